Context: an optimization exercise on an open-source flow, tuned for a short achievable clock period and few clock cycles. The choices shown serve that exercise and are no tape-out recipe.
Only simulation tests tie the RTL to the original design; equivalence was not proved.
The runs stand in the order in which they began. Some may have run side by side, so a run need not build on the results above it, and the first need not be the original design.
The series may have gaps, and a smaller design here may also do less where the tests do not look.
Power and IR drop assume default switching activity.

==> design.v <==
`timescale 1ns / 1ps
module Program_counter (
    input clk,
    input rst,
    input [31:0] nextPC,
    output reg [31:0] PC
);
  always @(posedge clk) begin
    if (rst) PC <= 32'b0;
    else PC <= nextPC;
  end
endmodule
`timescale 1ns / 1ps
module Next_pc (
    input [31:0] PC,
    input [31:0] instruction,
    input jump_or_not,
    input Branch,
    input not_eq,
    input zero,
    output reg [31:0] nextPC
);
  reg [31:0] sign_ext;
  reg [31:0] old_alter;   
  reg [31:0] jump;   
  reg zero_alter;
  always @(PC) begin
    old_alter = PC + 4;
  end
  always @(zero, not_eq) begin
    zero_alter = zero;
    if (not_eq == 1) begin
      zero_alter = !zero_alter;
    end
  end
  always @(instruction, old_alter) begin
    jump = {old_alter[31:28], instruction[25:0], 2'b0};
    if (instruction[15] == 1'b0) begin
      sign_ext = {16'b0, instruction[15:0]};
    end else begin
      sign_ext = {{16{1'b1}}, instruction[15:0]};
    end
    sign_ext = {sign_ext[29:0], 2'b0};   
  end
  always @(old_alter, sign_ext, jump, Branch, zero_alter, jump_or_not) begin
    if (Branch == 1 & zero_alter == 1) begin
      nextPC = old_alter + sign_ext;
    end else begin
      nextPC = old_alter;
    end
    if (jump_or_not == 1) begin
      nextPC = jump;
    end
  end
endmodule
`timescale 1ns / 1ps
module instruction_memory (address,imem_addr,imem_data,control,func,instruction);
  input [31:0] address;
  output [31:0] imem_addr;
  input [31:0] imem_data;
  output reg [31:0] instruction;
  output reg [5:0] func,control;
  assign imem_addr = address;
  always @(imem_data) begin
    instruction = imem_data;
    control = instruction[31:26];
    func = instruction[5:0];
  end
endmodule
`timescale 1ns / 1ps
module Register (
    input clk,
    input [31:0] instruction, 
    input WriteEnable,
    input destination,
    input [31:0] WriteData,
    output [31:0] ReadData1,
    output [31:0] ReadData2
);
  wire [4:0] dest_for_imm,dest_for_reg;
  assign dest_for_imm = instruction[20:16];
  assign dest_for_reg = instruction[15:11];
  reg [31:0] RegData[31:0];
  assign ReadData1 = RegData[instruction[25:21]];
  assign ReadData2 = RegData[instruction[20:16]];
  always @(posedge clk) begin
    if (WriteEnable == 1'b1 ) begin
        if(destination==1'b0)RegData[dest_for_imm] <= WriteData;  
		    else RegData[dest_for_reg] <= WriteData;  
    end
  end
endmodule
`timescale 1ns / 1ps
module ALU (data1, read2, instruction, source, ctrl_alu, zero, ALUresult);
input[31:0] data1, read2, instruction;
input source;
input [ 3:0] ctrl_alu;
output reg zero;
output reg [31:0] ALUresult;
  reg [31:0] data2;
  always @(source, read2, instruction) begin
    if (source == 0) begin
      data2 = read2;
    end else begin
      if (instruction[15] == 1'b0) begin
        data2 = {16'b0, instruction[15:0]};
      end else begin
        data2 = {{16{1'b1}}, instruction[15:0]};
      end
    end
  end
 always @(data1, data2, ctrl_alu) begin
  if (ctrl_alu == 4'b0000) begin
    ALUresult = data1 & data2;   
  end else if (ctrl_alu == 4'b0001) begin
    ALUresult = data1 | data2;   
  end else if (ctrl_alu == 4'b0010) begin
    ALUresult = data1 + data2;   
  end else if (ctrl_alu == 4'b0110) begin
    ALUresult = data1 - data2;   
  end else if (ctrl_alu == 4'b0111) begin
    ALUresult = (data1 < data2) ? 1 : 0;   
  end else if (ctrl_alu == 4'b1100) begin
    ALUresult = data1 | ~data2;   
  end else if (ctrl_alu == 4'b0101) begin
    ALUresult = data1 - data2;   
  end else if (ctrl_alu == 4'b0011) begin
    ALUresult = data1 ^ data2;   
  end else begin
    ALUresult = 32'b0;
  end
    if (ALUresult == 0) begin
      zero = 1;
    end else begin
      zero = 0;
    end
  end
endmodule
`timescale 1ns / 1ps
module ALU_control (
    input [1:0] Operation,
    input [5:0] instruction,
    output reg [3:0] ctrl_alu
);
  always @(Operation, instruction) begin
    if (Operation == 2'b00) begin
      ctrl_alu = 4'b0010;
    end else if (Operation == 2'b01) begin
      ctrl_alu = 4'b0110;
    end else if (Operation == 2'b10) begin
      if (instruction[5:0] == 6'b100000) begin
        ctrl_alu = 4'b0010;
      end else if (instruction[5:0] == 6'b100001) begin
        ctrl_alu = 4'b0010;
      end else if (instruction[5:0] == 6'b100010) begin
        ctrl_alu = 4'b0110;
      end else if (instruction[5:0] == 6'b100011) begin
        ctrl_alu = 4'b0101;
      end else if (instruction[5:0] == 6'b100100) begin
        ctrl_alu = 4'b0000;
      end else if (instruction[5:0] == 6'b100101) begin
        ctrl_alu = 4'b0001;
      end else if (instruction[5:0] == 6'b100110) begin
        ctrl_alu = 4'b0011;
      end else if (instruction[5:0] == 6'b100111) begin
        ctrl_alu = 4'b1100;
      end else if (instruction[5:0] == 6'b101010) begin
        ctrl_alu = 4'b0111;
      end else if (instruction[5:0] == 6'b101011) begin
        ctrl_alu = 4'b0111;
      end else begin
        ctrl_alu = 4'b0000;
      end
    end else begin
      ctrl_alu = 4'b0000;
    end
  end
endmodule
`timescale 1ns / 1ps
module Control (instruction, destination, jump_or_not, Branch, not_eq, read_memory, memory_to_register, Operation, write_memory, source, write_register);
    input [31:0] instruction;
    output reg destination, jump_or_not, Branch, not_eq, read_memory, memory_to_register, write_memory, source, write_register;
    output reg [1:0] Operation;
  always @(instruction) begin
    if (instruction[31:26] == 6'b000000) begin 
        destination = 1;
        source = 0;
        memory_to_register = 0;
        write_register = 1;
        read_memory = 0;
        write_memory = 0;
        Branch = 0;
        not_eq = 0;
        Operation = 2'b10;
        jump_or_not = 0;
    end
    else if (instruction[31:26] == 6'b001000) begin
        destination = 0;
        source = 1;
        memory_to_register = 0;
        write_register = 1;
        read_memory = 0;
        write_memory = 0;
        Branch = 0;
        not_eq = 0;
        Operation = 2'b00;
        jump_or_not = 0;
    end
    else if (instruction[31:26] == 6'b001100) begin
        destination = 0;
        source = 1;
        memory_to_register = 0;
        write_register = 1;
        read_memory = 0;
        write_memory = 0;
        Branch = 0;
        not_eq = 0;
        Operation = 2'b11;
        jump_or_not = 0;
    end
    else if (instruction[31:26] == 6'b000100) begin
        destination = 0;
        source = 0;
        memory_to_register = 0;
        write_register = 0;
        read_memory = 0;
        write_memory = 0;
        Branch = 1;
        not_eq = 0;
        Operation = 2'b01;
        jump_or_not = 0;
    end
    else if (instruction[31:26] == 6'b000101) begin
        destination = 0;
        source = 0;
        memory_to_register = 0;
        write_register = 0;
        read_memory = 0;
        write_memory = 0;
        Branch = 1;
        not_eq = 1;
        Operation = 2'b01;
        jump_or_not = 0;
    end
    else if (instruction[31:26] == 6'b100011) begin
        destination = 0;
        source = 1;
        memory_to_register = 1;
        write_register = 1;
        read_memory = 1;
        write_memory = 0;
        Branch = 0;
        not_eq = 0;
        Operation = 2'b00;
        jump_or_not = 0;
    end
    else if (instruction[31:26] == 6'b101011) begin
        destination = 0;
        source = 1;
        memory_to_register = 0;
        write_register = 0;
        read_memory = 0;
        write_memory = 1;
        Branch = 0;
        not_eq = 0;
        Operation = 2'b00;
        jump_or_not = 0;
    end
    else if (instruction[31:26] == 6'b000010) begin
        destination = 0;
        source = 0;
        memory_to_register = 0;
        write_register = 0;
        read_memory = 0;
        write_memory = 0;
        Branch = 0;
        not_eq = 0;
        Operation = 2'b01;
        jump_or_not = 1;
    end
    else begin
        destination = 0;
        source = 0;
        memory_to_register = 0;
        write_register = 0;
        read_memory = 0;
        write_memory = 0;
        Branch = 0;
        not_eq = 0;
        Operation = 2'b00;
        jump_or_not = 0;
    end
  end 
endmodule
`timescale 1ns / 1ps
module data_memory (clk,address,writeData,result,write_memory,read_memory,memory_to_register,readData);
    input clk;
    input [31:0] address,writeData,result;
    input write_memory,read_memory,memory_to_register;
    output reg [31:0] readData;
    reg [31:0] memory_data[31:0]; 
  always @(posedge clk) begin
    if (write_memory) begin
      memory_data[address[4:0]] <= writeData;
    end
  end
  always @(address,read_memory,memory_to_register,result) begin
    if (read_memory) begin
      if (memory_to_register) readData = memory_data[address[4:0]];
	  else readData = result;  
    end 
	else readData = result;
  end
endmodule
`timescale 1ns / 1ps
module top (
    input         clk,
    input         rst,
    output [31:0] imem_addr,
    input  [31:0] imem_data,
    output        reg_we,
    output [ 4:0] reg_waddr,
    output [31:0] reg_wdata,
    output        mem_we,
    output [ 4:0] mem_addr,
    output [31:0] mem_wdata
);
    wire Result_zero, dstRegister, Jumpcontrol, Branchcontrol, Branchnotequal, readmemory, memorytoregister, writememory, Src_ALU, writeRegister;
    wire [1:0] final_op;
    wire [3:0] controlALU;
    wire [ 5:0] control_mem, function_memory;
    wire [31:0] in, out, instruction_memory,register_data,read_data1, read_data2, final_result;
    wire reg_write_en = writeRegister & ~rst;
    wire mem_write_en = writememory & ~rst;
  Program_counter t1 (
      .clk   (clk),
      .rst   (rst),
      .nextPC(in),
      .PC    (out)
  );
  instruction_memory t2 (
      .address    (out),
      .imem_addr  (imem_addr),
      .imem_data  (imem_data),
      .control    (control_mem),
      .func       (function_memory),
      .instruction(instruction_memory)
  );
  Register reg1 (
      .clk        (clk),
      .instruction(instruction_memory),
      .WriteEnable(reg_write_en),
      .destination(dstRegister),
      .WriteData  (register_data),
      .ReadData1  (read_data1),
      .ReadData2  (read_data2)
  );
  ALU t4 (
      .data1      (read_data1),
      .read2      (read_data2),
      .instruction(instruction_memory),
      .source     (Src_ALU),
      .ctrl_alu (controlALU),
      .zero       (Result_zero),
      .ALUresult  (final_result)
  );
  ALU_control t5 (
      .Operation      (final_op),
      .instruction(function_memory),
      .ctrl_alu (controlALU)
  );
  Control t6 (
      .instruction(instruction_memory),
      .destination     (dstRegister),
      .jump_or_not       (Jumpcontrol),
      .Branch     (Branchcontrol),
      .not_eq        (Branchnotequal),
      .read_memory    (readmemory),
      .memory_to_register   (memorytoregister),
      .Operation      (final_op),
      .write_memory   (writememory),
      .source     (Src_ALU),
      .write_register   (writeRegister)
  );
  data_memory mem (
      .clk      (clk),
      .address  (final_result),
      .writeData(read_data2),
      .result   (final_result),
      .write_memory (mem_write_en),
      .read_memory  (readmemory),
      .memory_to_register (memorytoregister),
      .readData (register_data)
  );
  Next_pc t8 (
      .PC         (out),
      .instruction(instruction_memory),
      .jump_or_not       (Jumpcontrol),
      .Branch     (Branchcontrol),
      .not_eq        (Branchnotequal),
      .zero       (Result_zero),
      .nextPC     (in)
  );
  assign reg_we    = reg_write_en;
  assign reg_waddr = dstRegister ? instruction_memory[15:11] : instruction_memory[20:16];
  assign reg_wdata = register_data;
  assign mem_we    = mem_write_en;
  assign mem_addr  = final_result[4:0];
  assign mem_wdata = read_data2;
endmodule
==> run.sh <==
#!/bin/bash
# synth_recipe.tcl (not shown) runs the flow's synth.tcl, then flattens the netlist and writes it again
# the make line also repeats each setting of config.mk as NAME=value (left out here)
make -C /OpenROAD-flow-scripts/flow DESIGN_CONFIG=/design/flow/config.mk WORK_HOME=/design/flow/orfs CLKGATE_MAP_FILE= SYNTH_SCRIPT=/design/flow/synth_recipe.tcl finish
==> config.mk <==
export PLATFORM = sky130hd
export DESIGN_NAME = top
export DESIGN_NICKNAME = top
export VERILOG_FILES = /design/flow/design.v
export SDC_FILE = /design/flow/constraint.sdc
export NUM_CORES = 4
export LEC_CHECK = 0
export CAP_MARGIN = 20
export CORE_MARGIN = 2
export CORE_UTILIZATION = 40
export PLACE_DENSITY = 0.6
export SLEW_MARGIN = 20
==> constraint.sdc <==
create_clock -name core_clock -period 11.0 [get_ports {clk}]
set_input_delay 2.2000 -clock core_clock [delete_from_list [all_inputs] [get_ports {clk}]]
set_output_delay 2.2000 -clock core_clock [all_outputs]
set_load 0.01 [all_outputs]
==> summary.txt, run 1 <==
===============================================================================================
RD Place Congestion                                                                       0.970
Critical path's slowest cell                                                       sky130_fd_sc_hd__mux4_2
DRC                                                                                           0
Final clock skew                                                                        68.3 ps
Quantity of I/O buffers inserted on ports                                                   139
Total placed cells including tap cells                                                    10336
Wire length after detailed routing                                                    316000 µm
Post-synth EDFFs                                                                           2048
Initial core utilization                                                                  40.1%
Worst R2R End                                                                         t1.PC[24]
Worst-case hold slack                                                                    669 ps
Outcome                                                                            complete, no violations
Worst endpoint data arrival time                                                        8600 ps
Die height                                                                               497 µm
Final number of max-transition violations                                                     0
Net Switching                                                                         0.00732 W
Via count of the first global-routing pass                                                62781
CTS buffer count                                                                            213
Number of filler cells placed in the layout                                               20801
Critical setup path kind                                                           input port to output pin
Worst-skew pair later-pin latency                                                        890 ps
Depth of the worst register-to-register path                                                 27
Slew headroom                                                                             23.6%
Power Internal                                                                         0.0158 W
Delay-heaviest family, CP                                                          buffers and inverters
Endpoint of the worst hold path                                                       t1.PC[31]
Mean area per synthesized cell                                                         14.4 µm²
Critical path startpoint category                                                    input port
Area of the mapped netlist                                                           0.0974 mm²
Area of the die                                                                       0.248 mm²
Sum of internal, switching and leakage power                                           0.0231 W
Num rows                                                                                    181
Final cell count without fillers                                                          10753
Number of cells on the worst hold path                                                        3
Wirelength per Cell                                                                     29.3 µm
Capturing element type of the critical path                                          output pin
Number of endpoints with negative hold slack in the final report                              0
Required time reported for the critical path endpoint                                   8800 ps
Clock group share of total power                                                          31.5%
Fmax achieved                                                                          92.6 MHz
Main synth FF type                                                                 sky130_fd_sc_hd__edfxtp_1
Routed vias                                                                               63839
Post-synthesis sequential area ratio                                                      63.7%
Slew of the pin with the lowest slew margin                                             1140 ps
Beginning of the critical path                                                     imem_data[16]
Yosys warning count                                                                           8
Min-delay worst type                                                               register to register
Final period utilization                                                                  98.2%
Clock period minus final worst setup slack                                             10800 ps
Net Sw Frac                                                                               31.7%
Net count, final                                                                           7558
Global-route usage over all layers                                                        25.1%
Hold Crit Start                                                                       t1.PC[31]
Delay of the slowest critical-path stage                                                 520 ps
Clock input transition at the sequential cells of the worst setup and hold paths          60 ps
CTS Sinks                                                                                  2078
Number of setup violations in the final report                                                0
Share of flip-flops with an asynchronous set or reset                                        0%
Final Core Density                                                                        47.8%
Most prevalent standard cell on the critical path                                  sky130_fd_sc_hd__buf_12
Reg-to-reg slack, setup                                                                 3670 ps
Leakage component of the power                                                          40.1 nW
Fraction of power consumed by combinational cells                                         27.7%
Remaining antenna violation count after routing                                               0
X dimension of the die                                                                   497 µm
Average vias per placed instance                                                           5.94
1st-pass router iterations                                                                    6
Total negative setup slack                                                                 0 ps
Power density of the placed cells                                                    199 mW/mm²
Total of max-cap violations                                                                   0
Synthesis-to-layout area growth                                                           19.1%
Yosys cell types                                                                             89
Wire length of the first global-routing pass                                          451000 µm
DRT iter0 DRCs                                                                             7962
RSZ-0062 raised after global routing                                                        yes
HPWL after detailed placement                                                         198000 µm
Clock tree from TritonCTS                                                                  done
Share of final-layout standard cells stronger than drive strength 1                       25.0%
Highest net fanout along the worst path                                                      22
Count of H-tree levels built during CTS                                                       4
Number of buffers on the longest clock path                                                   3
Number of synthesized register bits                                                        2078
Sequential cell fraction of total power                                                   40.8%
I/O Pins                                                                                    142
Cells after synthesis                                                                      6751
Number of buffers and inverters on the critical path                                         13
Area inside the core boundary                                                         0.243 mm²
Worst R2R Start                                                                    reg1.RegData[2][1]
Antenna violations before repair                                                              7
GRT Residual Overflow                                                                         0
Largest net degree at the start of global routing                                            67
Maximum resistive drop on vdd                                                          0.159 mV
Cell chosen for the clock root                                                     sky130_fd_sc_hd__clkbuf_16
===============================================================================================
==> state kept, by name (all words and copies together) (netlist names) <==
register,flops
mem.memory_data,1024
reg1.RegData,1024
t1.PC,30
==> per-layer routing <==
| metal | vias up | share of wire [%] | global-route usage, % |
|---|---|---|---|
| met2 | 3127 | 48 | 41.4 |
| met4 | 6 | 3.6 | 8.59 |
| li1 | 27292 | - | - |
| met1 | 32822 | 39 | 33.6 |
| met5 | - | 0.013 | 0 |
| met3 | 592 | 8.7 | 4.33 |
==> Yosys cell counts, drive strengths merged, types with 17 or more instances <==
library cell | n | share of area (%)
nor2 | 242 | 0.93
nand3 | 53 | 0.27
nand2b | 22 | 0.14
buf | 99 | 0.43
xnor2 | 63 | 0.57
a21oi | 643 | 3.3
a211oi | 45 | 0.35
nor3 | 38 | 0.20
clkbuf | 349 | 1.3
ha | 158 | 2.0
nor4 | 35 | 0.23
and3 | 21 | 0.13
mux4 | 640 | 15
o21ai | 104 | 0.54
a31oi | 21 | 0.13
edfxtp | 2048 | 63
xor2 | 23 | 0.21
o21a | 28 | 0.22
mux2i | 82 | 0.84
o22ai | 149 | 0.96
mux2 | 29 | 0.34
dfxtp | 30 | 0.62
a21o | 30 | 0.23
o31ai | 17 | 0.13
inv | 131 | 0.50
nand2 | 1412 | 5.4
==> worst min-delay path: cells and delay by family, from the launching register on <==
family / cells / cell delay (ps)
AOI/OAI and AO/OA: 1 / 110
xor gates and xnor gates: 1 / 100
DFF: 1 / 360
and+or+nand+nor: 1 / 60
==> timing repair <==
action | CTS | global route
hold buffers | 0 | 0
resized for setup | 27 | 54
cloned | 0 | 2
pin swaps | 2 | 6
setup endpoints to repair | 32 | 31
buffers inserted | 3 | 9
==> cells in the final DEF, fill, tap and decap left out, types with 34 or more instances in the layout <==
master                            count
sky130_fd_sc_hd__a211oi_1            42
sky130_fd_sc_hd__a21oi_1            620
sky130_fd_sc_hd__buf_12             106
sky130_fd_sc_hd__buf_4              600
sky130_fd_sc_hd__clkbuf_1            34
sky130_fd_sc_hd__clkbuf_16          217
sky130_fd_sc_hd__clkdlybuf4s50_1    100
sky130_fd_sc_hd__clkinv_1            42
sky130_fd_sc_hd__clkinv_2            48
sky130_fd_sc_hd__edfxtp_1          2048
sky130_fd_sc_hd__ha_1               158
sky130_fd_sc_hd__inv_1              128
sky130_fd_sc_hd__mux2i_1             73
sky130_fd_sc_hd__mux4_2             640
sky130_fd_sc_hd__nand2_1           1408
sky130_fd_sc_hd__nand3_1             49
sky130_fd_sc_hd__nor2_1             177
sky130_fd_sc_hd__nor2_4              64
sky130_fd_sc_hd__nor3_1              37
sky130_fd_sc_hd__o21ai_0             72
sky130_fd_sc_hd__o22ai_1            149
sky130_fd_sc_hd__xnor2_1             63
==> cells by family after synthesis <==
family / synth area share [%]
simple gates: 8.16
other cells: 0.00385
flops: 63.7
buf+inv: 2.28
fa+ha+maj: 2.09
mux: 16.0
compound gates: 6.97
xor+xnor: 0.773
==> layout make-up <==
cell class,count,area [µm²],area share [%]
clock buffer,249,5510,4.75
multi-input combinational,4095,34200,29.5
clock inverter,153,1560,1.34
timing repair buffer,844,8140,7.02
sequential,2078,62100,53.5
inverter,131,499,0.430
tap,3202,4010,3.45
antenna,1,2.50,0.00216
==> worst max path at each step <==
stage / end / slack [ps] / cells past startpoint
after global routing: reg_wdata[1] / -20 / 30
after detailed placement: reg_wdata[1] / -1020 / 27
final: reg_wdata[1] / 200 / 30
after floorplan: reg_wdata[15] / 20 / 25
after CTS: reg_wdata[3] / 5 / 29
after global placement: reg_wdata[1] / -1000 / 27
==> power by group through the flow <==
stage / Sequential, W / Combinational [W] / Clock [W]
floorplan: 0.00960 / 0.00320 / 0
global placement: 0.00958 / 0.00619 / 0
detailed placement: 0.00958 / 0.00625 / 0
CTS: 0.00941 / 0.00632 / 0.00737
global route: 0.00941 / 0.00688 / 0.00767
finish: 0.00941 / 0.00641 / 0.00727
==> metrics by stage <==
| stage | area, µm² | setup WS [ps] |
|---|---|---|
| after floorplan | 97700 | 15.3 |
| after global placement | 108000 | -1000 |
| after detailed placement | 108000 | -1020 |
| after CTS | 116000 | 5.05 |
| after global routing | 116000 | -17.7 |
| final | 116000 | 203 |
Testbench counts, summed over its fixed seeds: cycles 103,332.
==> run 2, diff against run 1 <==
==> design.v (replaced) <==
`timescale 1ns / 1ps
module top (
    input         clk,
    input         rst,
    output [31:0] imem_addr,
    input  [31:0] imem_data,
    output        reg_we,
    output [ 4:0] reg_waddr,
    output [31:0] reg_wdata,
    output        mem_we,
    output [ 4:0] mem_addr,
    output [31:0] mem_wdata
);
  reg [31:0] pc;
  reg [31:0] rf[0:31];
  reg [31:0] dm[0:31];
  wire [31:0] ir = imem_data;
  wire [5:0] op = ir[31:26];
  wire [4:0] rs = ir[25:21];
  wire [4:0] rt = ir[20:16];
  wire [4:0] rd = ir[15:11];
  wire [5:0] fn = ir[5:0];
  wire [31:0] simm = {{16{ir[15]}}, ir[15:0]};
  wire is_r    = (op == 6'b000000);
  wire is_addi = (op == 6'b001000);
  wire is_andi = (op == 6'b001100);
  wire is_lw   = (op == 6'b100011);
  wire is_sw   = (op == 6'b101011);
  wire is_beq  = (op == 6'b000100);
  wire is_bne  = (op == 6'b000101);
  wire is_j    = (op == 6'b000010);
  reg        s2_rwe;      
  reg        s2_mwe;      
  reg        s2_ld;       
  reg [4:0]  s2_dst;
  reg [31:0] s2_a, s2_b, s2_sd;
  reg [4:0]  s2_maddr;    
  reg        s2_add, s2_sub, s2_and, s2_or, s2_xor, s2_nor, s2_slt;
  wire [31:0] s2_res;
  wire byp_a = s2_rwe && (s2_dst == rs);
  wire byp_b = s2_rwe && (s2_dst == rt);
  wire [31:0] rA = byp_a ? s2_res : rf[rs];
  wire [31:0] rB = byp_b ? s2_res : rf[rt];
  wire [31:0] pc4 = pc + 32'd4;
  wire [31:0] br_tgt = pc4 + {simm[29:0], 2'b00};
  wire [31:0] j_tgt = {pc4[31:28], ir[25:0], 2'b00};
  wire eq = (rA == rB);
  wire taken = (is_beq && eq) || (is_bne && !eq);
  wire [31:0] seq_pc = rst ? 32'd0 : (is_j ? j_tgt : pc4);
  wire [31:0] next_pc = (taken && !rst) ? br_tgt : seq_pc;
  always @(posedge clk) pc <= next_pc;
  reg d_add, d_sub, d_and, d_or, d_xor, d_nor, d_slt;
  always @* begin
    {d_add, d_sub, d_and, d_or, d_xor, d_nor, d_slt} = 7'b0;
    if (is_r) begin
      case (fn)
        6'b100000, 6'b100001: d_add = 1'b1;
        6'b100010, 6'b100011: d_sub = 1'b1;
        6'b100101: d_or = 1'b1;
        6'b100110: d_xor = 1'b1;
        6'b100111: d_nor = 1'b1;
        6'b101010, 6'b101011: d_slt = 1'b1;
        default: d_and = 1'b1;
      endcase
    end else if (is_andi) d_and = 1'b1;
    else d_add = 1'b1;
  end
  always @(posedge clk) begin
    s2_rwe <= !rst && (is_r || is_addi || is_andi || is_lw);
    s2_mwe <= !rst && is_sw;
    s2_ld <= is_lw;
    s2_dst <= is_r ? rd : rt;
    s2_a <= rA;
    s2_b <= is_r ? rB : simm;
    s2_sd <= rB;
    s2_maddr <= rA[4:0] + ir[4:0];
    {s2_add, s2_sub, s2_and, s2_or, s2_xor, s2_nor, s2_slt} <=
        {d_add, d_sub, d_and, d_or, d_xor, d_nor, d_slt};
  end
  wire [32:0] diff = {1'b0, s2_a} - {1'b0, s2_b};
  wire [31:0] alu = ({32{s2_add}} & (s2_a + s2_b)) |
                    ({32{s2_sub}} & diff[31:0]) |
                    ({32{s2_and}} & (s2_a & s2_b)) |
                    ({32{s2_or}}  & (s2_a | s2_b)) |
                    ({32{s2_xor}} & (s2_a ^ s2_b)) |
                    ({32{s2_nor}} & (s2_a | ~s2_b)) |
                    ({31'b0, s2_slt & diff[32]});
  assign s2_res = s2_ld ? dm[s2_maddr] : alu;
  always @(posedge clk) begin
    if (s2_rwe) rf[s2_dst] <= s2_res;
    if (s2_mwe) dm[s2_maddr] <= s2_sd;
  end
  reg        o_rwe, o_mwe;
  reg [4:0]  o_rwaddr, o_maddr;
  reg [31:0] o_rwdata, o_mwdata;
  always @(posedge clk) begin
    o_rwe <= s2_rwe && !rst;
    o_mwe <= s2_mwe && !rst;
    o_rwaddr <= s2_dst;
    o_rwdata <= s2_res;
    o_maddr <= s2_maddr;
    o_mwdata <= s2_sd;
  end
  assign imem_addr = pc;
  assign reg_we    = o_rwe & ~rst;
  assign reg_waddr = o_rwaddr;
  assign reg_wdata = o_rwdata;
  assign mem_we    = o_mwe & ~rst;
  assign mem_addr  = o_maddr;
  assign mem_wdata = o_mwdata;
endmodule
--- a/config.mk
+++ b/config.mk
@@ -7,2 +7,3 @@
 export LEC_CHECK = 0
+export ABC_CLOCK_PERIOD_IN_PS = 4000
 export CAP_MARGIN = 20
@@ -11,2 +12,3 @@
 export PLACE_DENSITY = 0.6
+export SETUP_SLACK_MARGIN = 5
 export SLEW_MARGIN = 20
==> summary.txt, run 2 <==
===============================================================================================
1st-pass router iterations                                                                    8   +2
Yosys cell types                                                                            109   +22%
Synthesis-to-layout area growth                                                           16.7%
Most frequent standard cell in the layout excluding fill and tap cells             sky130_fd_sc_hd__edfxtp_1
Number of synthesized register bits                                                        2270   +9.2%
Outcome                                                                            complete, no violations
Die height                                                                               513 µm   +3.1%
DRC                                                                                           0   unchanged
Clock input transition at the sequential cells of the worst setup and hold paths          60 ps   about the same
Count of H-tree levels built during CTS                                                       4   unchanged
Number of buffers and inverters on the critical path                                          5   -8
Final clock skew                                                                         125 ps   +56.3 ps
Wirelength per Cell                                                                     36.0 µm   +23%
Quantity of I/O buffers inserted on ports                                                   139   unchanged
Area of the mapped netlist                                                            0.104 mm²   +6.4%
Global-route usage over all layers                                                        27.5%   +2.5 points
Post-synthesis sequential area ratio                                                      63.6%   -0.15 points
Final period utilization                                                                  56.7%   -41 points
Clock group share of total power                                                          36.7%   +5.2 points
Delay-heaviest family, CP                                                          simple AND/OR/NAND/NOR gates
Cell type with the highest aggregate area in the netlist                           sky130_fd_sc_hd__edfxtp_1
Final number of max-transition violations                                                     0   unchanged
Cells after synthesis                                                                      6333   -6.2%
Cell-by-cell trace of the critical path                                            buf_16 -> buf_4 -> buf_4 -> mux4_2 -> a22oi_1 -> o21ai_1 -> nor3_2 -> a21oi_2 -> xor2_1 -> a31oi_1 -> nand4_1 -> or4_1 -> or4_4 -> o31a_1 -> o21ai_4 -> buf_12 -> buf_12 -> mux2_4
Delay of the slowest critical-path stage                                                 590 ps   +70 ps
Wire length of the first global-routing pass                                          510000 µm   +13%
Critical path's slowest cell                                                       sky130_fd_sc_hd__mux4_2
Clock period minus final worst setup slack                                              6240 ps   -4560 ps
Net count, final                                                                           6868   -9.1%
Main synth FF type                                                                 sky130_fd_sc_hd__edfxtp_1
Capturing element type of the critical path                                            register
RD Place Congestion                                                                       0.951   -2.0%
Slew of the pin with the lowest slew margin                                             1220 ps   +84.1 ps
Final Core Density                                                                        47.0%   -0.77 points
Most frequent cells in the layout                                                  2048 x sky130_fd_sc_hd__edfxtp_1, 631 x sky130_fd_sc_hd__mux4_2, 456 x sky130_fd_sc_hd__mux2i_1, 264 x sky130_fd_sc_hd__nand2_1
Number of setup violations in the final report                                                0   unchanged
Clock tree from TritonCTS                                                                  done
Worst R2R Start                                                                     s2_maddr[2]
DRT iter0 DRCs                                                                             9679   +22%
Num rows                                                                                    186   +2.8%
Number of endpoints with negative hold slack in the final report                              0   unchanged
Sequential cell fraction of total power                                                   45.4%   +4.6 points
Fmax achieved                                                                           160 MHz   +73%
Maximum resistive drop on vdd                                                          0.185 mV   +17%
Count leader, synth                                                                sky130_fd_sc_hd__edfxtp_1
Initial core utilization                                                                  40.3%   +0.16 points
Area of all sequential standard cells                                                0.0660 mm²   +6.3%
Total area of multi-input combinational cells                                        0.0365 mm²   +6.7%
Mean area per synthesized cell                                                         16.4 µm²   +13%
Top area cells in the synthesized netlist                                          sky130_fd_sc_hd__edfxtp_1 59%, sky130_fd_sc_hd__mux4_2 14%, sky130_fd_sc_hd__mux2i_1 4.5%
Fraction of post-synthesis cell area in the top cell type by area                         59.3%   -3.8 points
Yosys warning count                                                                           1   -7
Share of final-layout standard cells stronger than drive strength 1                       24.7%   -0.27 points
Commonest cells in the netlist                                                     2048 x sky130_fd_sc_hd__edfxtp_1, 631 x sky130_fd_sc_hd__mux4_2, 469 x sky130_fd_sc_hd__mux2i_1
Net Sw Frac                                                                               28.3%   -3.4 points
Critical setup path kind                                                           input port to register
Slew headroom                                                                             17.6%   -6.0 points
Depth of the worst register-to-register path                                                 18   -33%
Beginning of the critical path                                                     imem_data[16]
CTS buffer count                                                                            231   +8.5%
Leakage component of the power                                                          40.9 nW   +2.0%
Share of flip-flops with an asynchronous set or reset                                        0%   unchanged
Number of cells on the worst hold path                                                        0   -3
Worst endpoint data arrival time                                                        6940 ps   -1660 ps
Wire length after detailed routing                                                    369000 µm   +17%
Number of filler cells placed in the layout                                               21658   +4.1%
Hold Crit Start                                                                     s2_maddr[3]
Reg-to-reg slack, setup                                                                 4810 ps   +1140 ps
HPWL after detailed placement                                                         220000 µm   +11%
Power Internal                                                                         0.0161 W   +2.4%
Area inside the core boundary                                                         0.257 mm²   +6.0%
Area of the die                                                                       0.263 mm²   +6.4%
Worst R2R End                                                                            pc[14]
Average vias per placed instance                                                           6.44   +8.5%
Cell chosen for the clock root                                                     sky130_fd_sc_hd__clkbuf_16
I/O Pins                                                                                    142   unchanged
Number of buffers on the longest clock path                                                   3   unchanged
Min-delay worst type                                                               register to register
Required time reported for the critical path endpoint                                  11710 ps   +2910 ps
Antenna violations before repair                                                             16   +9
Worst-skew pair later-pin latency                                                        920 ps   +30 ps
Fraction of power consumed by combinational cells                                         17.8%   -9.9 points
GRT Residual Overflow                                                                         0   unchanged
Routed vias                                                                               66154   +3.6%
Critical path startpoint category                                                    input port
Post-synth EDFFs                                                                           2048   unchanged
Total negative setup slack                                                                 0 ps   unchanged
Endpoint of the worst hold path                                                      o_maddr[3]
Via count of the first global-routing pass                                                63935   +1.8%
Post-cts hold buffer count                                                                    0   unchanged
CTS Sinks                                                                                  2270   +9.2%
X dimension of the die                                                                   513 µm   +3.1%
Net Switching                                                                         0.00639 W   -13%
Largest net degree at the start of global routing                                            68   +1.5%
Total of max-cap violations                                                                   0   unchanged
RSZ-0062 raised after global routing                                                        yes
Power density of the placed cells                                                    186 mW/mm²   -6.4%
Highest net fanout along the worst path                                                       6   -73%
Remaining antenna violation count after routing                                               0   unchanged
===============================================================================================
==> run 2: metal layers <==
layer	track usage [%]	part of all wire, %	up-vias
met3	5.71	11	774
met1	37.5	38	34633
met4	12.2	5.2	2
li1	-	-	26370
met2	42.7	46	4375
met5	0	0.0035	-
==> run 2: how the worst max path moves through the flow <==
stage / slack [ps] / cells after the start / to
floorplan: 4720 / 18 / pc[11]
global placement: 2220 / 15 / pc[5]
detailed placement: 2160 / 15 / pc[6]
CTS: 4920 / 17 / pc[19]
global route: 4800 / 18 / pc[19]
finish: 4760 / 18 / pc[14]
==> run 2: worst reg2reg max path, cell delays in order, from the launching register on <==
cell and delay [ps]:
sky130_fd_sc_hd__dfxtp_2 320, sky130_fd_sc_hd__buf_6 410, sky130_fd_sc_hd__buf_4 430, sky130_fd_sc_hd__or2_2 390
sky130_fd_sc_hd__o32ai_1 200, sky130_fd_sc_hd__nor4_2 530, sky130_fd_sc_hd__and4_1 400, sky130_fd_sc_hd__a31o_2 400
sky130_fd_sc_hd__a21oi_1 190, sky130_fd_sc_hd__xor2_1 180, sky130_fd_sc_hd__a31oi_1 300, sky130_fd_sc_hd__nand4_1 140
sky130_fd_sc_hd__or4_1 550, sky130_fd_sc_hd__or4_4 500, sky130_fd_sc_hd__o31a_1 300, sky130_fd_sc_hd__o21ai_4 150
sky130_fd_sc_hd__buf_12 140, sky130_fd_sc_hd__buf_12 140, sky130_fd_sc_hd__mux2_4 310
==> run 2: cell type report <==
cell class / count / share of cell area (%)
Inverter: 150 / 0.492
Tap cell: 3384 / 3.50
Multi-Input combinational cell: 3527 / 30.2
Clock inverter: 134 / 1.50
Antenna cell: 18 / 0.0372
Clock buffer: 304 / 5.16
Timing Repair inverter: 1 / 0.00414
Sequential cell: 2270 / 54.5
Timing Repair Buffer: 478 / 4.62
==> run 2: stage by stage <==
step	setup WS, ps	area [µm²]	std cells	power, W	hold WS [ps]
final	4760	121000	10266	0.0225	515
after global placement	2220	110000	9678	0.0141	555
after CTS	4920	121000	10232	0.0225	517
after global routing	4800	121000	10255	0.0231	518
after floorplan	4720	104000	6334	0.0125	329
after detailed placement	2160	110000	9678	0.0141	573
==> run 2: kinds of logic after synthesis <==
logic type / share of synthesized area [%]
AOI/OAI and AO/OA: 6.47
xor gates and xnor gates: 0.997
adders and majority gates: 2.14
buffers and inverters: 2.61
DFF: 63.6
muxes: 19.0
other: 0.00362
and+or+nand+nor: 5.21
==> run 2: repair_timing <==
item,in CTS,in global routing
buffers inserted,73,15
pin swaps,24,9
cloned,43,1
endpoints found under the setup margin,31,29
endpoints found under the hold margin,0,0
gates resized for setup,233,33
==> run 2: power by group through the flow <==
stage               Combinational, W  Clock (W)  Sequential (W)
floorplan                    0.00217          0          0.0103
global placement             0.00363          0          0.0104
detailed placement           0.00367          0          0.0104
CTS                          0.00394    0.00834          0.0102
global route                 0.00418    0.00868          0.0102
finish                       0.00402    0.00828          0.0102
Testbench counts for the RTL of run 2, summed over its fixed seeds: cycles 103,492.
==> run 3, diff against run 2 <==
--- a/design.v
+++ b/design.v
@@ -36,3 +36,3 @@
   reg [31:0] s2_a, s2_b, s2_sd;
-  reg [4:0]  s2_maddr;    
+  reg [4:0]  s2_imm;      
   reg        s2_add, s2_sub, s2_and, s2_or, s2_xor, s2_nor, s2_slt;
@@ -46,6 +46,19 @@
   wire [31:0] j_tgt = {pc4[31:28], ir[25:0], 2'b00};
-  wire eq = (rA == rB);
-  wire taken = (is_beq && eq) || (is_bne && !eq);
-  wire [31:0] seq_pc = rst ? 32'd0 : (is_j ? j_tgt : pc4);
-  wire [31:0] next_pc = (taken && !rst) ? br_tgt : seq_pc;
+  wire is_br = is_beq || is_bne;
+  wire pred_t = is_br && ((rs == rt) ? is_beq : ir[15]);
+  reg        s2_br, s2_bne, s2_pred;
+  reg [31:0] s2_alt;        
+  wire s2_eq = (s2_a == s2_sd);
+  wire mispredict = s2_br && ((s2_bne ^ s2_eq) != s2_pred);
+  wire [31:0] next_pc = rst ? 32'd0 :
+                        mispredict ? s2_alt :
+                        is_j ? j_tgt :
+                        pred_t ? br_tgt : pc4;
+  wire v1 = !rst && !mispredict;    
+  always @(posedge clk) begin
+    s2_br <= v1 && is_br;
+    s2_bne <= is_bne;
+    s2_pred <= pred_t;
+    s2_alt <= pred_t ? pc4 : br_tgt;
+  end
   always @(posedge clk) pc <= next_pc;
@@ -68,4 +81,4 @@
   always @(posedge clk) begin
-    s2_rwe <= !rst && (is_r || is_addi || is_andi || is_lw);
-    s2_mwe <= !rst && is_sw;
+    s2_rwe <= v1 && (is_r || is_addi || is_andi || is_lw);
+    s2_mwe <= v1 && is_sw;
     s2_ld <= is_lw;
@@ -75,3 +88,3 @@
     s2_sd <= rB;
-    s2_maddr <= rA[4:0] + ir[4:0];
+    s2_imm <= ir[4:0];
     {s2_add, s2_sub, s2_and, s2_or, s2_xor, s2_nor, s2_slt} <=
@@ -87,2 +100,3 @@
                     ({31'b0, s2_slt & diff[32]});
+  wire [4:0] s2_maddr = s2_a[4:0] + s2_imm;
   assign s2_res = s2_ld ? dm[s2_maddr] : alu;
==> summary.txt, run 3 <==
===============================================================================================
Outcome                                                                            complete, no violations
Main synth FF type                                                                 sky130_fd_sc_hd__edfxtp_1
Most used routing layer in global routing                                                  met2
DRC                                                                                           0   unchanged
Wire length of the first global-routing pass                                          483000 µm   -5.3%
Endpoint of the worst hold path                                                       s2_alt[0]
Routed vias                                                                               63052   -4.7%
Reg-to-reg slack, setup                                                                 5060 ps   +250 ps
Average vias per placed instance                                                           6.37   -1.2%
Number of synthesized register bits                                                        2280   +0.44%
Via count of the first global-routing pass                                                61126   -4.4%
Maximum resistive drop on vdd                                                          0.172 mV   -7.4%
Min-delay worst type                                                               register to register
Number of setup violations in the final report                                                0   unchanged
RSZ-0062 raised after global routing                                                        yes
Slew of the pin with the lowest slew margin                                             1190 ps   -28.4 ps
Post-synthesis sequential area ratio                                                      64.4%   +0.82 points
Post-cts hold buffer count                                                                    0   unchanged
Cell type with the highest aggregate area in the netlist                           sky130_fd_sc_hd__edfxtp_1
Depth of the worst register-to-register path                                                 17   -1
Main combinational cell family by area after synthesis                             multiplexers
Required time reported for the critical path endpoint                                  11770 ps   +60 ps
Highest net fanout along the worst path                                                      34   +28
Yosys cell types                                                                             88   -19%
Multiplexer area fraction after synthesis                                                 19.9%   +0.92 points
Clock tree from TritonCTS                                                                  done
GRT Residual Overflow                                                                         0   unchanged
Fraction of the mapped netlist area in adder cells                                        2.25%   +0.11 points
Number of cells on the worst hold path                                                        0   unchanged
GR Layer Usage met1                                                                       35.3%   -2.1 points
CTS Sinks                                                                                  2280   +0.44%
Wirelength per Cell                                                                     35.1 µm   -2.4%
Final number of max-transition violations                                                     0   unchanged
Area inside the core boundary                                                         0.256 mm²   -0.54%
Capturing element type of the critical path                                            register
Sequential cell fraction of total power                                                   45.7%   +0.3 points
Fmax achieved                                                                           168 MHz   +5.0%
Yosys warning count                                                                           1   unchanged
Remaining antenna violation count after routing                                               0   unchanged
1st-pass router iterations                                                                    8   unchanged
Die height                                                                               511 µm   -0.48%
Share of final-layout standard cells stronger than drive strength 1                       26.5%   +1.8 points
Largest net degree at the start of global routing                                           115   +69%
Antenna violations before repair                                                              9   -7
Area of the die                                                                       0.261 mm²   -0.96%
HPWL after detailed placement                                                         205000 µm   -6.7%
Most frequent standard cell in the layout excluding fill and tap cells             sky130_fd_sc_hd__edfxtp_1
DRT iter0 DRCs                                                                             9006   -7.0%
Final period utilization                                                                  54.0%   -2.7 points
Met3 Resource Use GR                                                                      5.21%   -0.50 points
Synthesis-to-layout area growth                                                           16.0%
Number of endpoints with negative hold slack in the final report                              0   unchanged
Wire length after detailed routing                                                    348000 µm   -5.9%
Number of filler cells placed in the layout                                               21587   -0.33%
Worst-skew pair later-pin latency                                                        920 ps   about the same
Quantity of I/O buffers inserted on ports                                                   141   +1.4%
Final Core Density                                                                        46.5%   -0.47 points
Final clock skew                                                                        66.9 ps   -57.6 ps
X dimension of the die                                                                   511 µm   -0.48%
Initial core utilization                                                                  40.1%   -0.17 points
Power density of the placed cells                                                    187 mW/mm²   +0.12%
Clock input transition at the sequential cells of the worst setup and hold paths          60 ps   about the same
Slew headroom                                                                             19.9%   +2.3 points
Count of H-tree levels built during CTS                                                       4   unchanged
Cells after synthesis                                                                      5969   -5.7%
Total placed cells including tap cells                                                     9323   -3.7%
Clock period minus final worst setup slack                                              5940 ps   -295 ps
Critical setup path kind                                                           register to register
Fraction of post-synthesis cell area in the top cell type by area                         59.9%   +0.58 points
Worst endpoint data arrival time                                                        6710 ps   -230 ps
Worst R2R End                                                                          s2_b[27]
Num rows                                                                                    186   unchanged
Commonest cells in the netlist                                                     2048 x sky130_fd_sc_hd__edfxtp_1, 774 x sky130_fd_sc_hd__mux4_2, 315 x sky130_fd_sc_hd__nand2_1
Cell chosen for the clock root                                                     sky130_fd_sc_hd__clkbuf_16
Total of max-cap violations                                                                   0   unchanged
Clock group share of total power                                                          35.1%   -1.6 points
Net count, final                                                                           6523   -5.0%
Area of the mapped netlist                                                            0.103 mm²   -0.97%
Hold Crit Start                                                                           pc[0]
Leakage component of the power                                                          39.6 nW   -3.1%
Area fraction in and, or, nand and nor cells after synthesis                              4.22%   -1.0 points
Critical path startpoint category                                                      register
Xor-xnor portion of the synthesized cell area                                             1.04%   +0.044 points
I/O Pins                                                                                    142   unchanged
CTS buffer count                                                                            225   -2.6%
Top area cells in the synthesized netlist                                          sky130_fd_sc_hd__edfxtp_1 60%, sky130_fd_sc_hd__mux4_2 17%, sky130_fd_sc_hd__dfxtp_1 4.5%
Power Internal                                                                         0.0158 W   -1.9%
Final cell count without fillers                                                           9900   -3.6%
Global-route usage over all layers                                                        26.1%   -1.5 points
Post-synth EDFFs                                                                           2048   unchanged
Synth Area in Compound Gates                                                              5.92%   -0.55 points
Net Switching                                                                         0.00638 W   -0.18%
Area of all sequential standard cells                                                0.0662 mm²   +0.28%
Count leader, synth                                                                sky130_fd_sc_hd__edfxtp_1
Share of flip-flops with an asynchronous set or reset                                        0%   unchanged
Fraction of power consumed by combinational cells                                         19.2%   +1.4 points
Total negative setup slack                                                                 0 ps   unchanged
Mean area per synthesized cell                                                         17.2 µm²   +5.1%
Number of buffers on the longest clock path                                                   3   unchanged
Net Sw Frac                                                                               28.7%   +0.35 points
Met2 Resource Use GR                                                                      41.5%   -1.2 points
RD Place Congestion                                                                       0.911   -4.2%
Most frequent cells in the layout                                                  2048 x sky130_fd_sc_hd__edfxtp_1, 774 x sky130_fd_sc_hd__mux4_2, 313 x sky130_fd_sc_hd__nand2_1, 258 x sky130_fd_sc_hd__mux2i_1, 239 x sky130_fd_sc_hd__buf_4
Total area of multi-input combinational cells                                        0.0355 mm²   -2.8%
===============================================================================================
## run 3: cell count changes after synthesis, moves of 19 or more
cell / previous run / this run
sky130_fd_sc_hd__buf_4: 62 / 21
sky130_fd_sc_hd__o21ai_1: 22 / 2
sky130_fd_sc_hd__mux4_2: 631 / 774
sky130_fd_sc_hd__clkbuf_1: 169 / 203
sky130_fd_sc_hd__nor2_1: 308 / 210
sky130_fd_sc_hd__nand3_1: 124 / 88
sky130_fd_sc_hd__a22oi_1: 158 / 63
sky130_fd_sc_hd__nand2_1: 269 / 315
sky130_fd_sc_hd__nand2b_1: 41 / 20
sky130_fd_sc_hd__mux2_2: 49 / 30
sky130_fd_sc_hd__mux2i_1: 469 / 265
## run 3: repair_timing
item                       in CTS  in global routing
buffers inserted               68                 47
cloned                         21                  5
setup endpoints to repair    2154               1124
gates resized for setup       106                 57
pin swaps                      21                 14
## run 3: cells by family after synthesis
group	after synthesis
adders and majority gates	182
and+or+nand+nor	908
xor gates and xnor gates	122
muxes	1069
AOI/OAI and AO/OA	878
buffers and inverters	530
DFF	2280
## run 3: per-stage QoR
step	hold slack, ps	total power, W	setup WS (ps)	area, µm²
2_1_floorplan	329	0.0124	4160	103000
3_3_place_gp	360	0.0140	3010	109000
3_5_place_dp	363	0.0141	3080	109000
4_1_cts	378	0.0221	4810	118000
5_1_grt	387	0.0228	4880	119000
6_report	377	0.0222	5060	119000
## run 3: worst max path at each step
stage | slack, ps | end | start
after floorplan | 4160 | dm[12][0] | register
after global placement | 3010 | rf[12][2] | register
after CTS | 4810 | rf[9][23] | register
after detailed placement | 3080 | rf[3][24] | register
final | 5060 | s2_b[27] | register
after global routing | 4880 | s2_b[27] | register
## run 3: per-layer routing
metal,share of wire (%),routed length (µm)
met5,0.0037,13
met4,4.3,15100
met3,10,35800
met2,47,164000
met1,38,133000
## run 3: area by class of cell
class                   instances  share of cell area, %
diodes                          6                 0.0126
clock buffers                 316                   5.31
clock inverters               114                   1.03
inverters                     158                  0.536
multi-input cells            3166                   29.8
flip-flops and latches       2280                   55.5
well taps                    3384                   3.55
repair buffers                466                   4.18
repair inverters               10                 0.0630
## run 3: power by group through the flow
stage / clock network, W / logic, W / registers, W
after floorplan: 0 / 0.00208 / 0.0103
after global placement: 0 / 0.00367 / 0.0104
after detailed placement: 0 / 0.00371 / 0.0104
after CTS: 0.00789 / 0.00407 / 0.0102
after global routing: 0.00824 / 0.00443 / 0.0102
final: 0.00780 / 0.00426 / 0.0102
## run 3: worst max-delay path: stages, from the launching register on
cell and delay (ps):
sky130_fd_sc_hd__dfxtp_4 500, sky130_fd_sc_hd__buf_12 170, sky130_fd_sc_hd__buf_12 250, sky130_fd_sc_hd__mux4_2 620, sky130_fd_sc_hd__a22o_1 280, sky130_fd_sc_hd__a31oi_1 250
sky130_fd_sc_hd__o211a_2 400, sky130_fd_sc_hd__ha_1 420, sky130_fd_sc_hd__a21oi_1 370, sky130_fd_sc_hd__o21ai_0 160, sky130_fd_sc_hd__a21oi_1 230, sky130_fd_sc_hd__o21ai_0 180
sky130_fd_sc_hd__and3_1 210, sky130_fd_sc_hd__a2111oi_1 480, sky130_fd_sc_hd__mux2i_1 170, sky130_fd_sc_hd__o32a_2 630, sky130_fd_sc_hd__o21a_1 280, sky130_fd_sc_hd__a21o_1 170
Testbench counts for the RTL of run 3, summed over its fixed seeds: cycles 108,398.
==> run 4, diff against run 3 <==
==> design.v (replaced) <==
`timescale 1ns / 1ps
module dec (
    input  [31:0] ir,
    output        rwe,       
    output        mwe,       
    output        ld,
    output        br,        
    output        bne,
    output        jmp,
    output        use_rs,
    output        use_rt,
    output [4:0]  dst,
    output [6:0]  aluop      
);
  wire [5:0] op = ir[31:26];
  wire [5:0] fn = ir[5:0];
  wire is_r    = (op == 6'b000000);
  wire is_addi = (op == 6'b001000);
  wire is_andi = (op == 6'b001100);
  wire is_lw   = (op == 6'b100011);
  wire is_sw   = (op == 6'b101011);
  wire is_beq  = (op == 6'b000100);
  wire is_bne  = (op == 6'b000101);
  assign jmp = (op == 6'b000010);
  assign rwe = is_r | is_addi | is_andi | is_lw;
  assign mwe = is_sw;
  assign ld  = is_lw;
  assign br  = is_beq | is_bne;
  assign bne = is_bne;
  assign use_rs = rwe | is_sw | br;
  assign use_rt = is_r | is_sw | br;
  assign dst = is_r ? ir[15:11] : ir[20:16];
  reg [6:0] a;
  always @* begin
    a = 7'b0;
    if (is_r) begin
      case (fn)
        6'b100000, 6'b100001: a[0] = 1'b1;
        6'b100010, 6'b100011: a[1] = 1'b1;
        6'b100101: a[3] = 1'b1;
        6'b100110: a[4] = 1'b1;
        6'b100111: a[5] = 1'b1;
        6'b101010, 6'b101011: a[6] = 1'b1;
        default: a[2] = 1'b1;
      endcase
    end else if (is_andi) a[2] = 1'b1;
    else a[0] = 1'b1;
  end
  assign aluop = a;
endmodule
module alu (
    input  [31:0] a,
    input  [31:0] b,
    input  [6:0]  op,
    output [31:0] y
);
  wire [32:0] diff = {1'b0, a} - {1'b0, b};
  assign y = ({32{op[0]}} & (a + b)) |
             ({32{op[1]}} & diff[31:0]) |
             ({32{op[2]}} & (a & b)) |
             ({32{op[3]}} & (a | b)) |
             ({32{op[4]}} & (a ^ b)) |
             ({32{op[5]}} & (a | ~b)) |
             ({31'b0, op[6] & diff[32]});
endmodule
module top (
    input         clk,
    input         rst,
    output [31:0] imem_addr,
    input  [31:0] imem_data,
    output        reg_we,
    output [ 4:0] reg_waddr,
    output [31:0] reg_wdata,
    output        mem_we,
    output [ 4:0] mem_addr,
    output [31:0] mem_wdata
);
  localparam QN = 3;   
  reg [31:0] pc;
  reg [31:0] rf[0:31];
  reg [31:0] dm[0:31];
  reg [31:0] ic_data[0:31];
  reg [24:0] ic_tag[0:31];
  reg [31:2] ic_tgt[0:31];
  reg [2:0]  ic_fl[0:31];    
  reg [31:0] ic_v;
  reg        vA, vB;             
  reg        rweA, rweB, mweA, mweB, ldA, ldB, brA, brB, bneA, bneB, prA, prB;
  reg [4:0]  dstA, dstB, immA, immB;
  reg [31:0] aA, bA, sdA, aB, bB, sdB, altA, altB;
  reg [6:0]  opA, opB;
  wire [31:0] resA, resB;
  wire [31:0] pc4 = pc + 32'd4;
  wire [31:0] pc8 = pc + 32'd8;
  wire [31:0] i0 = imem_data;
  wire [4:0] ic_idx = pc[6:2];
  wire [31:0] i1 = ic_data[ic_idx];
  wire hit1 = ic_v[ic_idx] && (ic_tag[ic_idx] == pc4[31:7]);
  wire [31:0] tgt1 = {ic_tgt[ic_idx], 2'b00};
  wire pt1 = ic_fl[ic_idx][2];
  wire c_rwe1 = ic_fl[ic_idx][1];
  wire c_mem1 = ic_fl[ic_idx][0];
  wire rwe0, mwe0, ld0, br0, bne0, j0, urs0, urt0;
  wire rwe1, mwe1, ld1, br1, bne1, j1, urs1, urt1;
  wire [4:0] dst0, dst1;
  wire [6:0] op0, op1;
  dec d0 (.ir(i0), .rwe(rwe0), .mwe(mwe0), .ld(ld0), .br(br0), .bne(bne0), .jmp(j0),
          .use_rs(urs0), .use_rt(urt0), .dst(dst0), .aluop(op0));
  dec d1 (.ir(i1), .rwe(rwe1), .mwe(mwe1), .ld(ld1), .br(br1), .bne(bne1), .jmp(j1),
          .use_rs(urs1), .use_rt(urt1), .dst(dst1), .aluop(op1));
  wire [4:0] rs0 = i0[25:21], rt0 = i0[20:16];
  wire [4:0] rs1 = i1[25:21], rt1 = i1[20:16];
  wire [31:0] simm0 = {{16{i0[15]}}, i0[15:0]};
  wire [31:0] simm1 = {{16{i1[15]}}, i1[15:0]};
  wire [31:0] r0a = (rweB && dstB == rs0) ? resB : (rweA && dstA == rs0) ? resA : rf[rs0];
  wire [31:0] r0b = (rweB && dstB == rt0) ? resB : (rweA && dstA == rt0) ? resA : rf[rt0];
  wire [31:0] r1a = (rweB && dstB == rs1) ? resB : (rweA && dstA == rs1) ? resA : rf[rs1];
  wire [31:0] r1b = (rweB && dstB == rt1) ? resB : (rweA && dstA == rt1) ? resA : rf[rt1];
  wire bt_0 = br0 && ((rs0 == rt0) ? !bne0 : i0[15]);    
  wire pt0 = j0 || bt_0;
  wire [31:0] bt0 = pc4 + {simm0[29:0], 2'b00};
  wire [31:0] jt0 = {pc4[31:28], i0[25:0], 2'b00};
  wire [31:0] tgt0 = j0 ? jt0 : bt0;
  reg [2:0] qn;                        
  wire [1:0] k2 = rweA + rweB;         
  wire [2:0] qsum = qn + k2;
  wire [2:0] qn_ub = (qsum == 0) ? 3'd0 : qsum - 3'd1;
  wire room2 = (qn_ub <= QN - 1);      
  wire dep = rwe0 && ((urs1 && rs1 == dst0) || (urt1 && rt1 == dst0));
  wire pair = hit1 && !pt0 && !dep && !((mwe0 | ld0) && c_mem1) &&
              (room2 || !(rwe0 && c_rwe1));
  wire eqA = (aA == sdA);
  wire eqB = (aB == sdB);
  wire mispA = vA && brA && ((bneA ^ eqA) != prA);
  wire mispB = vB && brB && ((bneB ^ eqB) != prB);
  wire misp = mispA || mispB;
  wire [31:0] alt = mispA ? altA : altB;
  wire okB = vB && !mispA;             
  wire [31:0] next_pc = rst ? 32'd0 :
                        misp ? alt :
                        pt0 ? tgt0 :
                        !pair ? pc4 :
                        pt1 ? tgt1 : pc8;
  wire go = !rst && !misp;
  always @(posedge clk) begin
    pc <= next_pc;
    vA <= go;
    rweA <= go && rwe0;
    mweA <= go && mwe0;
    brA <= go && br0;
    ldA <= ld0;
    bneA <= bne0;
    prA <= bt_0;
    altA <= bt_0 ? pc4 : bt0;
    dstA <= dst0;
    immA <= i0[4:0];
    aA <= r0a;
    bA <= (rwe0 && !ld0 && i0[31:26] != 6'b000000) ? simm0 : r0b;
    sdA <= r0b;
    opA <= op0;
    vB <= go && pair;
    rweB <= go && pair && rwe1;
    mweB <= go && pair && mwe1;
    brB <= go && pair && br1;
    ldB <= ld1;
    bneB <= bne1;
    prB <= pt1;
    altB <= pt1 ? pc8 : tgt1;
    dstB <= dst1;
    immB <= i1[4:0];
    aB <= r1a;
    bB <= (rwe1 && !ld1 && i1[31:26] != 6'b000000) ? simm1 : r1b;
    sdB <= r1b;
    opB <= op1;
  end
  wire [4:0] fidx = pc[6:2] - 5'd1;
  always @(posedge clk) begin
    if (rst) ic_v <= 32'b0;
    else ic_v[fidx] <= 1'b1;
    if (!rst) begin
      ic_data[fidx] <= i0;
      ic_tag[fidx] <= pc[31:7];
      ic_tgt[fidx] <= tgt0[31:2];
      ic_fl[fidx] <= {pt0, rwe0, mwe0 | ld0};
    end
  end
  wire [31:0] aluA, aluB;
  alu ua (.a(aA), .b(bA), .op(opA), .y(aluA));
  alu ub (.a(aB), .b(bB), .op(opB), .y(aluB));
  wire [4:0] maA = aA[4:0] + immA;
  wire [4:0] maB = aB[4:0] + immB;
  assign resA = ldA ? dm[maA] : aluA;
  assign resB = ldB ? dm[maB] : aluB;
  wire wA = rweA;
  wire wB = rweB && okB;
  wire sA = mweA;
  wire sB = mweB && okB;
  wire [4:0] st_addr = sA ? maA : maB;
  wire [31:0] st_data = sA ? sdA : sdB;
  always @(posedge clk) begin
    if (wA) rf[dstA] <= resA;
    if (wB) rf[dstB] <= resB;
    if (sA || sB) dm[st_addr] <= st_data;
  end
  reg        o_rwe;
  reg [36:0] o_r;
  reg [36:0] q[0:QN-1];
  wire [36:0] eA = {dstA, resA};
  wire [36:0] eB = {dstB, resB};
  wire [1:0] k = wA + wB;
  wire [2:0] tot = qn + k;             
  wire [36:0] eAB = wA ? eA : eB;
  wire [36:0] el0 = (qn > 0) ? q[0] : eAB;
  wire [36:0] el1 = (qn > 1) ? q[1] : (qn == 1) ? eAB : eB;
  wire [36:0] el2 = (qn > 2) ? q[2] : (qn == 2) ? eAB : eB;
  wire [36:0] el3 = (qn == 3) ? eAB : eB;
  always @(posedge clk) begin
    if (rst) begin
      o_rwe <= 1'b0;
      qn <= 3'd0;
    end else begin
      o_rwe <= (tot != 0);
      if (tot != 0) qn <= tot - 3'd1;
      else qn <= 3'd0;
    end
    o_r <= el0;
    q[0] <= el1;
    q[1] <= el2;
    q[2] <= el3;
  end
  reg        o_mwe;
  reg [4:0]  o_maddr;
  reg [31:0] o_mwdata;
  always @(posedge clk) begin
    o_mwe <= (sA || sB) && !rst;
    o_maddr <= st_addr;
    o_mwdata <= st_data;
  end
  assign imem_addr = pc;
  assign reg_we    = o_rwe & ~rst;
  assign reg_waddr = o_r[36:32];
  assign reg_wdata = o_r[31:0];
  assign mem_we    = o_mwe & ~rst;
  assign mem_addr  = o_maddr;
  assign mem_wdata = o_mwdata;
endmodule
==> flow/run.sh (new file) <==
#!/bin/bash
# The standard layout, with timing repair aiming below the clock period:
# repair_timing works until the setup slack reaches the margin given here.
set -euo pipefail
bash standard.sh SETUP_SLACK_MARGIN=6.3 finish > make_finish.log 2>&1
==> standard.sh (new file) <==
#!/bin/bash
# synth_recipe.tcl (not shown) runs the flow's synth.tcl, then flattens the netlist and writes it again
# the make line also repeats each setting of config.mk as NAME=value (left out here)
make -C /OpenROAD-flow-scripts/flow DESIGN_CONFIG=/design/flow/config.mk WORK_HOME=/design/flow/orfs CLKGATE_MAP_FILE= SYNTH_SCRIPT=/design/flow/synth_recipe.tcl "${@:-finish}"
--- a/config.mk
+++ b/config.mk
@@ -7,7 +7,7 @@
 export LEC_CHECK = 0
-export ABC_CLOCK_PERIOD_IN_PS = 4000
+export ABC_CLOCK_PERIOD_IN_PS = 3000
 export CAP_MARGIN = 20
 export CORE_MARGIN = 2
-export CORE_UTILIZATION = 40
-export PLACE_DENSITY = 0.6
+export CORE_UTILIZATION = 55
+export PLACE_DENSITY = 0.65
 export SETUP_SLACK_MARGIN = 5
removed: run.sh
==> summary.txt, run 4 <==
===============================================================================================
Net count, final                                                                          19652   +200%
Post-synth EDFFs                                                                           4928   +140%
Worst-case hold slack                                                                    398 ps   +21.0 ps
1st-pass router iterations                                                                   11   +3
Sequential cell fraction of total power                                                   34.4%   -11 points
X dimension of the die                                                                   708 µm   +39%
Leakage component of the power                                                           107 nW   +170%
Main synth FF type                                                                 sky130_fd_sc_hd__edfxtp_1
Wirelength per Cell                                                                     41.4 µm   +18%
Power Internal                                                                         0.0457 W   +190%
CTS Sinks                                                                                  5486   +140%
Clock period minus final worst setup slack                                              5060 ps   -882 ps
Critical setup path kind                                                           input port to register
Fmax achieved                                                                           198 MHz   +17%
Number of endpoints with negative hold slack in the final report                              0   unchanged
Worst-skew pair later-pin latency                                                       1120 ps   +200 ps
Multiplexer area fraction after synthesis                                                 22.0%   +2.1 points
Average vias per placed instance                                                           7.45   +17%
Final number of max-transition violations                                                     0   unchanged
Share of flip-flops with an asynchronous set or reset                                        0%   unchanged
Yosys warning count                                                                           3   +2
Slew headroom                                                                             9.02%   -11 points
Net Switching                                                                          0.0288 W   +350%
Number of setup violations in the final report                                                0   unchanged
Commonest cells in the netlist                                                     4928 x sky130_fd_sc_hd__edfxtp_1, 3198 x sky130_fd_sc_hd__nand2_1, 1976 x sky130_fd_sc_hd__mux4_2
Post-cts hold buffer count                                                                    0   unchanged
Delay of the slowest critical-path stage                                                 730 ps   +100 ps
Power density of the placed cells                                                    238 mW/mm²   +28%
Top area cells in the synthesized netlist                                          sky130_fd_sc_hd__edfxtp_1 54%, sky130_fd_sc_hd__mux4_2 16%, sky130_fd_sc_hd__mux2i_1 4.4%
Required time reported for the critical path endpoint                                  11950 ps   +180 ps
Wire length after detailed routing                                                   1090000 µm   +210%
Count of H-tree levels built during CTS                                                       6   +2
Global-route usage over all layers                                                        42.1%   +16 points
Total of max-cap violations                                                                   0   unchanged
Clock group share of total power                                                          26.6%   -8.5 points
Cells after synthesis                                                                     19204   +220%
Clock input transition at the sequential cells of the worst setup and hold paths          60 ps   about the same
HPWL after detailed placement                                                         594000 µm   +190%
Die height                                                                               708 µm   +39%
Num rows                                                                                    258   +39%
Clock tree from TritonCTS                                                                  done
Number of synthesized register bits                                                        5486   +140%
Synthesis-to-layout area growth                                                           14.7%
Quantity of I/O buffers inserted on ports                                                   141   unchanged
CTS buffer count                                                                            586   +160%
Fraction of power consumed by combinational cells                                         39.0%   +20 points
Largest net degree at the start of global routing                                           106   -7.8%
Area inside the core boundary                                                         0.494 mm²   +93%
Initial core utilization                                                                  55.2%   +15 points
Area of all sequential standard cells                                                 0.159 mm²   +140%
Cell chosen for the clock root                                                     sky130_fd_sc_hd__clkbuf_16
Cell type with the highest aggregate area in the netlist                           sky130_fd_sc_hd__edfxtp_1
Xor-xnor portion of the synthesized cell area                                            0.844%   -0.20 points
Maximum resistive drop on vdd                                                          0.352 mV   +100%
Routed vias                                                                              196259   +210%
DRC                                                                                           0   unchanged
Outcome                                                                            complete, no violations
Share of final-layout standard cells stronger than drive strength 1                       24.7%   -1.8 points
Yosys cell types                                                                            103   +17%
Highest net fanout along the worst path                                                      61   +79%
Cell-by-cell trace of the critical path                                            buf_12 -> buf_6 -> buf_6 -> mux4_2 -> mux4_2 -> mux2i_4 -> nand2_1 -> nand3_1 -> o21ai_0 -> mux2_2
Mean area per synthesized cell                                                         14.2 µm²   -17%
Most frequent standard cell in the layout excluding fill and tap cells             sky130_fd_sc_hd__edfxtp_1
RSZ-0062 raised after global routing                                                        yes
Area of the die                                                                       0.502 mm²   +92%
Final period utilization                                                                  46.0%   -8.0 points
Min-delay worst type                                                               register to register
Final clock skew                                                                        80.4 ps   +13.5 ps
Post-synthesis sequential area ratio                                                      58.3%   -6.1 points
Count leader, synth                                                                sky130_fd_sc_hd__edfxtp_1
Via count of the first global-routing pass                                               182763   +200%
Critical path's slowest cell                                                       sky130_fd_sc_hd__mux2i_4
RD Place Congestion                                                                       0.984   +8.0%
Remaining antenna violation count after routing                                               0   unchanged
Wire length of the first global-routing pass                                         1470000 µm   +200%
Number of filler cells placed in the layout                                               35767   +66%
Worst endpoint data arrival time                                                        6010 ps   -700 ps
Total negative setup slack                                                                 0 ps   unchanged
Net Sw Frac                                                                               38.6%   +9.9 points
Most frequent cells in the layout                                                  4928 x sky130_fd_sc_hd__edfxtp_1, 3165 x sky130_fd_sc_hd__nand2_1, 1976 x sky130_fd_sc_hd__mux4_2, 1168 x sky130_fd_sc_hd__mux2i_1, 863 x sky130_fd_sc_hd__nand3_1
Fraction of the mapped netlist area in adder cells                                        1.47%   -0.78 points
Area of the mapped netlist                                                            0.273 mm²   +170%
Number of buffers on the longest clock path                                                   4   +1
DRT iter0 DRCs                                                                            35448   +290%
Main combinational cell family by area after synthesis                             multiplexers
Fraction of post-synthesis cell area in the top cell type by area                         54.2%   -5.6 points
Synth Area in Compound Gates                                                              6.12%   +0.20 points
Total area of multi-input combinational cells                                         0.111 mm²   +210%
Slew of the pin with the lowest slew margin                                             1360 ps   +171 ps
Antenna violations before repair                                                             74   +65
Capturing element type of the critical path                                            register
I/O Pins                                                                                    142   unchanged
Critical path startpoint category                                                    input port
GRT Residual Overflow                                                                         0   unchanged
Area fraction in and, or, nand and nor cells after synthesis                              8.37%   +4.1 points
===============================================================================================
run 4: changes by cell type after synthesis, sizes merged, moves of 802 or more:
cell	change
nand2	+2882
mux4	+1202
clkbuf	+902
edfxtp	+2880
nand3	+802
mux2i	+940
run 4: layout make-up:
| type | count | area share, % |
|---|---|---|
| Multi-Input combinational cell | 11797 | 35.4 |
| Sequential cell | 5486 | 50.9 |
| Clock inverter | 298 | 0.940 |
| Tap cell | 6500 | 2.60 |
| Timing Repair Buffer | 1147 | 4.68 |
| Antenna cell | 65 | 0.0520 |
| Inverter | 285 | 0.351 |
| Clock buffer | 772 | 5.11 |
run 4: logic make-up after synthesis:
group / Yosys count
mux: 3480
buf+inv: 1951
simple gates: 5270
flops: 5486
xor+xnor: 263
fa+ha+maj: 315
compound gates: 2439
run 4: path summary, 6_finish.rpt:
path / startpoint / to / slack [ps] / cells past startpoint
worst max-delay path: imem_data[17] / bA[8] / 5940 / 10
worst min-delay path: q[1][26] / q[0][26] / 400 / 2
worst min register to register: q[1][26] / q[0][26] / 400 / 2
worst max register to register: aA[24] / rf[18][1] / 6080 / 11
run 4: timing repair:
| action | in CTS | in global routing |
|---|---|---|
| endpoints found under the setup margin | 5945 | 2455 |
| gates cloned | 77 | 41 |
| pin swaps | 109 | 66 |
| gates resized for setup | 736 | 324 |
| buffers inserted | 217 | 84 |
run 4: per-layer routing:
metal	GRT usage (%)	vias up	share of wire (%)
met1	54.3	99055	34
met5	0.211	-	0.051
met3	14.3	4156	15
li1	-	75497	-
met4	28.8	58	8.8
met2	60.4	17493	43
run 4: power by group through the flow:
stage | combinational, W | clock (W) | sequential (W)
after floorplan | 0.0158 | 0 | 0.0256
after global placement | 0.0251 | 0 | 0.0260
after detailed placement | 0.0254 | 0 | 0.0260
after CTS | 0.0272 | 0.0198 | 0.0256
after global routing | 0.0297 | 0.0206 | 0.0256
final | 0.0290 | 0.0198 | 0.0256
run 4: stage by stage:
step / util (%) / std cells / worst slack [ps] / power (W) / cell area, µm²
finish: 63.3 / 26350 / 5940 / 0.0744 / 313000
global route: 63.3 / 26294 / 6040 / 0.0759 / 313000
CTS: 62.7 / 26158 / 6030 / 0.0725 / 310000
detailed placement: 57.4 / 24794 / 4030 / 0.0514 / 283000
global placement: 57.3 / 24787 / 4030 / 0.0511 / 283000
floorplan: - / 19204 / 5400 / 0.0414 / 274000
run 4: worst max-delay path, delay by kind of cell:
kind,cells,cell delay [ps]
mux,4,1980
buf+inv,3,1170
simple gates,2,250
compound gates,1,140
Testbench counts for the RTL of run 4, summed over its fixed seeds: cycles 86,259.
==> run 5, diff against run 4 <==
--- a/design.v
+++ b/design.v
@@ -77,3 +77,3 @@
 );
-  localparam QN = 3;   
+  localparam QN = 24;   
   reg [31:0] pc;
@@ -82,5 +82,5 @@
   reg [31:0] ic_data[0:31];
-  reg [24:0] ic_tag[0:31];
+  reg [31:2] ic_n[0:31];     
   reg [31:2] ic_tgt[0:31];
-  reg [2:0]  ic_fl[0:31];    
+  reg [1:0]  ic_fl[0:31];    
   reg [31:0] ic_v;
@@ -91,5 +91,6 @@
   reg [6:0]  opA, opB;
+  reg [4:0]  biA, biB;        
+  reg        lateB, fLa, fLb;  
   wire [31:0] resA, resB;
   wire [31:0] pc4 = pc + 32'd4;
-  wire [31:0] pc8 = pc + 32'd8;
   wire [31:0] i0 = imem_data;
@@ -97,5 +98,6 @@
   wire [31:0] i1 = ic_data[ic_idx];
-  wire hit1 = ic_v[ic_idx] && (ic_tag[ic_idx] == pc4[31:7]);
+  wire tag1 = ic_v[ic_idx];
+  wire [31:0] n1 = {ic_n[ic_idx], 2'b00};     
+  wire [31:0] n1p4 = n1 + 32'd4;
   wire [31:0] tgt1 = {ic_tgt[ic_idx], 2'b00};
-  wire pt1 = ic_fl[ic_idx][2];
   wire c_rwe1 = ic_fl[ic_idx][1];
@@ -118,14 +120,29 @@
   wire [31:0] r1b = (rweB && dstB == rt1) ? resB : (rweA && dstA == rt1) ? resA : rf[rt1];
-  wire bt_0 = br0 && ((rs0 == rt0) ? !bne0 : i0[15]);    
+  reg [1:0]  bc[0:31];
+  reg [31:0] bv;
+  wire [4:0] bi0 = pc[6:2];
+  wire [4:0] bi1 = n1[6:2];
+  wire bt_0 = br0 && ((rs0 == rt0) ? !bne0 : (bv[bi0] ? bc[bi0][1] : i0[15]));
+  wire bt_1 = br1 && ((rs1 == rt1) ? !bne1 : (bv[bi1] ? bc[bi1][1] : i1[15]));
+  wire pt1 = j1 || bt_1;
   wire pt0 = j0 || bt_0;
-  wire [31:0] bt0 = pc4 + {simm0[29:0], 2'b00};
+  wire [30:0] bsum = {pc[31:2], 1'b1} + {simm0[29:0], 1'b1};
+  wire [31:0] bt0 = {bsum[30:1], 2'b00};
   wire [31:0] jt0 = {pc4[31:28], i0[25:0], 2'b00};
   wire [31:0] tgt0 = j0 ? jt0 : bt0;
-  reg [2:0] qn;                        
+  reg [4:0] qn;                        
   wire [1:0] k2 = rweA + rweB;         
-  wire [2:0] qsum = qn + k2;
-  wire [2:0] qn_ub = (qsum == 0) ? 3'd0 : qsum - 3'd1;
+  wire [5:0] qsum = qn + k2;
+  wire [5:0] qn_ub = (qsum == 0) ? 6'd0 : qsum - 6'd1;
   wire room2 = (qn_ub <= QN - 1);      
-  wire dep = rwe0 && ((urs1 && rs1 == dst0) || (urt1 && rt1 == dst0));
-  wire pair = hit1 && !pt0 && !dep && !((mwe0 | ld0) && c_mem1) &&
+  wire fla = rwe0 && urs1 && (rs1 == dst0);
+  wire flb = rwe0 && urt1 && (rt1 == dst0);
+  wire dep = (fla || flb) && !br1;
+  wire [29:0] bx = pc[31:2], by = simm0[29:0], bs = n1[31:2];
+  wire [29:0] cin = bx ^ by ^ bs;                        
+  wire [29:0] cout = (bx & by) | ((bx | by) & cin);      
+  wire n1_bt = cin[0] && (cin[29:1] == cout[28:0]);
+  wire n1_jt = (n1 == jt0);
+  wire hit1 = tag1 && (pt0 ? (j0 ? n1_jt : n1_bt) : (n1 == pc4));
+  wire pair = hit1 && !dep && !(mwe0 && c_mem1) &&
               (room2 || !(rwe0 && c_rwe1));
@@ -133,13 +150,54 @@
   wire eqB = (aB == sdB);
-  wire mispA = vA && brA && ((bneA ^ eqA) != prA);
-  wire mispB = vB && brB && ((bneB ^ eqB) != prB);
+  reg        lt_v, lt_bne, lt_pr;
+  reg [31:0] lt_a, lt_b;
+  reg [4:0]  lt_bi;
+  reg [31:0] lt_alt;
+  wire lt_tk = lt_bne ^ (lt_a == lt_b);
+  wire kill2 = lt_v && (lt_tk != lt_pr);
+  wire okA = vA && !kill2;             
+  wire mispA = okA && brA && ((bneA ^ eqA) != prA);
+  wire mispB = vB && !kill2 && brB && !lateB && ((bneB ^ eqB) != prB);
   wire misp = mispA || mispB;
   wire [31:0] alt = mispA ? altA : altB;
-  wire okB = vB && !mispA;             
+  wire okB = vB && !mispA && !kill2;   
+  always @(posedge clk) begin
+    lt_v <= !rst && okB && brB && lateB;
+    lt_a <= fLa ? resA : aB;
+    lt_b <= fLb ? resA : sdB;
+    lt_bne <= bneB;
+    lt_pr <= prB;
+    lt_bi <= biB;
+    lt_alt <= altB;
+  end
+  wire tkA = bneA ^ eqA;
+  wire tkB = bneB ^ eqB;
+  always @(posedge clk) begin
+    if (rst) bv <= 32'b0;
+    else begin
+      if (lt_v) begin
+        bv[lt_bi] <= 1'b1;
+        if (!bv[lt_bi]) bc[lt_bi] <= lt_tk ? 2'b10 : 2'b01;
+        else if (lt_tk && bc[lt_bi] != 2'b11) bc[lt_bi] <= bc[lt_bi] + 2'b01;
+        else if (!lt_tk && bc[lt_bi] != 2'b00) bc[lt_bi] <= bc[lt_bi] - 2'b01;
+      end
+      if (okA && brA) begin
+        bv[biA] <= 1'b1;
+        if (!bv[biA]) bc[biA] <= tkA ? 2'b10 : 2'b01;
+        else if (tkA && bc[biA] != 2'b11) bc[biA] <= bc[biA] + 2'b01;
+        else if (!tkA && bc[biA] != 2'b00) bc[biA] <= bc[biA] - 2'b01;
+      end
+      if (okB && brB && !lateB) begin
+        bv[biB] <= 1'b1;
+        if (!bv[biB]) bc[biB] <= tkB ? 2'b10 : 2'b01;
+        else if (tkB && bc[biB] != 2'b11) bc[biB] <= bc[biB] + 2'b01;
+        else if (!tkB && bc[biB] != 2'b00) bc[biB] <= bc[biB] - 2'b01;
+      end
+    end
+  end
   wire [31:0] next_pc = rst ? 32'd0 :
+                        kill2 ? lt_alt :
                         misp ? alt :
-                        pt0 ? tgt0 :
-                        !pair ? pc4 :
-                        pt1 ? tgt1 : pc8;
-  wire go = !rst && !misp;
+                        pair ? (pt1 ? tgt1 : n1p4) :
+                        pt0 ? tgt0 : pc4;
+  wire go = !rst && !misp && !kill2;
   always @(posedge clk) begin
@@ -166,4 +224,9 @@
     bneB <= bne1;
-    prB <= pt1;
-    altB <= pt1 ? pc8 : tgt1;
+    prB <= bt_1;
+    biA <= bi0;
+    lateB <= fla || flb;
+    fLa <= fla;
+    fLb <= flb;
+    biB <= bi1;
+    altB <= pt1 ? n1p4 : tgt1;
     dstB <= dst1;
@@ -175,11 +238,17 @@
   end
-  wire [4:0] fidx = pc[6:2] - 5'd1;
+  reg        lastv;
+  reg [31:0] last_pc;
+  always @(posedge clk) begin
+    lastv <= go;
+    last_pc <= pair ? n1 : pc;
+  end
+  wire [4:0] fidx = last_pc[6:2];
   always @(posedge clk) begin
     if (rst) ic_v <= 32'b0;
-    else ic_v[fidx] <= 1'b1;
-    if (!rst) begin
+    else if (lastv) ic_v[fidx] <= 1'b1;
+    if (!rst && lastv) begin
       ic_data[fidx] <= i0;
-      ic_tag[fidx] <= pc[31:7];
+      ic_n[fidx] <= pc[31:2];
       ic_tgt[fidx] <= tgt0[31:2];
-      ic_fl[fidx] <= {pt0, rwe0, mwe0 | ld0};
+      ic_fl[fidx] <= {rwe0, mwe0 | ld0};
     end
@@ -193,5 +262,5 @@
   assign resB = ldB ? dm[maB] : aluB;
-  wire wA = rweA;
+  wire wA = rweA && !kill2;
   wire wB = rweB && okB;
-  wire sA = mweA;
+  wire sA = mweA && !kill2;
   wire sB = mweB && okB;
@@ -210,8 +279,11 @@
   wire [1:0] k = wA + wB;
-  wire [2:0] tot = qn + k;             
+  wire [5:0] tot = qn + k;             
   wire [36:0] eAB = wA ? eA : eB;
-  wire [36:0] el0 = (qn > 0) ? q[0] : eAB;
-  wire [36:0] el1 = (qn > 1) ? q[1] : (qn == 1) ? eAB : eB;
-  wire [36:0] el2 = (qn > 2) ? q[2] : (qn == 2) ? eAB : eB;
-  wire [36:0] el3 = (qn == 3) ? eAB : eB;
+  reg [36:0] el[0:QN];
+  integer n;
+  always @* begin
+    for (n = 0; n < QN; n = n + 1)
+      el[n] = (qn > n) ? q[n] : (qn == n) ? eAB : eB;
+    el[QN] = (qn == QN) ? eAB : eB;
+  end
   always @(posedge clk) begin
@@ -219,12 +291,10 @@
       o_rwe <= 1'b0;
-      qn <= 3'd0;
+      qn <= 5'd0;
     end else begin
       o_rwe <= (tot != 0);
-      if (tot != 0) qn <= tot - 3'd1;
-      else qn <= 3'd0;
+      if (tot != 0) qn <= tot - 6'd1;
+      else qn <= 5'd0;
     end
-    o_r <= el0;
-    q[0] <= el1;
-    q[1] <= el2;
-    q[2] <= el3;
+    o_r <= el[0];
+    for (n = 0; n < QN; n = n + 1) q[n] <= el[n + 1];
   end
==> flow/run.sh (replaced) <==
#!/bin/bash
# The standard layout, with timing repair after placement aiming below the
# clock period: repair_timing works until the setup slack reaches the margin
# given here (none at floorplan, which sees no wires yet).
# Pin placement keeps rst beside reg_we and mem_we (flow/pins.tcl), and the
# port buffers are buf_8 rather than the tool's pick.
set -euo pipefail
bash standard.sh SETUP_SLACK_MARGIN=0 synth floorplan > make_floorplan.log 2>&1
bash standard.sh SETUP_SLACK_MARGIN=6.3 TNS_END_PERCENT=20 \
  PRE_IO_PLACEMENT_TCL="$PWD/flow/pins.tcl" \
  BUFFER_PORTS_ARGS="-buffer_cell sky130_fd_sc_hd__buf_8" finish > make_finish.log 2>&1
==> flow/pins.tcl (new file) <==
# Keep the reset input next to the two write-enable outputs it gates, so
# the short rst -> reg_we / mem_we path does not cross the die.
set_io_pin_constraint -pin_names {reg_we rst mem_we} -group -order
--- a/config.mk
+++ b/config.mk
@@ -10,4 +10,4 @@
 export CORE_MARGIN = 2
-export CORE_UTILIZATION = 55
-export PLACE_DENSITY = 0.65
+export CORE_UTILIZATION = 45
+export PLACE_DENSITY = 0.6
 export SETUP_SLACK_MARGIN = 5
==> summary.txt, run 5 <==
===============================================================================================
Main combinational cell family by area after synthesis                             multiplexers
HPWL after detailed placement                                                         727000 µm   +22%
Most frequent cells in the layout                                                  5120 x sky130_fd_sc_hd__edfxtp_1, 3432 x sky130_fd_sc_hd__nand2_1, 1979 x sky130_fd_sc_hd__mux4_2, 1446 x sky130_fd_sc_hd__dfxtp_1, 1204 x sky130_fd_sc_hd__mux2i_1
Most frequent standard cell in the layout excluding fill and tap cells             sky130_fd_sc_hd__edfxtp_1
Count leader, synth                                                                sky130_fd_sc_hd__edfxtp_1
Area inside the core boundary                                                         0.711 mm²   +44%
CTS buffer count                                                                            698   +19%
Number of synthesized register bits                                                        6607   +20%
Synthesis-to-layout area growth                                                           16.7%
Slew headroom                                                                             11.6%   +2.6 points
Critical setup path kind                                                           input port to register
Area of the die                                                                       0.720 mm²   +43%
GRT Residual Overflow                                                                         0   unchanged
Slew of the pin with the lowest slew margin                                             1330 ps   -38.9 ps
Post-synth EDFFs                                                                           5120   +3.9%
Initial core utilization                                                                  45.1%   -10 points
Final period utilization                                                                  46.9%   +0.88 points
Wire length of the first global-routing pass                                         1760000 µm   +20%
Final number of max-transition violations                                                     0   unchanged
Routed vias                                                                              236893   +21%
Final clock skew                                                                         145 ps   +64.3 ps
Worst endpoint data arrival time                                                        6140 ps   +130 ps
Worst-skew pair later-pin latency                                                       1230 ps   +110 ps
Worst R2R Start                                                                           pc[2]
Clock input transition at the sequential cells of the worst setup and hold paths          70 ps   about the same
Share of final-layout standard cells stronger than drive strength 1                       23.3%   -1.4 points
Net Sw Frac                                                                               41.4%   +2.8 points
Die height                                                                               848 µm   +20%
Number of endpoints with negative hold slack in the final report                              0   unchanged
Cell type with the highest aggregate area in the netlist                           sky130_fd_sc_hd__edfxtp_1
Xor-xnor portion of the synthesized cell area                                             1.10%   +0.26 points
Required time reported for the critical path endpoint                                  11980 ps   +30 ps
Number of buffers on the longest clock path                                                   4   unchanged
RSZ-0062 raised after global routing                                                        yes
Average vias per placed instance                                                           6.96   -6.5%
Clock tree from TritonCTS                                                                  done
Fmax achieved                                                                           194 MHz   -1.9%
Wirelength per Cell                                                                     38.9 µm   -6.0%
Hold Crit Start                                                                        altB[10]
Power density of the placed cells                                                    277 mW/mm²   +16%
Fraction of power consumed by combinational cells                                         45.7%   +6.7 points
Antenna violations before repair                                                             84   +14%
Fraction of the mapped netlist area in adder cells                                        1.60%   +0.13 points
Area of the mapped netlist                                                            0.321 mm²   +18%
Area fraction in and, or, nand and nor cells after synthesis                              8.08%   -0.28 points
Yosys warning count                                                                           4   +1
Power Internal                                                                         0.0608 W   +33%
Post-cts hold buffer count                                                                    0   unchanged
Wire length after detailed routing                                                   1320000 µm   +21%
Leakage component of the power                                                           132 nW   +23%
CTS Sinks                                                                                  6607   +20%
1st-pass router iterations                                                                   21   +10
Net count, final                                                                          24253   +23%
Top area cells in the synthesized netlist                                          sky130_fd_sc_hd__edfxtp_1 48%, sky130_fd_sc_hd__mux4_2 14%, sky130_fd_sc_hd__dfxtp_1 9.3%
DRT iter0 DRCs                                                                            42265   +19%
I/O Pins                                                                                    142   unchanged
Largest net degree at the start of global routing                                            99   -6.6%
Number of setup violations in the final report                                                0   unchanged
Capturing element type of the critical path                                            register
Num rows                                                                                    310   +20%
Critical path startpoint category                                                    input port
Net Switching                                                                          0.0429 W   +49%
Synth Area in Compound Gates                                                              9.42%   +3.3 points
Total of max-cap violations                                                                   0   unchanged
Fraction of post-synthesis cell area in the top cell type by area                         47.9%   -6.3 points
Yosys cell types                                                                            111   +7.8%
Main synth FF type                                                                 sky130_fd_sc_hd__edfxtp_1
Commonest cells in the netlist                                                     5120 x sky130_fd_sc_hd__edfxtp_1, 3508 x sky130_fd_sc_hd__nand2_1, 1977 x sky130_fd_sc_hd__mux4_2
Cell chosen for the clock root                                                     sky130_fd_sc_hd__clkbuf_16
Multiplexer area fraction after synthesis                                                 19.2%   -2.8 points
Post-synthesis sequential area ratio                                                      57.2%   -1.1 points
Total negative setup slack                                                                 0 ps   unchanged
Maximum resistive drop on vdd                                                          0.540 mV   +53%
Clock group share of total power                                                          23.2%   -3.4 points
DRC                                                                                           0   unchanged
Number of filler cells placed in the layout                                               58432   +63%
Count of H-tree levels built during CTS                                                       6   unchanged
Via count of the first global-routing pass                                               220903   +21%
Outcome                                                                            complete, no violations
Mean area per synthesized cell                                                         13.5 µm²   -5.1%
Clock period minus final worst setup slack                                              5160 ps   +97.2 ps
Quantity of I/O buffers inserted on ports                                                   141   unchanged
Beginning of the critical path                                                     imem_data[26]
Share of flip-flops with an asynchronous set or reset                                        0%   unchanged
Worst-case hold slack                                                                    342 ps   -56.2 ps
Highest net fanout along the worst path                                                      36   -41%
Cells after synthesis                                                                     23797   +24%
Sequential cell fraction of total power                                                   31.1%   -3.3 points
X dimension of the die                                                                   848 µm   +20%
RD Place Congestion                                                                       0.972   -1.3%
Remaining antenna violation count after routing                                               0   unchanged
Min-delay worst type                                                               register to register
Global-route usage over all layers                                                        34.6%   -7.5 points
===============================================================================================
-- run 5: cell types whose count changed in the layout (fill, tap and decap cells not counted), moves of 201 or more --
cell / before / now
sky130_fd_sc_hd__o21ai_0: 421 / 820
sky130_fd_sc_hd__nand2_1: 3165 / 3432
sky130_fd_sc_hd__buf_4: 524 / 725
sky130_fd_sc_hd__dfxtp_1: 516 / 1446
sky130_fd_sc_hd__o211ai_1: 296 / 91
sky130_fd_sc_hd__o221ai_1: 44 / 519
sky130_fd_sc_hd__a21oi_1: 385 / 643
sky130_fd_sc_hd__nor2_1: 357 / 666
sky130_fd_sc_hd__and2_1: 26 / 291
sky130_fd_sc_hd__a211oi_1: 73 / 433
sky130_fd_sc_hd__nand3_1: 863 / 561
-- run 5: cell type report --
type                       count  area (µm²)  share of cell area (%)
sequential                  6607      184000                    49.0
clock inverter               323        3680                   0.983
clock buffer                 980       19400                    5.17
antenna                       76         190                  0.0508
inverter                     362        1430                   0.382
timing repair buffer        1511       20800                    5.55
tap                         9516       11900                    3.18
multi-input combinational  14648      133000                    35.6
timing repair inverter         3        23.8                 0.00635
-- run 5: cells by family after synthesis --
logic type	after synthesis
AO/OA/AOI/OAI	4373
XOR/XNOR	403
adder cells (fa/ha/maj)	388
buffers and inverters	2585
flip-flops	6607
multiplexers	3483
AND/OR/NAND/NOR	5958
-- run 5: final timing paths --
check	end	slack, ps	cells after the start
min	lt_alt[10]	340	0
max	fidx[3]	5840	15
max reg2reg	pc[18]	5940	23
min reg2reg	lt_alt[10]	340	0
-- run 5: through the flow --
stage | std cells | power (W) | worst slack, ps | cell area (µm²) | utilization (%)
floorplan | 23797 | 0.0561 | 3560 | 321000 | -
global placement | 31964 | 0.0703 | 3390 | 334000 | 47.0
detailed placement | 31969 | 0.0708 | 3400 | 334000 | 47.0
CTS | 33667 | 0.0975 | 5980 | 368000 | 51.7
global route | 33967 | 0.106 | 5840 | 374000 | 52.6
finish | 34026 | 0.104 | 5840 | 374000 | 52.6
-- run 5: power groups by stage --
stage	clock network [W]	logic (W)	registers, W
after floorplan	0	0.0239	0.0322
after global placement	0	0.0376	0.0327
after detailed placement	0	0.0381	0.0327
after CTS	0.0241	0.0412	0.0322
after global routing	0.0251	0.0487	0.0324
final	0.0241	0.0474	0.0323
-- run 5: repair_timing --
action	in CTS	in global routing
endpoints found under the setup margin	5171	4144
gates resized for setup	1004	643
gates cloned	113	101
pin swaps	189	145
setup buffers	282	179
-- run 5: worst max-delay path: stages --
cell and delay, ps:
sky130_fd_sc_hd__buf_8 160, sky130_fd_sc_hd__or4_4 580, sky130_fd_sc_hd__nor3_4 250, sky130_fd_sc_hd__buf_12 180, sky130_fd_sc_hd__mux2i_2 250, sky130_fd_sc_hd__clkinv_2 120, sky130_fd_sc_hd__xnor2_1 160, sky130_fd_sc_hd__or4_4 530
sky130_fd_sc_hd__or4b_4 570, sky130_fd_sc_hd__nand3_4 180, sky130_fd_sc_hd__a211oi_4 70, sky130_fd_sc_hd__buf_12 170, sky130_fd_sc_hd__buf_4 140, sky130_fd_sc_hd__buf_6 130, sky130_fd_sc_hd__o21ai_0 410
-- run 5: metal layers --
metal  routed length (µm)  track usage (%)
met1               467000             45.3
met2               573000             51.5
met3               181000             10.2
met4               102000             20.1
met5                  367          0.00661
Testbench counts for the RTL of run 5, summed over its fixed seeds: cycles 77,805.

[afterwards: timing with drivers on the ports]
How much do the figures lean on ideal ports? The routed layouts below were timed once more, with nothing changed but the port constraints.
Step 1 sets driving cells, clkbuf_16 on the clock port and buf_2 on the other inputs (assumed; they add their load-dependent delay and slew).
Step 2 moves the port delays by t, midway between the first and last clock arrival at a register: inputs arrive t later, outputs are due t later. That takes back most of the time a late clock gives input paths.
Slacks: no drivers / after step 1 / after step 2; pairs: no drivers / after step 1.
| run | t (ns) | slack for setup (ns) | cell pins on the clock port's net |
|---|---|---|---|
| run 1 | 0.949 | 0.203 / 0.062 / 0.062 | 1 |
| run 2 | 0.948 | 4.765 / 4.508 / 3.561 | 1 |
| run 3 | 0.983 | 5.060 / 5.060 / 4.457 | 1 |
| run 4 | 1.206 | 5.942 / 5.833 / 4.627 | 1 |
| run 5 | 1.306 | 5.844 / 5.846 / 4.540 | 1 |
After both steps every run listed still meets setup and hold. For run 4, which loses most, drivers alone change the setup slack by -0.109 ns; drivers and shift together by -1.315 ns.
